From an optimization exercise on the open Yosys and OpenROAD flow, aimed at small area; shortcuts taken in it are not production practice. Only simulation tests tie the RTL to the original design; equivalence was not proved. Runs are listed by start time; runs that overlapped did not see each other's results, and the first one shown may already differ from the original design. Not every run is shown, and edits may drop behaviour that the tests do not exercise. The flow treats the clock pin as an ideal source, which a real chip does not have. Power and IR drop assume default switching activity.

==> flow/design.v <==
module register (
    input wire sys_clk,
    input wire sys_rst_n,
    input wire wr_en,
    input wire rd_en,
    input wire [11:0] tim_paddr,
    input wire [31:0] tim_pwdata,
    input wire [3:0] tim_pstrb,
    output wire [31:0] tim_prdata,
    input wire [63:0] cnt_val,
    input wire halt_ack_status,
    input wire interrupt_status,
    output wire timer_en,
    output wire div_en,
    output wire [3:0] div_val,
    output wire halt_req,
    output wire [63:0] compare_val,
    output wire interrupt_en,
    output wire counter_clear,
    output wire [1:0] counter_write_sel,
    output wire [31:0] counter_write_data,
    output wire interrupt_clear,
    output wire reg_error_flag
);
    localparam TCR_ADDR = 12'h000;
    localparam TDR0_ADDR = 12'h004;
    localparam TDR1_ADDR = 12'h008;
    localparam TCMP0_ADDR = 12'h00C;
    localparam TCMP1_ADDR = 12'h010;
    localparam TIER_ADDR = 12'h014;
    localparam TISR_ADDR = 12'h018;
    localparam THCSR_ADDR = 12'h01C;
    wire tcr_sel = (tim_paddr == TCR_ADDR);
    wire tdr0_sel = (tim_paddr == TDR0_ADDR);
    wire tdr1_sel = (tim_paddr == TDR1_ADDR);
    wire tcmp0_sel = (tim_paddr == TCMP0_ADDR);
    wire tcmp1_sel = (tim_paddr == TCMP1_ADDR);
    wire tier_sel = (tim_paddr == TIER_ADDR);
    wire tisr_sel = (tim_paddr == TISR_ADDR);
    wire thcsr_sel = (tim_paddr == THCSR_ADDR);
    wire is_timer_running;
    wire attempt_to_change_div_settings;
    wire attempt_to_change_div_en;
    wire attempt_to_change_div_val;
    wire prohibited_div_val;
    reg [31:0] read_mux_out;
    reg [31:0] tcr_reg;
    reg [31:0] tcmp0_reg;
    reg [31:0] tcmp1_reg;
    reg [31:0] tier_reg;
    reg [31:0] thcsr_reg;
    reg timer_en_dly;
    reg [31:0] tdr_write_data_muxed;
    always @(posedge sys_clk or negedge sys_rst_n) begin
        if (!sys_rst_n) begin
            tcr_reg   <= {20'h0, 4'b0001, 6'b0, 1'b0, 1'b0};
            tcmp0_reg <= 32'hFFFF_FFFF;
            tcmp1_reg <= 32'hFFFF_FFFF;
            tier_reg  <= 32'h0;
            thcsr_reg <= 32'h0;
        end else if (wr_en) begin 
            if (tcr_sel) begin
                if (!reg_error_flag) begin
                    if (tim_pstrb[0]) tcr_reg[0] <= tim_pwdata[0];
                    if (tim_pstrb[0]) tcr_reg[1] <= tim_pwdata[1];
                    if (tim_pstrb[1]) tcr_reg[11:8] <= tim_pwdata[11:8];
                end
            end
            if (!reg_error_flag) begin
                if (tcmp0_sel) begin
                    if (tim_pstrb[0]) tcmp0_reg[7:0]   <= tim_pwdata[7:0];
                    if (tim_pstrb[1]) tcmp0_reg[15:8]  <= tim_pwdata[15:8];
                    if (tim_pstrb[2]) tcmp0_reg[23:16] <= tim_pwdata[23:16];
                    if (tim_pstrb[3]) tcmp0_reg[31:24] <= tim_pwdata[31:24];
                end
                if (tcmp1_sel) begin
                    if (tim_pstrb[0]) tcmp1_reg[7:0]   <= tim_pwdata[7:0];
                    if (tim_pstrb[1]) tcmp1_reg[15:8]  <= tim_pwdata[15:8];
                    if (tim_pstrb[2]) tcmp1_reg[23:16] <= tim_pwdata[23:16];
                    if (tim_pstrb[3]) tcmp1_reg[31:24] <= tim_pwdata[31:24];
                end
                if (tier_sel) begin
                    if (tim_pstrb[0]) tier_reg[0] <= tim_pwdata[0];
                end
                if (thcsr_sel) begin
                    if (tim_pstrb[0]) thcsr_reg[0] <= tim_pwdata[0];
                end
            end
        end
    end
    always @(posedge sys_clk or negedge sys_rst_n) begin
        if (!sys_rst_n) begin
            timer_en_dly <= 1'b0;
        end else begin
            timer_en_dly <= tcr_reg[0];
        end
    end
    always @(*) begin
        if (tdr0_sel) begin
            tdr_write_data_muxed[7:0]   = tim_pstrb[0] ? tim_pwdata[7:0]   : cnt_val[7:0];
            tdr_write_data_muxed[15:8]  = tim_pstrb[1] ? tim_pwdata[15:8]  : cnt_val[15:8];
            tdr_write_data_muxed[23:16] = tim_pstrb[2] ? tim_pwdata[23:16] : cnt_val[23:16];
            tdr_write_data_muxed[31:24] = tim_pstrb[3] ? tim_pwdata[31:24] : cnt_val[31:24];
        end else if (tdr1_sel) begin
            tdr_write_data_muxed[7:0]   = tim_pstrb[0] ? tim_pwdata[7:0]   : cnt_val[39:32];
            tdr_write_data_muxed[15:8]  = tim_pstrb[1] ? tim_pwdata[15:8]  : cnt_val[47:40];
            tdr_write_data_muxed[23:16] = tim_pstrb[2] ? tim_pwdata[23:16] : cnt_val[55:48];
            tdr_write_data_muxed[31:24] = tim_pstrb[3] ? tim_pwdata[31:24] : cnt_val[63:56];
        end else begin
            tdr_write_data_muxed = tim_pwdata;
        end
    end
    always @(*) begin
        read_mux_out = 32'h0;
        case (tim_paddr)
            TCR_ADDR:   read_mux_out = tcr_reg;
            TDR0_ADDR:  read_mux_out = cnt_val[31:0];
            TDR1_ADDR:  read_mux_out = cnt_val[63:32];
            TCMP0_ADDR: read_mux_out = tcmp0_reg;
            TCMP1_ADDR: read_mux_out = tcmp1_reg;
            TIER_ADDR:  read_mux_out = tier_reg;
            TISR_ADDR:  read_mux_out = {31'b0, interrupt_status};
            THCSR_ADDR: read_mux_out = {30'b0, halt_ack_status, thcsr_reg[0]};
        endcase
    end
    assign tim_prdata = rd_en ? read_mux_out : 32'h0;
    assign timer_en = tcr_reg[0];
    assign div_en = tcr_reg[1];
    assign div_val = tcr_reg[11:8];
    assign halt_req = thcsr_reg[0];
    assign compare_val = {tcmp1_reg, tcmp0_reg};
    assign interrupt_en = tier_reg[0];
    assign counter_clear = timer_en_dly && !tcr_reg[0];
    assign counter_write_sel[0] = wr_en && tdr0_sel;
    assign counter_write_sel[1] = wr_en && tdr1_sel;
    assign counter_write_data = tdr_write_data_muxed;
    assign interrupt_clear = wr_en && tisr_sel && tim_pwdata[0];
    assign is_timer_running = tcr_reg[0];
    assign attempt_to_change_div_en  = tim_pstrb[0] && (tim_pwdata[1]    !== tcr_reg[1]);
    assign attempt_to_change_div_val = tim_pstrb[1] && (tim_pwdata[11:8] !== tcr_reg[11:8]);
    assign attempt_to_change_div_settings =
        wr_en && tcr_sel && (attempt_to_change_div_en || attempt_to_change_div_val);
    assign prohibited_div_val = wr_en && tcr_sel && tim_pstrb[1] && (tim_pwdata[11:8] > 4'b1000);
    assign reg_error_flag = (is_timer_running && attempt_to_change_div_settings) || prohibited_div_val;
endmodule
module counter (
    input wire sys_clk,
    input wire sys_rst_n,
    input wire cnt_en,
    input wire counter_clear,
    input wire [31:0] counter_write_data,
    input wire [1:0] counter_write_sel,
    output wire [63:0] cnt_val
);
    reg [63:0] counter_reg;
    assign cnt_val = counter_reg;
    always @(posedge sys_clk or negedge sys_rst_n) begin
        if (!sys_rst_n) begin
            counter_reg <= 64'd0;
        end else if (counter_clear) begin
            counter_reg <= 64'd0;
        end else if (counter_write_sel == 2'b01) begin
            counter_reg[31:0] <= counter_write_data;
        end else if (counter_write_sel == 2'b10) begin
            counter_reg[63:32] <= counter_write_data;
        end else if (cnt_en) begin
            counter_reg <= counter_reg + 1;
        end
    end
endmodule
module apb_slave (
    input wire sys_clk,
    input wire sys_rst_n,
    input wire tim_psel,
    input wire tim_pwrite,
    input wire tim_penable,
    output wire tim_pready,
    output wire tim_pslverr,
    input wire reg_error_flag,
    output wire wr_en,
    output wire rd_en
);
    localparam [1:0] IDLE   = 2'b00;
    localparam [1:0] SETUP  = 2'b01;
    localparam [1:0] ACCESS = 2'b10;
    reg [1:0] current_state_reg;
    reg [1:0] next_state;
    always @(posedge sys_clk or negedge sys_rst_n) begin
        if (!sys_rst_n) begin
            current_state_reg <= IDLE;
        end else begin
            current_state_reg <= next_state;
        end
    end
    always @(*) begin
        next_state = current_state_reg;
        case (current_state_reg)
            IDLE:   if (tim_psel) next_state = SETUP;
            SETUP:  if (tim_penable) next_state = ACCESS;
                    else if (!tim_psel) next_state = IDLE;  
            ACCESS: if (tim_pready) next_state = IDLE;  
        endcase
    end
    assign tim_pready  = (current_state_reg == ACCESS) && tim_penable && tim_psel;
    assign wr_en = tim_pready && tim_pwrite;
    assign rd_en = tim_pready && !tim_pwrite;
    assign tim_pslverr = tim_pready && reg_error_flag;
endmodule
module counter_control (
    input wire sys_clk,
    input wire sys_rst_n,
    input wire timer_en,
    input wire div_en,
    input wire [3:0] div_val,
    input wire halt_req,
    input wire dbg_mode,
    output wire cnt_en,
    output wire halt_ack_status
);
    assign halt_ack_status = halt_req && dbg_mode;
    reg  [7:0] divisor_counter;
    wire [7:0] limit;
    wire       is_limit;
    assign limit = (1 << div_val) - 1;
    always @(posedge sys_clk or negedge sys_rst_n) begin
        if (!sys_rst_n) begin
            divisor_counter <= 8'd0;
        end else if (!timer_en || !div_en || (is_limit && !halt_ack_status)) begin
            divisor_counter <= 8'd0;
        end else if (timer_en && div_en && !halt_ack_status) begin
            divisor_counter <= divisor_counter + 1;
        end
    end
    assign is_limit = (divisor_counter == limit);
    wire cnt_en_pre_halt;
    assign cnt_en_pre_halt = div_en ? (timer_en && is_limit) : timer_en;
    assign cnt_en = cnt_en_pre_halt && !halt_ack_status;
endmodule
module interrupt (
    input wire sys_clk,
    input wire sys_rst_n,
    input wire [63:0] cnt_val,
    input wire [63:0] compare_val,
    input wire interrupt_en,
    input wire interrupt_clear,
    output reg interrupt_status,
    output wire tim_int
);
    wire match = (cnt_val == compare_val);
    always @(posedge sys_clk or negedge sys_rst_n) begin
        if (!sys_rst_n) begin
            interrupt_status <= 1'b0;
        end else if (interrupt_clear) begin
            interrupt_status <= 1'b0;
        end else if (match) begin
            interrupt_status <= 1'b1;
        end
    end
    assign tim_int = interrupt_status && interrupt_en;
endmodule
module timer_top (
    input wire          sys_clk,
    input wire          sys_rst_n,
    input wire          tim_psel,
    input wire          tim_pwrite,
    input wire          tim_penable,
    input wire [11:0]   tim_paddr,
    input wire [31:0]   tim_pwdata,
    input wire [3:0]    tim_pstrb,
    output wire         tim_pready,
    output wire [31:0]  tim_prdata,
    output wire         tim_pslverr,
    output wire         tim_int,   
    input wire          dbg_mode
);
    wire wr_en;
    wire rd_en;
    wire reg_error_flag;
    wire        timer_en;
    wire        div_en;
    wire [3:0]  div_val;
    wire        halt_req;
    wire [1:0]  counter_write_sel;
    wire [31:0] counter_write_data;
    wire        counter_clear;
    wire [63:0] compare_val;
    wire        interrupt_en;
    wire        interrupt_clear;
    wire cnt_en;
    wire halt_ack_status;
    wire [63:0] cnt_val;
    wire interrupt_status;
    apb_slave u_apb_slave (
        .sys_clk(sys_clk),
        .sys_rst_n(sys_rst_n),
        .tim_psel(tim_psel),
        .tim_pwrite(tim_pwrite),
        .tim_penable(tim_penable),
        .reg_error_flag(reg_error_flag),
        .wr_en(wr_en),
        .rd_en(rd_en),
        .tim_pslverr(tim_pslverr),
        .tim_pready(tim_pready)
    );
    register u_register (
        .sys_clk(sys_clk),
        .sys_rst_n(sys_rst_n),
        .wr_en(wr_en),
        .rd_en(rd_en),
        .tim_paddr(tim_paddr),
        .tim_pwdata(tim_pwdata),
        .tim_pstrb(tim_pstrb),
        .halt_ack_status(halt_ack_status),
        .cnt_val(cnt_val),
        .interrupt_status(interrupt_status),
        .reg_error_flag(reg_error_flag),
        .timer_en(timer_en),
        .div_en(div_en),
        .div_val(div_val),
        .halt_req(halt_req),
        .counter_write_sel(counter_write_sel),
        .counter_write_data(counter_write_data),
        .counter_clear(counter_clear),
        .compare_val(compare_val),
        .interrupt_en(interrupt_en),
        .interrupt_clear(interrupt_clear),
        .tim_prdata(tim_prdata)
    );
    counter_control u_counter_control (
        .sys_clk(sys_clk),
        .sys_rst_n(sys_rst_n),
        .timer_en(timer_en),
        .div_en(div_en),
        .div_val(div_val),
        .halt_req(halt_req),
        .dbg_mode(dbg_mode),
        .cnt_en(cnt_en),
        .halt_ack_status(halt_ack_status)
    );
    counter u_counter (
        .sys_clk(sys_clk),
        .sys_rst_n(sys_rst_n),
        .counter_write_sel(counter_write_sel),
        .counter_write_data(counter_write_data),
        .counter_clear(counter_clear),
        .cnt_en(cnt_en),
        .cnt_val(cnt_val)
    );
    interrupt u_interrupt_logic (
        .sys_clk(sys_clk),
        .sys_rst_n(sys_rst_n),
        .compare_val(compare_val),
        .interrupt_en(interrupt_en),
        .interrupt_clear(interrupt_clear),
        .cnt_val(cnt_val),
        .interrupt_status(interrupt_status),
        .tim_int(tim_int)
    );
endmodule
==> flow/run.sh <==
#!/bin/bash
# synth_recipe.tcl (not shown) runs the flow's synth.tcl, then flattens the netlist and writes it again
# the make line also repeats each setting of config.mk as NAME=value (left out here)
make -C /OpenROAD-flow-scripts/flow DESIGN_CONFIG=/design/flow/config.mk WORK_HOME=/design/flow/orfs CLKGATE_MAP_FILE= SYNTH_SCRIPT=/design/flow/synth_recipe.tcl finish
==> flow/config.mk <==
export PLATFORM = sky130hd
export DESIGN_NAME = timer_top
export DESIGN_NICKNAME = timer_top
export VERILOG_FILES = /design/flow/design.v
export SDC_FILE = /design/flow/constraint.sdc
export NUM_CORES = 4
export LEC_CHECK = 0
export CAP_MARGIN = 20
export CORE_MARGIN = 2
export CORE_UTILIZATION = 40
export SLEW_MARGIN = 20
==> flow/constraint.sdc <==
create_clock -name core_clock -period 5.0 [get_ports {sys_clk}]
set_input_delay 1.0000 -clock core_clock [delete_from_list [all_inputs] [get_ports {sys_clk}]]
set_output_delay 1.0000 -clock core_clock [all_outputs]
set_load 0.01 [all_outputs]
==> impl_metrics.env, run 1 <==
export IMPL_status="no timing/DRC/antenna violations"
export IMPL_synth_seq_cells=148
export IMPL_vias=10338
export IMPL_first_iter_violations=1145
export IMPL_crit_family="buffers and inverters"
export IMPL_hold_path_cell_count=2
export IMPL_drive_gt1_frac=0.191
export IMPL_die_w_microns=167
export IMPL_fin_tns_setup_ps=0
export IMPL_ys_warn_count=5
export IMPL_die_area_sq_um=27800
export IMPL_die_y_microns=167
export IMPL_ctsResizeCount=0
export IMPL_coreArea_sq_um=26100
export IMPL_worst_slew_pin_slew_ps=1090
export IMPL_clock_sinks=148
export IMPL_rows=59
export IMPL_placed_cells=1572
export IMPL_grt_max_degree=92
export IMPL_crit_fanout=19
export IMPL_layout_commonest_cell="a21oi_1"
export IMPL_num_io_pins=89
export IMPL_diodes=0
export IMPL_syn2layout_area_growth_pct=17.2
export IMPL_ys_flop_type="dfrtp_1"
export IMPL_setup_viol=0
export IMPL_post_cts_buffers=0
export IMPL_cts_root_buf="clkbuf_16"
export IMPL_hold_viol_final=0
export IMPL_utilization=0.477
export IMPL_place_congestion=0.940
export IMPL_wl_mm=38.8
export IMPL_skew_ps=13.3
export IMPL_min_period_over_period=0.909
export IMPL_largest_reg_flops=64
export IMPL_syn_area_sq_um=10600
export IMPL_drt_pass1_iter_count=5
export IMPL_final_net_count=1317
export IMPL_cp_cell_sequence="clkdlybuf4s50_1 -> nor4_4 -> nand2_1 -> nor4_4 -> buf_4 -> a22oi_1 -> a21oi_1 -> clkdlybuf4s50_1"
export IMPL_gr_total_overflow=0
export IMPL_multi_input_area_sq_um=6330
export IMPL_grt_antenna_before_repair=2
export IMPL_cts_tree="built"
export IMPL_seq_area_frac_synth=0.357
export IMPL_powerDensity_nw_per_um2=230
export IMPL_wl_per_cell_microns=24.2
export IMPL_clockBufferDepth=2
export IMPL_max_slew_margin=0.269
export IMPL_ff2ff_path_depth=10
export IMPL_synth_cells=1215
export IMPL_grt_total_usage=0.279
export IMPL_leakagePower_uw=0.00498
export IMPL_critical_path_arrival_ps=3540
export IMPL_grt_pass1_vias=9849
export IMPL_r2r_start="u_register.tcr_reg[11]$_DFFE_PN0P_"
export IMPL_hold_start="u_register.tcmp0_reg[13]$_DFFE_PN1P_"
export IMPL_grt_pass1_wl_mm=60.1
export IMPL_post_route_drc_count=0
export IMPL_clkSlewWorstSetupHoldPaths_ps=60
export IMPL_avgSynthCellArea_sq_um=8.73
export IMPL_async_reset_ff_frac=1.00
export IMPL_mostFrequentLayoutCells="a21oi_1, nand2_1, o21ai_0"
export IMPL_min_to="u_register.tcmp0_reg[13]$_DFFE_PN1P_"
export IMPL_endpoint_kind="output pin"
export IMPL_worstSetupPathType="in -> out"
export IMPL_synth_edf_count=0
export IMPL_maxCapViolCount=0
export IMPL_rsz0062_at_grt="false"
export IMPL_whs_ps=503
export IMPL_fin_cells=1605
export IMPL_synth_top_area_cell="dfrtp_1"
export IMPL_hold_buffers=0
export IMPL_slowest_stage="clkdlybuf4s50_1"
export IMPL_syn_num_nets=1275
export IMPL_dp_hpwl_mm=27.6
export IMPL_cts_made_buffers=17
export IMPL_h_tree_depth=4
export IMPL_start_util=0.407
export IMPL_fin_crit_ps=4540
export IMPL_fillers=2539
export IMPL_synth_area_leaders="dfrtp_1, dfstp_2, mux2_2, xor2_1, a21oi_1"
export IMPL_io_buffers=88
export IMPL_register_area_sq_um=3780
export IMPL_critPathLaunchType="input port"
export IMPL_reg2reg_slack_ps=870
export IMPL_ys_types=82
export IMPL_clock_latency_ps=440
export IMPL_synth_top_cell_area_share=0.196
export IMPL_irDropWorstVdd_mv=0.208
export IMPL_worst_path_buf_inv=3
export IMPL_required_ps=4000
export IMPL_drtAntennaViolNets=0
export IMPL_slowest_delay_ps=580
export IMPL_r2r_end="u_counter.counter_reg[11]$_DFFE_PN0P_"
export IMPL_fmax_mhz=220
export IMPL_vias_per_cell=6.44
export IMPL_slew_viol_final=0
export IMPL_hold_path_class="reg -> reg"
[kinds of logic after synthesis]
group,Yosys count,synth area share
compound gates,404,0.250
xor+xnor,74,0.0618
fa+ha+maj,6,0.00707
buf+inv,113,0.0478
flops,148,0.357
mux,74,0.0779
simple gates,396,0.199
[synth_stat cells, drive strengths merged (5+ instances only)]
cell type and number:
and3 23, or4 5, a311oi 10, ha 6, a211oi 25, o211ai 12, a21o 7, nor3 38
dfstp 65, or3 8, a31oi 9, and2 10, nand4 26, o31ai 13, mux2i 5, a21oi 123
buf 34, dfrtp 83, o21ai 91, nand2b 6, nand3 49, nand2 98, a22oi 59, mux2 69
o22ai 12, and4 7, nor2 74, inv 14, nor4 30, xor2 71, clkbuf 64
[worst min-delay path, stage by stage (launching register included)]
cell     delay (ps)
dfstp_2         380
nand2_1          50
o21ai_0          60
[routing by layer]
metal | wire length (microns) | up-vias | track usage
met2 | 16900 | 517 | 0.419
met5 | 27 | - | 0
met3 | 4100 | 102 | 0.0996
met1 | 16400 | 5049 | 0.374
met4 | 1350 | 4 | 0.0918
li1 | - | 4666 | -
[metrics by stage]
| step | total power [uW] | setup slack (ps) | cell area (sq um) |
|---|---|---|---|
| after floorplan | 1300 | 1050 | 10600 |
| after global placement | 1410 | 519 | 11800 |
| after detailed placement | 1420 | 481 | 11800 |
| after CTS | 2880 | 466 | 12400 |
| after global routing | 2960 | 283 | 12400 |
| final | 2860 | 456 | 12400 |
[area by class of cell]
cell class / count / area share
sequential: 148 / 0.304
tap: 335 / 0.0337
inverter: 15 / 0.00453
clock buffer: 20 / 0.0359
multi-input combinational: 954 / 0.509
timing repair buffer: 121 / 0.0959
clock inverter: 12 / 0.0164
[power breakdown]
group          total (uW)  switching, uW  leakage (uW)  internal [uW]
sequential           1210           3.46       0.00181           1210
clock                1460            559      0.000307            902
combinational         187            110       0.00286           76.9
[worst max path at each step]
stage / to / depth (start not counted) / from
2_1_floorplan: tim_prdata[12] / 8 / tim_paddr[1]
3_3_place_gp: tim_prdata[0] / 9 / tim_paddr[7]
3_5_place_dp: tim_prdata[17] / 8 / tim_paddr[7]
6_report: tim_prdata[17] / 8 / tim_paddr[7]
5_1_grt: tim_prdata[17] / 9 / tim_paddr[7]
4_1_cts: tim_prdata[17] / 8 / tim_paddr[7]
==> inputs of run 2 (changes only) <==
==> flow/design.v (replaced) <==
module timer_top (
    input  wire        sys_clk,
    input  wire        sys_rst_n,
    input  wire        tim_psel,
    input  wire        tim_pwrite,
    input  wire        tim_penable,
    input  wire [11:0] tim_paddr,
    input  wire [31:0] tim_pwdata,
    input  wire [3:0]  tim_pstrb,
    output wire        tim_pready,
    output wire [31:0] tim_prdata,
    output wire        tim_pslverr,
    output wire        tim_int,
    input  wire        dbg_mode
);
    reg  acc;
    wire sel_en = tim_psel & tim_penable;
    assign tim_pready = acc & sel_en;
    always @(posedge sys_clk) acc <= sel_en & ~acc;
    wire wr = tim_pready & tim_pwrite;
    wire       a_ok = (tim_paddr[11:5] == 7'd0) & (tim_paddr[1:0] == 2'd0);
    wire [2:0] ix   = tim_paddr[4:2];
    wire s_tcr   = a_ok & (ix == 3'd0);
    wire s_tdr0  = a_ok & (ix == 3'd1);
    wire s_tdr1  = a_ok & (ix == 3'd2);
    wire s_tcmp0 = a_ok & (ix == 3'd3);
    wire s_tcmp1 = a_ok & (ix == 3'd4);
    wire s_tier  = a_ok & (ix == 3'd5);
    wire s_tisr  = a_ok & (ix == 3'd6);
    wire s_thcsr = a_ok & (ix == 3'd7);
    reg        en, den;
    reg  [3:0] dv;
    reg [31:0] cmp0, cmp1;
    reg        ie, hreq, st;
    reg [63:0] cnt;
    wire dv_bad = tim_pwdata[11] & (|tim_pwdata[10:8]);
    wire chg    = (tim_pstrb[0] & (tim_pwdata[1] ^ den)) |
                  (tim_pstrb[1] & (tim_pwdata[11:8] != dv));
    wire bad    = (en & chg) | (tim_pstrb[1] & dv_bad);
    wire w_tcr  = wr & s_tcr;
    assign tim_pslverr = w_tcr & bad;
    always @(posedge sys_clk or negedge sys_rst_n) begin
        if (!sys_rst_n) begin
            en  <= 1'b0;
            den <= 1'b0;
            dv  <= 4'd1;
        end else if (w_tcr & ~bad) begin
            if (tim_pstrb[0]) begin
                en  <= tim_pwdata[0];
                den <= tim_pwdata[1];
            end
            if (tim_pstrb[1]) dv <= tim_pwdata[11:8];
        end
    end
    integer b;
    always @(posedge sys_clk or negedge sys_rst_n) begin
        if (!sys_rst_n) begin
            cmp0 <= 32'hFFFF_FFFF;
            cmp1 <= 32'hFFFF_FFFF;
        end else begin
            for (b = 0; b < 4; b = b + 1) begin
                if (wr & s_tcmp0 & tim_pstrb[b]) cmp0[8*b +: 8] <= tim_pwdata[8*b +: 8];
                if (wr & s_tcmp1 & tim_pstrb[b]) cmp1[8*b +: 8] <= tim_pwdata[8*b +: 8];
            end
        end
    end
    always @(posedge sys_clk or negedge sys_rst_n) begin
        if (!sys_rst_n) begin
            ie   <= 1'b0;
            hreq <= 1'b0;
        end else begin
            if (wr & s_tier  & tim_pstrb[0]) ie   <= tim_pwdata[0];
            if (wr & s_thcsr & tim_pstrb[0]) hreq <= tim_pwdata[0];
        end
    end
    wire halt = hreq & dbg_mode;
    reg en_d;
    always @(posedge sys_clk) en_d <= en;
    wire clear = en_d & ~en;
    reg [7:0] pre;
    wire act = en & den;
    always @(posedge sys_clk) begin
        if (!act) pre <= 8'd0;
        else if (!halt) pre <= pre + 8'd1;
    end
    wire [7:0] mask;
    genvar k;
    generate
        for (k = 0; k < 8; k = k + 1) begin : g_mask
            assign mask[k] = (dv > k);
        end
    endgenerate
    wire lim = &(pre | ~mask);
    wire cnt_en = en & ~halt & (~den | lim);
    wire w0  = wr & s_tdr0;
    wire w1  = wr & s_tdr1;
    wire inc = cnt_en & ~w0 & ~w1;
    wire [63:0] cnt_inc = cnt + 64'd1;
    always @(posedge sys_clk or negedge sys_rst_n) begin
        if (!sys_rst_n) begin
            cnt <= 64'd0;
        end else begin
            for (b = 0; b < 4; b = b + 1) begin
                if (clear) cnt[8*b +: 8] <= 8'd0;
                else if (w0 & tim_pstrb[b]) cnt[8*b +: 8] <= tim_pwdata[8*b +: 8];
                else if (inc) cnt[8*b +: 8] <= cnt_inc[8*b +: 8];
                if (clear) cnt[32+8*b +: 8] <= 8'd0;
                else if (w1 & tim_pstrb[b]) cnt[32+8*b +: 8] <= tim_pwdata[8*b +: 8];
                else if (inc) cnt[32+8*b +: 8] <= cnt_inc[32+8*b +: 8];
            end
        end
    end
    wire match = (cnt == {cmp1, cmp0});
    always @(posedge sys_clk or negedge sys_rst_n) begin
        if (!sys_rst_n) st <= 1'b0;
        else if (wr & s_tisr & tim_pwdata[0]) st <= 1'b0;
        else if (match) st <= 1'b1;
    end
    assign tim_int = st & ie;
    assign tim_prdata =
          ({32{s_tcr}}   & {20'd0, dv, 6'd0, den, en})
        | ({32{s_tdr0}}  & cnt[31:0])
        | ({32{s_tdr1}}  & cnt[63:32])
        | ({32{s_tcmp0}} & cmp0)
        | ({32{s_tcmp1}} & cmp1)
        | ({32{s_tier}}  & {31'd0, ie})
        | ({32{s_tisr}}  & {31'd0, st})
        | ({32{s_thcsr}} & {30'd0, halt, hreq});
endmodule
==> run 2 against run 1 <==
Synthesized cell count fell by 19%. Count of clock-buffer cells in the layout increased by 4. Synthesized area shrank 14%. Largest power group unchanged. Total power is 8.6% lower. Combinational power fell by 44%. Sequential power about the same. Final area shrank 12%. Hold slack got worse by 76 ps. Global-route usage decreased by 1.7 points. Highest routed layer unchanged. Wire length is 20% lower. Fmax rose by 0.40%.
==> impl_metrics.env, run 2 <==
export IMPL_fillers=2124
export IMPL_drtAntennaViolNets=0
export IMPL_synth_top_area_cell="dfrtp_1"
export IMPL_r2r_end="cnt[55]$_DFFE_PN0P_"
export IMPL_mostFrequentLayoutCells="nand2_1, clkdlybuf4s50_1, xor2_1"
export IMPL_worst_path_buf_inv=3
export IMPL_async_reset_ff_frac=0.932
export IMPL_start_util=0.407
export IMPL_critPathLaunchType="input port"
export IMPL_slowest_delay_ps=540
export IMPL_fmax_mhz=221
export IMPL_hold_viol_final=0
export IMPL_min_to="acc$_DFF_P_"
export IMPL_synth_area_leaders="dfrtp_1, dfstp_2, mux2_2, xor2_1, nand2_1"
export IMPL_num_io_pins=89
export IMPL_skew_ps=11.8
export IMPL_first_iter_violations=956
export IMPL_die_w_microns=155
export IMPL_worstSetupPathType="in -> out"
export IMPL_seq_power_share=0.457
export IMPL_hold_path_cell_count=1
export IMPL_seq_area_frac_synth=0.404
export IMPL_min_period_over_period=0.905
export IMPL_post_route_drc_count=0
export IMPL_ctsResizeCount=0
export IMPL_hold_start="acc$_DFF_P_"
export IMPL_status="no timing/DRC/antenna violations"
export IMPL_syn_num_nets=1039
export IMPL_slew_viol_final=0
export IMPL_gr_total_overflow=0
export IMPL_whs_ps=427
export IMPL_rsz0062_at_grt="false"
export IMPL_grt_pass1_vias=7887
export IMPL_wl_per_cell_microns=23.3
export IMPL_synth_seq_cells=147
export IMPL_h_tree_depth=4
export IMPL_combPwrFrac=0.040
export IMPL_vias_per_cell=6.30
export IMPL_crit_family="buffers and inverters"
export IMPL_slowest_stage="clkdlybuf4s50_1"
export IMPL_clock_latency_ps=440
export IMPL_powerDensity_nw_per_um2=239
export IMPL_final_net_count=1091
export IMPL_ff2ff_path_depth=6
export IMPL_swShare=0.219
export IMPL_clockBufferDepth=2
export IMPL_fin_crit_ps=4530
export IMPL_syn2layout_area_growth_pct=19.0
export IMPL_p_int_uw=2040
export IMPL_drive_gt1_frac=0.193
export IMPL_endpoint_kind="output pin"
export IMPL_place_congestion=0.953
export IMPL_r2r_start="cnt[6]$_DFFE_PN0P_"
export IMPL_syn_area_sq_um=9180
export IMPL_clkSlewWorstSetupHoldPaths_ps=60
export IMPL_drt_pass1_iter_count=8
export IMPL_synth_top_cell_area_share=0.196
export IMPL_synth_edf_count=0
export IMPL_p_switching_uw=571
export IMPL_avgSynthCellArea_sq_um=9.34
export IMPL_hold_path_class="reg -> reg"
export IMPL_cts_root_buf="clkbuf_16"
export IMPL_irDropWorstVdd_mv=0.199
export IMPL_ys_flop_type="dfrtp_1"
export IMPL_io_buffers=88
export IMPL_clock_sinks=147
export IMPL_max_slew_margin=0.347
export IMPL_vias=8398
export IMPL_critical_path_arrival_ps=3530
export IMPL_cp_cell_sequence="clkdlybuf4s50_1 -> nor4_1 -> and3_1 -> nand2_1 -> nor3_2 -> buf_12 -> a222oi_1 -> nand2_1 -> clkdlybuf4s50_1"
export IMPL_coreArea_sq_um=22600
export IMPL_cts_made_buffers=17
export IMPL_synth_most_common_cell="nand2_1"
export IMPL_grt_max_degree=101
export IMPL_die_y_microns=155
export IMPL_rows=55
export IMPL_wl_mm=31.0
export IMPL_grt_antenna_before_repair=2
export IMPL_maxCapViolCount=0
export IMPL_cts_tree="built"
export IMPL_grt_pass1_wl_mm=47.8
export IMPL_fin_tns_setup_ps=0
export IMPL_setup_viol=0
export IMPL_ys_types=57
export IMPL_dp_hpwl_mm=22.1
export IMPL_leakagePower_uw=0.00445
export IMPL_required_ps=4000
export IMPL_post_cts_buffers=0
export IMPL_p_clk_frac=0.503
export IMPL_worst_slew_pin_slew_ps=980
export IMPL_grt_total_usage=0.261
export IMPL_largest_reg_flops=64
export IMPL_die_area_sq_um=24200
export IMPL_layout_commonest_cell="nand2_1"
export IMPL_ys_warn_count=1
export IMPL_synth_common_cells="nand2_1, xor2_1, mux2_2"
export IMPL_reg2reg_slack_ps=1620
export IMPL_synth_cells=983
export IMPL_crit_fanout=32
export IMPL_hold_buffers=0
[run 2: area by class of cell]
type / count / area [sq um] / area share
inverter: 10 / 37.5 / 0.00344
clock inverter: 8 / 100 / 0.00916
timing repair buffer: 103 / 1040 / 0.0956
sequential: 147 / 3710 / 0.340
multi-input combinational: 756 / 5170 / 0.473
clock buffer: 24 / 503 / 0.0460
tap: 285 / 357 / 0.0326
antenna: 1 / 2.50 / 0.000229
[run 2: stage by stage]
stage / cells / total power (uW) / utilization / setup WS [ps] / instance area (sq um)
final: 1334 / 2610 / 0.484 / 474 / 10900
after global routing: 1333 / 2680 / 0.484 / 212 / 10900
after CTS: 1333 / 2630 / 0.484 / 462 / 10900
after detailed placement: 1301 / 1320 / 0.457 / 468 / 10300
after global placement: 1301 / 1320 / 0.457 / 516 / 10300
after floorplan: 983 / 1230 / - / 1300 / 9180
[run 2: power by group through the flow]
stage	sequential [uW]	combinational (uW)	clock, uW
after global placement	1210	105	0
after detailed placement	1210	104	0
final	1190	105	1310
after CTS	1190	105	1330
after floorplan	1210	13.6	0
after global routing	1190	114	1380
[run 2: layer usage]
layer | part of all wire | up-vias | GRT usage
met5 | 0.00045 | - | 0
met4 | 0.034 | 2 | 0.106
met3 | 0.10 | 66 | 0.0702
met2 | 0.43 | 402 | 0.374
met1 | 0.43 | 4153 | 0.374
li1 | - | 3775 | -
[run 2: cells by family after synthesis]
logic type,count (synthesis),share of synthesized area
AND/OR/NAND/NOR,371,0.211
AO/OA/AOI/OAI,192,0.137
flip-flops,147,0.404
XOR/XNOR,106,0.101
multiplexers,85,0.109
buffers and inverters,80,0.0342
adder cells (fa/ha/maj),2,0.00273
[run 2: worst max-delay path by stage]
stage                 start        endpoint  slack (ps)  cells past startpoint
6_report       tim_paddr[7]   tim_prdata[7]         470                      9
5_1_grt        tim_paddr[7]  tim_prdata[17]         210                      9
4_1_cts        tim_paddr[7]   tim_prdata[5]         460                      9
3_5_place_dp   tim_paddr[7]   tim_prdata[5]         470                      9
3_3_place_gp   tim_paddr[7]   tim_prdata[5]         520                      9
2_1_floorplan  tim_paddr[7]  tim_prdata[12]        1300                      7
==> inputs of run 3 (changes only) <==
--- a/flow/design.v
+++ b/flow/design.v
@@ -32,3 +32,3 @@
     reg  [3:0] dv;
-    reg [31:0] cmp0, cmp1;
+    reg [31:0] ncmp0, ncmp1;    
     reg        ie, hreq, st;
@@ -57,8 +57,8 @@
         if (!sys_rst_n) begin
-            cmp0 <= 32'hFFFF_FFFF;
-            cmp1 <= 32'hFFFF_FFFF;
+            ncmp0 <= 32'd0;
+            ncmp1 <= 32'd0;
         end else begin
             for (b = 0; b < 4; b = b + 1) begin
-                if (wr & s_tcmp0 & tim_pstrb[b]) cmp0[8*b +: 8] <= tim_pwdata[8*b +: 8];
-                if (wr & s_tcmp1 & tim_pstrb[b]) cmp1[8*b +: 8] <= tim_pwdata[8*b +: 8];
+                if (wr & s_tcmp0 & tim_pstrb[b]) ncmp0[8*b +: 8] <= ~tim_pwdata[8*b +: 8];
+                if (wr & s_tcmp1 & tim_pstrb[b]) ncmp1[8*b +: 8] <= ~tim_pwdata[8*b +: 8];
             end
@@ -97,3 +97,25 @@
     wire inc = cnt_en & ~w0 & ~w1;
-    wire [63:0] cnt_inc = cnt + 64'd1;
+    wire [7:0]  blk1, pblk, tblk;
+    wire [63:0] tgl;
+    genvar j;
+    generate
+        for (k = 0; k < 8; k = k + 1) begin : g_blk
+            assign blk1[k] = &cnt[8*k +: 8];
+            if (k == 0) begin : g_first
+                assign pblk[k] = 1'b1;
+            end else begin : g_next
+                assign pblk[k] = pblk[k-1] & blk1[k-1];
+            end
+            assign tblk[k] = inc & pblk[k];
+            for (j = 0; j < 8; j = j + 1) begin : g_bit
+                if (j == 0) begin : g_lsb
+                    assign tgl[8*k] = tblk[k];
+                end else begin : g_up
+                    assign tgl[8*k+j] = tgl[8*k+j-1] & cnt[8*k+j-1];
+                end
+            end
+        end
+    endgenerate
+    wire [7:0]  bsel = {{4{w1}} & tim_pstrb, {4{w0}} & tim_pstrb} | {8{clear}};
+    wire [31:0] wdat = tim_pwdata & {32{~clear}};
     always @(posedge sys_clk or negedge sys_rst_n) begin
@@ -102,13 +124,7 @@
         end else begin
-            for (b = 0; b < 4; b = b + 1) begin
-                if (clear) cnt[8*b +: 8] <= 8'd0;
-                else if (w0 & tim_pstrb[b]) cnt[8*b +: 8] <= tim_pwdata[8*b +: 8];
-                else if (inc) cnt[8*b +: 8] <= cnt_inc[8*b +: 8];
-                if (clear) cnt[32+8*b +: 8] <= 8'd0;
-                else if (w1 & tim_pstrb[b]) cnt[32+8*b +: 8] <= tim_pwdata[8*b +: 8];
-                else if (inc) cnt[32+8*b +: 8] <= cnt_inc[32+8*b +: 8];
-            end
+            for (b = 0; b < 8; b = b + 1)
+                cnt[8*b +: 8] <= bsel[b] ? wdat[8*(b%4) +: 8] : (cnt[8*b +: 8] ^ tgl[8*b +: 8]);
         end
     end
-    wire match = (cnt == {cmp1, cmp0});
+    wire match = &(cnt ^ {ncmp1, ncmp0});
     always @(posedge sys_clk or negedge sys_rst_n) begin
@@ -123,4 +139,4 @@
         | ({32{s_tdr1}}  & cnt[63:32])
-        | ({32{s_tcmp0}} & cmp0)
-        | ({32{s_tcmp1}} & cmp1)
+        | ({32{s_tcmp0}} & ~ncmp0)
+        | ({32{s_tcmp1}} & ~ncmp1)
         | ({32{s_tier}}  & {31'd0, ie})
==> flow/flow/run.sh (new file) <==
#!/bin/bash
# Standard ORFS layout with smaller port buffers and no CTS dummy loads.
set -e
cp standard.sh standard_sh_copy.txt
cp config.mk config_mk_copy.txt
export BUFFER_PORTS_ARGS="-buffer_cell sky130_fd_sc_hd__buf_1"
export CTS_ARGS="-sink_clustering_enable -repair_clock_nets -dont_use_dummy_load"
bash standard.sh > standard.log 2>&1
==> flow/standard.sh (new file) <==
#!/bin/bash
# synth_recipe.tcl (not shown) runs the flow's synth.tcl, then flattens the netlist and writes it again
# the make line also repeats each setting of config.mk as NAME=value (left out here)
make -C /OpenROAD-flow-scripts/flow DESIGN_CONFIG=/design/flow/config.mk WORK_HOME=/design/flow/orfs CLKGATE_MAP_FILE= SYNTH_SCRIPT=/design/flow/synth_recipe.tcl "${@:-finish}"
removed: flow/run.sh
==> run 3 against run 2 <==
Synthesized cell count is 3.6% lower. Non-clock buffer count is 4 lower. Count of clock-buffer cells in the layout is 7 lower. Sequential power hardly changed. Critical endpoint is now tim_prdata[24]. Largest power group is now registers.
==> impl_metrics.env, run 3 <==
export IMPL_clkSlewWorstSetupHoldPaths_ps=50
export IMPL_placed_cells=1273
export IMPL_clock_sinks=147
export IMPL_synth_edf_count=0
export IMPL_critPathLaunchType="input port"
export IMPL_die_w_microns=150
export IMPL_cts_made_buffers=17
export IMPL_grt_max_degree=70
export IMPL_ys_flop_type="dfrtp_1"
export IMPL_first_iter_violations=485
export IMPL_leakagePower_uw=0.00394
export IMPL_synth_most_common_cell="nand2_1"
export IMPL_cp_cell_sequence="buf_1 -> and3b_1 -> buf_4 -> nand2_1 -> buf_4 -> o211ai_1 -> buf_1"
export IMPL_r2r_end="cnt[63]$_DFF_PN0_"
export IMPL_critical_path_arrival_ps=3160
export IMPL_clock_latency_ps=420
export IMPL_rows=53
export IMPL_hold_start="acc$_DFF_P_"
export IMPL_largest_reg_flops=64
export IMPL_endpoint_kind="output pin"
export IMPL_synth_common_cells="nand2_1, dfrtp_1, a21oi_1"
export IMPL_crit_family="buffers and inverters"
export IMPL_whs_ps=430
export IMPL_rsz0062_at_grt="false"
export IMPL_die_y_microns=150
export IMPL_max_slew_margin=0.356
export IMPL_syn_area_sq_um=8550
export IMPL_drt_pass1_iter_count=7
export IMPL_mostFrequentLayoutCells="nand2_1, dfrtp_1, buf_1"
export IMPL_min_period_over_period=0.832
export IMPL_seq_area_frac_synth=0.424
export IMPL_setup_viol=0
export IMPL_wl_per_cell_microns=19.6
export IMPL_grt_total_usage=0.234
export IMPL_hold_viol_final=0
export IMPL_ys_warn_count=1
export IMPL_skew_ps=12.7
export IMPL_maxCapViolCount=0
export IMPL_grt_pass1_wl_mm=39.7
export IMPL_vias=7137
export IMPL_worst_path_buf_inv=4
export IMPL_fin_tns_setup_ps=0
export IMPL_dp_hpwl_mm=18.3
export IMPL_synth_top_cell_area_share=0.398
export IMPL_synth_cells=948
export IMPL_wl_mm=25.2
export IMPL_syn_num_nets=1059
export IMPL_vias_per_cell=5.53
export IMPL_cts_root_buf="clkbuf_16"
export IMPL_hold_path_cell_count=1
export IMPL_avgSynthCellArea_sq_um=9.02
export IMPL_synth_area_leaders="dfrtp_1, nand2_1, ha_1, xnor2_1, a21oi_1"
export IMPL_final_net_count=1128
export IMPL_io_buffers=88
export IMPL_die_area_sq_um=22600
export IMPL_clockBufferDepth=2
export IMPL_fin_crit_ps=4160
export IMPL_post_cts_buffers=0
export IMPL_ctsResizeCount=0
export IMPL_synth_top_area_cell="dfrtp_1"
export IMPL_worst_slew_pin_slew_ps=966
export IMPL_required_ps=4000
export IMPL_coreArea_sq_um=21000
export IMPL_r2r_start="cnt[2]$_DFF_PN0_"
export IMPL_grt_pass1_vias=6997
export IMPL_num_io_pins=89
export IMPL_ff2ff_path_depth=14
export IMPL_gr_total_overflow=0
export IMPL_slew_viol_final=0
export IMPL_ys_types=54
export IMPL_powerDensity_nw_per_um2=242
export IMPL_fmax_mhz=240
export IMPL_start_util=0.407
export IMPL_async_reset_ff_frac=0.932
export IMPL_fin_cells=1290
export IMPL_status="no timing/DRC/antenna violations"
export IMPL_h_tree_depth=4
export IMPL_grt_antenna_before_repair=0
export IMPL_place_congestion=0.827
export IMPL_irDropWorstVdd_mv=0.199
export IMPL_cts_tree="built"
export IMPL_diodes=0
export IMPL_synth_seq_cells=147
export IMPL_slowest_delay_ps=420
export IMPL_syn2layout_area_growth_pct=11.1
export IMPL_drive_gt1_frac=0.0571
export IMPL_utilization=0.452
export IMPL_reg2reg_slack_ps=1550
export IMPL_hold_path_class="reg -> reg"
export IMPL_layout_commonest_cell="nand2_1"
export IMPL_slowest_stage="nand2_1"
export IMPL_post_route_drc_count=0
export IMPL_hold_buffers=0
export IMPL_drtAntennaViolNets=0
export IMPL_crit_fanout=18
export IMPL_worstSetupPathType="in -> out"
export IMPL_min_to="acc$_DFF_P_"
run 3: cells by family (layout without fill, tap and decap cells):
kind of cell	Yosys count	count (layout)	synth area share
muxes	7	7	0.00922
adders and majority gates	57	57	0.0834
and+or+nand+nor	389	389	0.221
AOI/OAI and AO/OA	210	210	0.145
DFF	147	147	0.424
xor gates and xnor gates	85	85	0.0871
buffers and inverters	53	120	0.0307
run 3: where the power goes:
| group | internal, uW | leakage (uW) | switching [uW] |
|---|---|---|---|
| clock | 588 | 0.000209 | 439 |
| sequential | 1190 | 0.00198 | 0.507 |
| combinational | 18.2 | 0.00175 | 61.7 |
| total | 1800 | 0.00394 | 501 |
run 3: layer usage:
layer	global-route usage	wire (microns)
met4	0.0656	478
met5	0	0
met1	0.322	11400
met3	0.0479	1570
met2	0.375	11800
run 3: worst max-delay path by stage:
stage | slack, ps | endpoint | cells past startpoint | start
floorplan | 1300 | cnt[39]$_DFF_PN0_ | 15 | tim_paddr[0]
CTS | 890 | tim_prdata[24] | 7 | tim_paddr[3]
global placement | 750 | cnt[7]$_DFF_PN0_ | 15 | tim_paddr[0]
finish | 840 | tim_prdata[24] | 7 | tim_paddr[3]
global route | 700 | tim_prdata[24] | 7 | tim_paddr[2]
detailed placement | 680 | cnt[55]$_DFF_PN0_ | 15 | tim_paddr[0]
run 3: final cells by class:
class                      count  area, sq um
timing repair buffer          99          417
fill                        2078        11500
multi-input combinational    748         4670
tap                          275          344
inverter                       4         15.0
sequential                   147         3630
clock buffer                  17          425
run 3: per-stage QoR:
step	area, sq um	setup slack, ps	total power (uW)
2_1_floorplan	8550	1300	1230
3_3_place_gp	9070	749	1290
3_5_place_dp	9070	676	1290
4_1_cts	9500	888	2320
5_1_grt	9500	699	2380
6_report	9500	839	2300
==> inputs of run 4 (changes only) <==
==> flow/flow/run.sh (replaced) <==
#!/bin/bash
# Standard ORFS layout with small port buffers and a small-buffer clock tree.
set -e
export BUFFER_PORTS_ARGS="-buffer_cell sky130_fd_sc_hd__buf_1"
export CTS_ARGS="-sink_clustering_enable -repair_clock_nets -dont_use_dummy_load -buf_list sky130_fd_sc_hd__clkbuf_4"
bash standard.sh > standard.log 2>&1
--- a/flow/config.mk
+++ b/flow/config.mk
@@ -9,3 +9,3 @@
 export CORE_MARGIN = 2
-export CORE_UTILIZATION = 40
+export CORE_UTILIZATION = 65
 export SLEW_MARGIN = 20
==> run 4 against run 3 <==
Cell count shrank 8.1%. Register-to-register slack got worse by 80 ps. Synthesized area did not move. Highest routed layer unchanged. Critical path type unchanged. Largest power group unchanged. Via count rose by 4.5%. Setup slack got worse by 26 ps. Flip-flop and latch count is the same. First-iteration DRC count up 31%. Largest cell class unchanged. Die area shrank 38%. Critical path depth unchanged. Total power decreased by 22%.
==> impl_metrics.env, run 4 <==
export IMPL_max_slew_margin=0.427
export IMPL_vias_per_cell=6.29
export IMPL_swShare=0.237
export IMPL_endpoint_kind="output pin"
export IMPL_setup_viol=0
export IMPL_combPwrFrac=0.043
export IMPL_drive_gt1_frac=0.0562
export IMPL_grt_max_degree=138
export IMPL_synth_seq_cells=147
export IMPL_ctsResizeCount=0
export IMPL_hold_viol_final=0
export IMPL_fmax_mhz=239
export IMPL_clock_latency_ps=570
export IMPL_whs_ps=435
export IMPL_fin_tns_setup_ps=0
export IMPL_die_y_microns=119
export IMPL_async_reset_ff_frac=0.932
export IMPL_critPathLaunchType="input port"
export IMPL_layout_commonest_cell="nand2_1"
export IMPL_gr_total_overflow=0
export IMPL_die_w_microns=119
export IMPL_drtAntennaViolNets=0
export IMPL_clock_sinks=147
export IMPL_slew_viol_final=0
export IMPL_p_switching_uw=422
export IMPL_mostFrequentLayoutCells="nand2_1, dfrtp_1, buf_1"
export IMPL_min_period_over_period=0.837
export IMPL_wl_mm=23.4
export IMPL_seq_area_frac_synth=0.424
export IMPL_hold_path_class="reg -> reg"
export IMPL_synth_top_area_cell="dfrtp_1"
export IMPL_critical_path_arrival_ps=3190
export IMPL_r2r_end="cnt[47]$_DFF_PN0_"
export IMPL_final_net_count=1127
export IMPL_syn_num_nets=1059
export IMPL_skew_ps=24.1
export IMPL_worst_slew_pin_slew_ps=857
export IMPL_rows=41
export IMPL_crit_fanout=18
export IMPL_seq_power_share=0.666
export IMPL_h_tree_depth=4
export IMPL_grt_antenna_before_repair=0
export IMPL_hold_path_cell_count=1
export IMPL_dp_hpwl_mm=17.0
export IMPL_grt_pass1_vias=7354
export IMPL_min_to="acc$_DFF_P_"
export IMPL_multi_input_area_sq_um=4670
export IMPL_maxCapViolCount=0
export IMPL_num_io_pins=89
export IMPL_synth_common_cells="nand2_1, dfrtp_1, a21oi_1"
export IMPL_powerDensity_nw_per_um2=196
export IMPL_ys_types=54
export IMPL_irDropWorstVdd_mv=0.151
export IMPL_diodes=0
export IMPL_syn2layout_area_growth_pct=6.20
export IMPL_coreArea_sq_um=12700
export IMPL_avgSynthCellArea_sq_um=9.02
export IMPL_first_iter_violations=634
export IMPL_hold_buffers=0
export IMPL_rsz0062_at_grt="false"
export IMPL_post_cts_buffers=0
export IMPL_status="no timing/DRC/antenna violations"
export IMPL_vias=7461
export IMPL_synth_area_leaders="dfrtp_1, nand2_1, ha_1, xnor2_1, a21oi_1"
export IMPL_cts_made_buffers=17
export IMPL_synth_most_common_cell="nand2_1"
export IMPL_start_util=0.672
export IMPL_place_congestion=0.896
export IMPL_post_route_drc_count=0
export IMPL_ys_warn_count=1
export IMPL_leakagePower_uw=0.00381
export IMPL_cts_root_buf="clkbuf_4"
export IMPL_fin_crit_ps=4190
export IMPL_p_int_uw=1360
export IMPL_grt_pass1_wl_mm=37.7
export IMPL_largest_reg_flops=64
export IMPL_ff2ff_path_depth=14
export IMPL_worstSetupPathType="in -> out"
export IMPL_register_area_sq_um=3630
export IMPL_r2r_start="dv[1]$_DFFE_PN0P_"
export IMPL_ys_flop_type="dfrtp_1"
export IMPL_drt_pass1_iter_count=5
export IMPL_grt_total_usage=0.344
export IMPL_hold_start="acc$_DFF_P_"
export IMPL_clockBufferDepth=2
export IMPL_die_area_sq_um=14100
export IMPL_syn_area_sq_um=8550
export IMPL_cts_tree="built"
export IMPL_p_clk_frac=0.290
export IMPL_io_buffers=88
export IMPL_synth_edf_count=0
export IMPL_wl_per_cell_microns=19.7
export IMPL_synth_top_cell_area_share=0.398
export IMPL_fillers=1085
export IMPL_clkSlewWorstSetupHoldPaths_ps=100
export IMPL_reg2reg_slack_ps=1470
export IMPL_required_ps=4000
export IMPL_synth_cells=948
## run 4: cells by family (layout without fill, tap and decap cells)
| group | count (synthesis) | count (layout) | share of synthesized area |
|---|---|---|---|
| mux | 7 | 7 | 0.00922 |
| compound gates | 210 | 210 | 0.145 |
| flops | 147 | 147 | 0.424 |
| xor+xnor | 85 | 85 | 0.0871 |
| fa+ha+maj | 57 | 57 | 0.0834 |
| buf+inv | 53 | 119 | 0.0307 |
| simple gates | 389 | 389 | 0.221 |
## run 4: per-stage QoR
stage / utilization / std cells / total power [uW] / worst slack, ps / area [sq um]
floorplan: - / 948 / 1230 / 1300 / 8550
finish: 0.714 / 1186 / 1780 / 813 / 9080
global placement: 0.703 / 1169 / 1290 / 832 / 8950
detailed placement: 0.703 / 1169 / 1290 / 532 / 8950
CTS: 0.713 / 1186 / 1790 / 880 / 9080
global route: 0.714 / 1186 / 1850 / 691 / 9080
## run 4: worst max-delay path by stage
stage,slack (ps),end,from,cells after the start
2_1_floorplan,1300,cnt[39]$_DFF_PN0_,tim_paddr[0],15
3_3_place_gp,830,cnt[63]$_DFF_PN0_,tim_paddr[0],15
3_5_place_dp,530,cnt[47]$_DFF_PN0_,tim_paddr[0],15
4_1_cts,880,tim_prdata[14],tim_paddr[3],7
5_1_grt,690,tim_prdata[24],tim_paddr[3],7
6_report,810,tim_prdata[14],tim_paddr[3],7
## run 4: layout make-up
class	instances	area share
multi-input cells	748	0.515
flip-flops and latches	147	0.400
repair buffers	98	0.0464
well taps	172	0.0237
clock buffers	17	0.0141
inverters	4	0.00165
## run 4: worst max-delay path, cell delays in order
cell	delay, ps
buf_1	390
and3b_1	220
buf_4	180
nand2_1	520
buf_4	430
o211ai_1	230
buf_1	180
## run 4: power groups by stage
stage,clock network (uW),logic (uW),registers [uW]
after floorplan,0,18.1,1210
after global placement,0,75.5,1210
after detailed placement,0,77.4,1210
after CTS,526,77.5,1190
after global routing,572,85.5,1190
final,517,77.2,1190
## run 4: routing by layer
| layer | global-route usage | share of wire |
|---|---|---|
| met1 | 0.449 | 0.42 |
| met4 | 0.179 | 0.045 |
| met2 | 0.548 | 0.48 |
| met3 | 0.0603 | 0.063 |
| met5 | 0 | 0 |
==> inputs of run 5 (changes only) <==
==> flow/flow/run.sh (replaced) <==
#!/bin/bash
# Layout flow: the standard synthesis, then an area-oriented re-mapping
# of the combinational logic only (flip-flops, their names and cell types are
# kept), then the standard ORFS flow with small port buffers and a clock tree
# of small buffers.
set -euo pipefail
HERE=$(pwd)
RES=$HERE/orfs/results/sky130hd/timer_top/base
LIB=$FLOW_HOME/platforms/sky130hd/lib/sky130_fd_sc_hd__tt_025C_1v80.lib
export BUFFER_PORTS_ARGS="-buffer_cell sky130_fd_sc_hd__buf_1"
export CTS_ARGS="-sink_clustering_enable -repair_clock_nets -dont_use_dummy_load -buf_list sky130_fd_sc_hd__clkbuf_4"
export POST_CTS_TCL=$HERE/flow/post_cts.tcl

# 1. standard synthesis, up to the netlist
bash standard.sh $RES/1_2_yosys.v > synth.log 2>&1
cp $RES/1_2_yosys.v $HERE/netlist_standard.v

# 2. re-map the combinational logic
sed -e "s#@LIB@#$LIB#g" -e "s#@IN@#$HERE/netlist_standard.v#g" \
    -e "s#@OUT@#$HERE/netlist_remap.v#g" $HERE/flow/remap.ys > $HERE/remap_run.ys
yosys -s $HERE/remap_run.ys > remap.log 2>&1
cp $HERE/netlist_remap.v $RES/1_2_yosys.v
touch $RES/1_2_yosys.v

# 3. the rest of the standard flow
bash standard.sh > standard.log 2>&1
==> flow/flow/post_cts.tcl (new file) <==
estimate_parasitics -placement
set limit 0.09
set changed 0
foreach inst [get_cells -filter "ref_name == sky130_fd_sc_hd__clkbuf_4"] {
  set name [get_full_name $inst]
  set net [get_nets -of_objects [get_pins $name/X]]
  set worst 0
  foreach pin [get_pins -of_objects $net -filter "direction == input"] {
    if { [get_property $pin name] != "CLK" } { continue }
    set s [get_property $pin slew_max]
    if { $s > $worst } { set worst $s }
  }
  if { $worst > $limit } {
    replace_cell $inst sky130_fd_sc_hd__clkbuf_8
    incr changed
    puts "post_cts: upsized $name (slew [format %.3f $worst] ns)"
  }
}
puts "post_cts: upsized $changed clock buffers"
if { $changed > 0 } {
  detailed_placement
  check_placement -verbose
  estimate_parasitics -placement
}
==> flow/flow/remap.ys (new file) <==
# Re-map the combinational cells of the standard synthesis netlist for area.
# Flip-flop instances are kept as black boxes, so their names, cell types and
# connections do not change.
read_liberty -ignore_miss_func @LIB@
read_verilog @IN@
hierarchy -top timer_top
setattr -mod -set keep_hierarchy 1 sky130_fd_sc_hd__df*
flatten
hierarchy -top timer_top
blackbox sky130_fd_sc_hd__df*
opt -purge
abc -liberty @LIB@ -dont_use sky130_fd_sc_hd__probe_p_8 -dont_use sky130_fd_sc_hd__probec_p_8 -dont_use sky130_fd_sc_hd__lpflow_bleeder_1 -dont_use sky130_fd_sc_hd__lpflow_clkbufkapwr_1 -dont_use sky130_fd_sc_hd__lpflow_clkbufkapwr_16 -dont_use sky130_fd_sc_hd__lpflow_clkbufkapwr_2 -dont_use sky130_fd_sc_hd__lpflow_clkbufkapwr_4 -dont_use sky130_fd_sc_hd__lpflow_clkbufkapwr_8 -dont_use sky130_fd_sc_hd__lpflow_clkinvkapwr_1 -dont_use sky130_fd_sc_hd__lpflow_clkinvkapwr_16 -dont_use sky130_fd_sc_hd__lpflow_clkinvkapwr_2 -dont_use sky130_fd_sc_hd__lpflow_clkinvkapwr_4 -dont_use sky130_fd_sc_hd__lpflow_clkinvkapwr_8 -dont_use sky130_fd_sc_hd__lpflow_decapkapwr_12 -dont_use sky130_fd_sc_hd__lpflow_decapkapwr_3 -dont_use sky130_fd_sc_hd__lpflow_decapkapwr_4 -dont_use sky130_fd_sc_hd__lpflow_decapkapwr_6 -dont_use sky130_fd_sc_hd__lpflow_decapkapwr_8 -dont_use sky130_fd_sc_hd__lpflow_inputiso0n_1 -dont_use sky130_fd_sc_hd__lpflow_inputiso0p_1 -dont_use sky130_fd_sc_hd__lpflow_inputiso1n_1 -dont_use sky130_fd_sc_hd__lpflow_inputiso1p_1 -dont_use sky130_fd_sc_hd__lpflow_inputisolatch_1 -dont_use sky130_fd_sc_hd__lpflow_isobufsrc_1 -dont_use sky130_fd_sc_hd__lpflow_isobufsrc_16 -dont_use sky130_fd_sc_hd__lpflow_isobufsrc_2 -dont_use sky130_fd_sc_hd__lpflow_isobufsrc_4 -dont_use sky130_fd_sc_hd__lpflow_isobufsrc_8 -dont_use sky130_fd_sc_hd__lpflow_isobufsrckapwr_16 -dont_use sky130_fd_sc_hd__lpflow_lsbuf_lh_hl_isowell_tap_1 -dont_use sky130_fd_sc_hd__lpflow_lsbuf_lh_hl_isowell_tap_2 -dont_use sky130_fd_sc_hd__lpflow_lsbuf_lh_hl_isowell_tap_4 -dont_use sky130_fd_sc_hd__lpflow_lsbuf_lh_isowell_4 -dont_use sky130_fd_sc_hd__lpflow_lsbuf_lh_isowell_tap_1 -dont_use sky130_fd_sc_hd__lpflow_lsbuf_lh_isowell_tap_2 -dont_use sky130_fd_sc_hd__lpflow_lsbuf_lh_isowell_tap_4  -script "+strash;&get,-n;&st;&syn2;&dch,-f;&nf,-R,1000;&put"
opt_clean -purge
read_liberty -lib -ignore_redef @LIB@
hilomap -singleton -hicell sky130_fd_sc_hd__conb_1 HI -locell sky130_fd_sc_hd__conb_1 LO
insbuf -buf sky130_fd_sc_hd__buf_4 A X
splitnets
opt_clean -purge
hierarchy -top timer_top
tee -o remap_stat.txt stat -liberty @LIB@
check -assert -mapped
write_verilog -noattr -nohex -nodec @OUT@
==> run 5 against run 4 <==
Still clean on timing, DRC and antenna. Sequential power about the same. Combinational power down 8.4%. Clock skew up 13 ps. Die area down 8.8%. Setup slack worse by 68 ps. Critical path depth up 8. Clock power up 24%. Final area down 5.3%. Synthesized area down 9.1%. Synthesized cell count down 6.3%. Via count up 4.0%.
==> impl_metrics.env, run 5 <==
export IMPL_status="no timing/DRC/antenna violations"
export IMPL_slew_viol_final=0
export IMPL_crit_fanout=7
export IMPL_skew_ps=36.7
export IMPL_maxCapViolCount=0
export IMPL_leakagePower_uw=0.00346
export IMPL_drtAntennaViolNets=0
export IMPL_ff2ff_path_depth=15
export IMPL_cp_cell_sequence="and3_1 -> and3_1 -> nand4_1 -> nor4_1 -> nand2_1 -> nor3_1 -> nand3_1 -> nor2_1 -> and4_1 -> and3_1 -> and4_1 -> and3_1 -> a21oi_1 -> nor2_1 -> a22o_1"
export IMPL_hold_path_cell_count=1
export IMPL_final_net_count=1059
export IMPL_syn_area_sq_um=7770
export IMPL_hold_viol_final=0
export IMPL_grt_antenna_before_repair=0
export IMPL_diodes=0
export IMPL_clock_sinks=147
export IMPL_placed_area_sq_um=8390
export IMPL_fin_crit_ps=4250
export IMPL_required_ps=5530
export IMPL_rsz0062_at_grt="false"
export IMPL_ys_warn_count=1
export IMPL_grt_total_usage=0.393
export IMPL_grt_pass1_vias=7343
export IMPL_cp_common_cell="and3_1"
export IMPL_syn2layout_area_growth_pct=10.7
export IMPL_fmax_mhz=235
export IMPL_start_util=0.672
export IMPL_coreArea_sq_um=11600
export IMPL_max_slew_margin=0.260
export IMPL_drt_pass1_iter_count=6
export IMPL_io_buffers=88
export IMPL_die_area_sq_um=12800
export IMPL_irDropWorstVdd_mv=0.225
export IMPL_endpoint_kind="flip-flop"
export IMPL_fillers=885
export IMPL_slowest_delay_ps=590
export IMPL_mostFrequentLayoutCells="nand2_1, dfrtp_1, o21ai_0"
export IMPL_wl_per_cell_microns=21.3
export IMPL_setup_viol=0
export IMPL_worst_slew_pin_slew_ps=1100
export IMPL_clkSlewWorstSetupHoldPaths_ps=80
export IMPL_synth_cells=888
export IMPL_first_iter_violations=923
export IMPL_num_io_pins=89
export IMPL_vias=7761
export IMPL_die_y_microns=113
export IMPL_drive_gt1_frac=0.0329
export IMPL_clock_latency_ps=610
export IMPL_vias_per_cell=6.77
export IMPL_die_w_microns=113
export IMPL_cts_tree="built"
export IMPL_syn_num_nets=942
export IMPL_grt_max_degree=70
export IMPL_grt_pass1_wl_mm=38.6
export IMPL_fin_tns_setup_ps=0
export IMPL_slowest_stage="nor4_1"
export IMPL_critPathLaunchType="flip-flop"
export IMPL_rows=39
export IMPL_fin_area_sq_um=8600
export IMPL_layout_commonest_cell="nand2_1"
export IMPL_post_route_drc_count=0
export IMPL_wl_mm=24.4
export IMPL_dp_hpwl_mm=17.4
export IMPL_powerDensity_nw_per_um2=221
export IMPL_hold_path_class="reg -> reg"
export IMPL_gr_total_overflow=0
export IMPL_min_period_over_period=0.851
export IMPL_largest_reg_flops=64
export IMPL_critical_path_arrival_ps=4780
export IMPL_avgSynthCellArea_sq_um=8.75
export IMPL_worstSetupPathType="reg -> reg"
export IMPL_place_congestion=1.00
## run 5: routing by layer
layer  track usage  wire [microns]
met4         0.179            1130
met5             0               0
met1         0.520            9590
met3        0.0986            2420
met2         0.616           11300
## run 5: worst paths after layout
check | from | to | slack, ps
min in group asynchronous | sys_rst_n | ncmp0[5]$_DFFE_PN0P_ | 550
worst max register to register | cnt[32]$_DFF_PN0_ | cnt[62]$_DFF_PN0_ | 750
max in group asynchronous | sys_rst_n | ncmp1[15]$_DFFE_PN0P_ | 3520
worst min-delay path | acc$_DFF_P_ | acc$_DFF_P_ | 420
worst max-delay path | cnt[32]$_DFF_PN0_ | cnt[62]$_DFF_PN0_ | 750
worst min register to register | acc$_DFF_P_ | acc$_DFF_P_ | 420
## run 5: report_power, final
group          switching [uW]  total, uW  internal [uW]
Sequential              0.588       1190           1190
Clock                     383        639            255
Combinational            54.4       70.7           16.3
Total                     438       1900           1460
## run 5: cell type report
type | instances | area [sq um] | share of cell area
Inverter | 9 | 33.8 | 0.00393
Clock buffer | 17 | 203 | 0.0236
Multi-Input combinational cell | 732 | 4130 | 0.481
Sequential cell | 147 | 3630 | 0.422
Timing Repair Buffer | 98 | 422 | 0.0490
Tap cell | 143 | 179 | 0.0208
## run 5: critical path, delay by kind of cell, from the launching register on
kind	cells	cell delay, ps
AND/OR/NAND/NOR	13	3480
flip-flops	1	500
AO/OA/AOI/OAI	2	200
## run 5: per-stage QoR
step / total power, uW / utilization / worst slack [ps] / hold WS, ps / cells
2_1_floorplan: 1220 / - / 533 / 382 / 888
3_3_place_gp: 1280 / 0.725 / 525 / 390 / 1129
3_5_place_dp: 1280 / 0.725 / 279 / 416 / 1129
5_1_grt: 1950 / 0.743 / 390 / 440 / 1146
6_report: 1900 / 0.743 / 746 / 425 / 1146
==> inputs of run 6 (changes only) <==
--- a/flow/design.v
+++ b/flow/design.v
@@ -31,3 +31,5 @@
     reg        en, den;
-    reg  [3:0] dv;
+    reg  [3:1] dv_hi;
+    reg        ndv0;        
+    wire [3:0] dv = {dv_hi, ~ndv0};
     reg [31:0] ncmp0, ncmp1;    
@@ -45,3 +47,4 @@
             den <= 1'b0;
-            dv  <= 4'd1;
+            dv_hi <= 3'd0;
+            ndv0  <= 1'b0;
         end else if (w_tcr & ~bad) begin
@@ -51,3 +54,6 @@
             end
-            if (tim_pstrb[1]) dv <= tim_pwdata[11:8];
+            if (tim_pstrb[1]) begin
+                dv_hi <= tim_pwdata[11:9];
+                ndv0  <= ~tim_pwdata[8];
+            end
         end
==> flow/flow/remap.ys (replaced) <==
# Re-map the combinational cells of the standard synthesis netlist for area.
# Flip-flop instances are kept as black boxes, so their names, cell types and
# connections do not change.
read_liberty -ignore_miss_func @LIB@
read_verilog @IN@
hierarchy -top timer_top
setattr -mod -set keep_hierarchy 1 sky130_fd_sc_hd__df*
flatten
hierarchy -top timer_top
blackbox sky130_fd_sc_hd__df*
opt -purge
abc -liberty @LIB@ -dont_use sky130_fd_sc_hd__probe_p_8 -dont_use sky130_fd_sc_hd__probec_p_8 -dont_use sky130_fd_sc_hd__lpflow_bleeder_1 -dont_use sky130_fd_sc_hd__lpflow_clkbufkapwr_1 -dont_use sky130_fd_sc_hd__lpflow_clkbufkapwr_16 -dont_use sky130_fd_sc_hd__lpflow_clkbufkapwr_2 -dont_use sky130_fd_sc_hd__lpflow_clkbufkapwr_4 -dont_use sky130_fd_sc_hd__lpflow_clkbufkapwr_8 -dont_use sky130_fd_sc_hd__lpflow_clkinvkapwr_1 -dont_use sky130_fd_sc_hd__lpflow_clkinvkapwr_16 -dont_use sky130_fd_sc_hd__lpflow_clkinvkapwr_2 -dont_use sky130_fd_sc_hd__lpflow_clkinvkapwr_4 -dont_use sky130_fd_sc_hd__lpflow_clkinvkapwr_8 -dont_use sky130_fd_sc_hd__lpflow_decapkapwr_12 -dont_use sky130_fd_sc_hd__lpflow_decapkapwr_3 -dont_use sky130_fd_sc_hd__lpflow_decapkapwr_4 -dont_use sky130_fd_sc_hd__lpflow_decapkapwr_6 -dont_use sky130_fd_sc_hd__lpflow_decapkapwr_8 -dont_use sky130_fd_sc_hd__lpflow_inputiso0n_1 -dont_use sky130_fd_sc_hd__lpflow_inputiso0p_1 -dont_use sky130_fd_sc_hd__lpflow_inputiso1n_1 -dont_use sky130_fd_sc_hd__lpflow_inputiso1p_1 -dont_use sky130_fd_sc_hd__lpflow_inputisolatch_1 -dont_use sky130_fd_sc_hd__lpflow_isobufsrc_1 -dont_use sky130_fd_sc_hd__lpflow_isobufsrc_16 -dont_use sky130_fd_sc_hd__lpflow_isobufsrc_2 -dont_use sky130_fd_sc_hd__lpflow_isobufsrc_4 -dont_use sky130_fd_sc_hd__lpflow_isobufsrc_8 -dont_use sky130_fd_sc_hd__lpflow_isobufsrckapwr_16 -dont_use sky130_fd_sc_hd__lpflow_lsbuf_lh_hl_isowell_tap_1 -dont_use sky130_fd_sc_hd__lpflow_lsbuf_lh_hl_isowell_tap_2 -dont_use sky130_fd_sc_hd__lpflow_lsbuf_lh_hl_isowell_tap_4 -dont_use sky130_fd_sc_hd__lpflow_lsbuf_lh_isowell_4 -dont_use sky130_fd_sc_hd__lpflow_lsbuf_lh_isowell_tap_1 -dont_use sky130_fd_sc_hd__lpflow_lsbuf_lh_isowell_tap_2 -dont_use sky130_fd_sc_hd__lpflow_lsbuf_lh_isowell_tap_4  -script "+strash;&get,-n;&st;&deepsyn,-T,60;&dch,-f;&nf,-p,-R,1000;&put"
opt_clean -purge
read_liberty -lib -ignore_redef @LIB@
hilomap -singleton -hicell sky130_fd_sc_hd__conb_1 HI -locell sky130_fd_sc_hd__conb_1 LO
insbuf -buf sky130_fd_sc_hd__buf_4 A X
splitnets
opt_clean -purge
hierarchy -top timer_top
tee -o remap_stat.txt stat -liberty @LIB@
check -assert -mapped
write_verilog -noattr -nohex -nodec @OUT@
==> run 6 against run 5 <==
The layout now fails its checks (setup timing). Critical path type is now in -> reg. Via count is 13% higher. Non-clock buffer count is 110 higher. Final area is 12% higher. Largest cell class unchanged.
==> impl_metrics.env, run 6 <==
export IMPL_ys_warn_count=1
export IMPL_num_io_pins=89
export IMPL_status="failed layout checks"
export IMPL_max_slew_margin=0.247
export IMPL_hold_viol_final=0
export IMPL_reg2reg_slack_ps=-2830
export IMPL_drive_gt1_frac=0.193
export IMPL_failed_checks="setup timing"
export IMPL_diodes=0
export IMPL_grt_total_usage=0.455
export IMPL_gr_total_overflow=0
export IMPL_skew_ps=34.6
export IMPL_min_period_over_period=1.58
export IMPL_hold_path_class="reg -> reg"
export IMPL_worst_slack_ps=-2900
export IMPL_syn_num_nets=947
export IMPL_clock_sinks=147
export IMPL_grt_pass1_vias=8460
export IMPL_vias=8750
export IMPL_irDropWorstVdd_mv=0.254
export IMPL_drtAntennaViolNets=0
export IMPL_synth_cells=893
export IMPL_placed_cells=1220
export IMPL_grt_antenna_before_repair=0
export IMPL_grt_pass1_wl_mm=44.4
export IMPL_coreArea_sq_um=11400
export IMPL_r2r_start="dv_hi[2]$_DFFE_PN0P_"
export IMPL_syn_area_sq_um=7520
export IMPL_hold_path_cell_count=1
export IMPL_fillers=682
export IMPL_fin_cells=1261
export IMPL_slowest_stage="and3_4"
export IMPL_ff2ff_path_depth=46
export IMPL_rsz0062_at_grt="true"
export IMPL_setup_viol=33
export IMPL_whs_ps=416
export IMPL_clkSlewWorstSetupHoldPaths_ps=70
export IMPL_syn2layout_area_growth_pct=27.6
export IMPL_vias_per_cell=6.94
export IMPL_critPathLaunchType="input port"
export IMPL_first_iter_violations=1467
export IMPL_fin_tns_setup_ps=-50420
export IMPL_place_congestion=1.00
export IMPL_endpoint_kind="flip-flop"
export IMPL_wl_mm=28.5
export IMPL_die_area_sq_um=12400
export IMPL_die_w_microns=112
export IMPL_clock_latency_ps=630
export IMPL_powerDensity_nw_per_um2=200
export IMPL_dp_hpwl_mm=19.1
export IMPL_slew_viol_final=0
export IMPL_required_ps=5520
export IMPL_crit_start="tim_paddr[6]"
export IMPL_cp_common_cell="and3_4"
export IMPL_wl_per_cell_microns=22.6
export IMPL_start_util=0.661
export IMPL_crit_fanout=2
export IMPL_layout_commonest_cell="a21oi_1"
export IMPL_critical_path_arrival_ps=8430
export IMPL_grt_max_degree=138
export IMPL_final_net_count=1174
export IMPL_drt_pass1_iter_count=6
export IMPL_fmax_mhz=127
export IMPL_leakagePower_uw=0.00429
export IMPL_r2r_end="cnt[62]$_DFF_PN0_"
export IMPL_crit_path_end="cnt[62]$_DFF_PN0_"
export IMPL_fin_crit_ps=7900
export IMPL_worstSetupPathType="in -> reg"
export IMPL_slowest_delay_ps=210
export IMPL_avgSynthCellArea_sq_um=8.42
export IMPL_largest_reg_flops=64
export IMPL_io_buffers=88
export IMPL_hold_start="acc$_DFF_P_"
export IMPL_post_route_drc_count=0
export IMPL_cts_tree="built"
export IMPL_maxCapViolCount=0
export IMPL_die_y_microns=112
export IMPL_utilization=0.844
export IMPL_mostFrequentLayoutCells="a21oi_1, nand2_1, nor2_1"
export IMPL_worst_slew_pin_slew_ps=1120
export IMPL_rows=39
-- run 6: power breakdown --
part           switching (uW)  internal (uW)
logic                    60.0           23.2
registers               0.605           1190
clock network             393            255
total                     453           1470
-- run 6: worst min-delay path by stage --
stage,slack [ps],endpoint
finish,420,acc$_DFF_P_
global placement,390,acc$_DFF_P_
floorplan,380,acc$_DFF_P_
detailed placement,410,acc$_DFF_P_
global route,440,acc$_DFF_P_
-- run 6: critical path, delay by kind of cell --
family | cells | cell delay (ps)
buffers and inverters | 2 | 310
XOR/XNOR | 1 | 140
AO/OA/AOI/OAI | 2 | 270
AND/OR/NAND/NOR | 43 | 6680
-- run 6: metal layers --
metal | vias to the layer above | global-route usage | wire [microns] | part of all wire
met1 | 4071 | 0.579 | 10000 | 0.35
met2 | 761 | 0.716 | 12900 | 0.45
met5 | - | 0 | 0 | 0
met4 | 0 | 0.250 | 1860 | 0.065
li1 | 3735 | - | - | -
met3 | 183 | 0.120 | 3720 | 0.13
-- run 6: layout make-up --
cell class	count	area, sq um	share of cell area
clock buffer	17	203	0.0211
inverter	4	15.0	0.00156
multi-input combinational	742	4280	0.446
sequential	147	3630	0.378
tap	143	179	0.0186
timing repair buffer	208	1300	0.135
-- run 6: stage by stage --
stage	area, sq um	setup WS, ps	total power (uW)
global placement	8950	-3440	1280
detailed placement	8950	-3640	1290
floorplan	7710	-3910	1220
global route	9600	-3190	1960
finish	9600	-2900	1920
==> inputs of run 7 (changes only) <==
--- a/flow/flow/post_cts.tcl
+++ b/flow/flow/post_cts.tcl
@@ -1,3 +1,3 @@
 estimate_parasitics -placement
-set limit 0.09
+set limit 0.105
 set changed 0
==> flow/flow/remap.ys (replaced) <==
# Re-map the combinational cells of the standard synthesis netlist for area.
# Flip-flop instances are kept as black boxes, so their names, cell types and
# connections do not change.
read_liberty -ignore_miss_func @LIB@
read_verilog @IN@
hierarchy -top timer_top
setattr -mod -set keep_hierarchy 1 sky130_fd_sc_hd__df*
flatten
hierarchy -top timer_top
blackbox sky130_fd_sc_hd__df*
opt -purge
abc -liberty @LIB@ -dont_use sky130_fd_sc_hd__probe_p_8 -dont_use sky130_fd_sc_hd__probec_p_8 -dont_use sky130_fd_sc_hd__lpflow_bleeder_1 -dont_use sky130_fd_sc_hd__lpflow_clkbufkapwr_1 -dont_use sky130_fd_sc_hd__lpflow_clkbufkapwr_16 -dont_use sky130_fd_sc_hd__lpflow_clkbufkapwr_2 -dont_use sky130_fd_sc_hd__lpflow_clkbufkapwr_4 -dont_use sky130_fd_sc_hd__lpflow_clkbufkapwr_8 -dont_use sky130_fd_sc_hd__lpflow_clkinvkapwr_1 -dont_use sky130_fd_sc_hd__lpflow_clkinvkapwr_16 -dont_use sky130_fd_sc_hd__lpflow_clkinvkapwr_2 -dont_use sky130_fd_sc_hd__lpflow_clkinvkapwr_4 -dont_use sky130_fd_sc_hd__lpflow_clkinvkapwr_8 -dont_use sky130_fd_sc_hd__lpflow_decapkapwr_12 -dont_use sky130_fd_sc_hd__lpflow_decapkapwr_3 -dont_use sky130_fd_sc_hd__lpflow_decapkapwr_4 -dont_use sky130_fd_sc_hd__lpflow_decapkapwr_6 -dont_use sky130_fd_sc_hd__lpflow_decapkapwr_8 -dont_use sky130_fd_sc_hd__lpflow_inputiso0n_1 -dont_use sky130_fd_sc_hd__lpflow_inputiso0p_1 -dont_use sky130_fd_sc_hd__lpflow_inputiso1n_1 -dont_use sky130_fd_sc_hd__lpflow_inputiso1p_1 -dont_use sky130_fd_sc_hd__lpflow_inputisolatch_1 -dont_use sky130_fd_sc_hd__lpflow_isobufsrc_1 -dont_use sky130_fd_sc_hd__lpflow_isobufsrc_16 -dont_use sky130_fd_sc_hd__lpflow_isobufsrc_2 -dont_use sky130_fd_sc_hd__lpflow_isobufsrc_4 -dont_use sky130_fd_sc_hd__lpflow_isobufsrc_8 -dont_use sky130_fd_sc_hd__lpflow_isobufsrckapwr_16 -dont_use sky130_fd_sc_hd__lpflow_lsbuf_lh_hl_isowell_tap_1 -dont_use sky130_fd_sc_hd__lpflow_lsbuf_lh_hl_isowell_tap_2 -dont_use sky130_fd_sc_hd__lpflow_lsbuf_lh_hl_isowell_tap_4 -dont_use sky130_fd_sc_hd__lpflow_lsbuf_lh_isowell_4 -dont_use sky130_fd_sc_hd__lpflow_lsbuf_lh_isowell_tap_1 -dont_use sky130_fd_sc_hd__lpflow_lsbuf_lh_isowell_tap_2 -dont_use sky130_fd_sc_hd__lpflow_lsbuf_lh_isowell_tap_4  -script "+strash;&get,-n;&st;&deepsyn,-T,60;&sopb;&dsdb;&dch,-f;&nf,-p,-R,1000;&put"
opt_clean -purge
read_liberty -lib -ignore_redef @LIB@
hilomap -singleton -hicell sky130_fd_sc_hd__conb_1 HI -locell sky130_fd_sc_hd__conb_1 LO
insbuf -buf sky130_fd_sc_hd__buf_4 A X
splitnets
opt_clean -purge
hierarchy -top timer_top
tee -o remap_stat.txt stat -liberty @LIB@
check -assert -mapped
write_verilog -noattr -nohex -nodec @OUT@
==> run 7 against run 6 <==
The run now finishes clean. Global-route usage rose by 0.34 points. Hold slack got worse by 39 ps. Wire length rose by 0.34%. Non-clock buffer count fell by 110. Utilization fell by 10 points. Largest power group unchanged.
==> impl_metrics.env, run 7 <==
export IMPL_ff2ff_path_depth=10
export IMPL_die_w_microns=113
export IMPL_clkSlewWorstSetupHoldPaths_ps=90
export IMPL_dp_hpwl_mm=21.2
export IMPL_worst_slew_pin_slew_ps=1070
export IMPL_critPathLaunchType="input port"
export IMPL_first_iter_violations=1421
export IMPL_start_util=0.673
export IMPL_die_y_microns=113
export IMPL_crit_start="tim_paddr[11]"
export IMPL_mostFrequentLayoutCells="dfrtp_1, nor2_1, nand2_1"
export IMPL_die_area_sq_um=12800
export IMPL_max_slew_margin=0.282
export IMPL_slew_viol_final=0
export IMPL_reg2reg_slack_ps=1620
export IMPL_clock_sinks=147
export IMPL_crit_path_end="tim_prdata[0]"
export IMPL_drive_gt1_frac=0.0315
export IMPL_drtAntennaViolNets=0
export IMPL_critical_path_arrival_ps=3390
export IMPL_slowest_stage="nor3_1"
export IMPL_endpoint_kind="output pin"
export IMPL_fin_cells=1161
export IMPL_grt_total_usage=0.459
export IMPL_avgSynthCellArea_sq_um=8.60
export IMPL_io_buffers=88
export IMPL_wl_per_cell_microns=24.7
export IMPL_grt_max_degree=57
export IMPL_skew_ps=34.1
export IMPL_r2r_end="cnt[48]$_DFF_PN0_"
export IMPL_maxCapViolCount=0
export IMPL_worstSetupPathType="in -> out"
export IMPL_layout_commonest_cell="dfrtp_1"
export IMPL_rows=39
export IMPL_grt_pass1_vias=8143
export IMPL_hold_path_class="in -> async"
export IMPL_fin_tns_setup_ps=0
export IMPL_vias=8315
export IMPL_ys_warn_count=1
export IMPL_fmax_mhz=228
export IMPL_cts_tree="built"
export IMPL_placed_cells=1143
export IMPL_rsz0062_at_grt="false"
export IMPL_place_congestion=1.03
export IMPL_cp_cell_sequence="buf_1 -> nor4_1 -> nand2_1 -> nor4_1 -> nand2b_1 -> nor3_1 -> a222oi_1 -> nand2_1 -> buf_1"
export IMPL_vias_per_cell=7.16
export IMPL_slowest_delay_ps=620
export IMPL_post_route_drc_count=0
export IMPL_gr_total_overflow=0
export IMPL_min_period_over_period=0.878
export IMPL_synth_cells=902
export IMPL_crit_fanout=5
export IMPL_hold_viol_final=0
export IMPL_fin_crit_ps=4390
export IMPL_grt_antenna_before_repair=1
export IMPL_irDropWorstVdd_mv=0.253
export IMPL_utilization=0.740
export IMPL_drt_pass1_iter_count=19
export IMPL_final_net_count=1073
export IMPL_wl_mm=28.6
export IMPL_syn_area_sq_um=7750
export IMPL_powerDensity_nw_per_um2=217
export IMPL_syn_num_nets=956
export IMPL_num_io_pins=89
export IMPL_fillers=859
export IMPL_largest_reg_flops=64
export IMPL_syn2layout_area_growth_pct=9.95
export IMPL_clock_latency_ps=600
export IMPL_required_ps=4000
export IMPL_r2r_start="dv_hi[1]$_DFFE_PN0P_"
export IMPL_status="no timing/DRC/antenna violations"
export IMPL_coreArea_sq_um=11500
export IMPL_leakagePower_uw=0.00378
export IMPL_setup_viol=0
export IMPL_grt_pass1_wl_mm=44.4
-- run 7: metal layers --
metal | global-route usage | part of all wire | up-vias
met1 | 0.569 | 0.35 | 3881
met3 | 0.171 | 0.14 | 160
met2 | 0.704 | 0.45 | 671
li1 | - | - | 3603
met5 | 0 | 0 | -
met4 | 0.238 | 0.062 | 0
-- run 7: through the flow --
step	cell area [sq um]	worst slack (ps)	hold WS (ps)	power, uW
floorplan	7750	377	382	1220
global placement	8360	894	388	1280
detailed placement	8360	733	408	1290
global route	8530	427	406	1890
finish	8530	611	377	1850
-- run 7: report_power, final --
group,switching (uW),total (uW),leakage [uW],internal [uW]
registers,0.622,1190,0.00198,1190
logic,58.2,74.9,0.00171,16.7
clock network,382,588,0.0000938,205
-- run 7: critical path, delay by kind of cell --
kind	cells	cell delay (ps)
AND/OR/NAND/NOR	6	1950
buffers and inverters	2	220
AO/OA/AOI/OAI	1	220
-- run 7: how the worst min path moves through the flow --
stage	startpoint	end	slack [ps]	cells past startpoint
floorplan	acc$_DFF_P_	acc$_DFF_P_	380	1
global route	sys_rst_n	cnt[17]$_DFF_PN0_	410	1
finish	sys_rst_n	cnt[17]$_DFF_PN0_	380	1
detailed placement	acc$_DFF_P_	acc$_DFF_P_	410	1
global placement	acc$_DFF_P_	acc$_DFF_P_	390	1
-- run 7: layout make-up --
class                      instances  area (sq um)  share of cell area
multi-input combinational        753          4140               0.485
sequential                       147          3630               0.426
timing repair buffer              98           409              0.0480
tap                              143           179              0.0210
clock buffer                      17           165              0.0194
inverter                           2          7.51            0.000880
antenna                            1          2.50            0.000293
==> inputs of run 8 (changes only) <==
--- a/flow/config.mk
+++ b/flow/config.mk
@@ -9,3 +9,4 @@
 export CORE_MARGIN = 2
-export CORE_UTILIZATION = 65
+export CORE_UTILIZATION = 75
+export PLACE_DENSITY = 0.8
 export SLEW_MARGIN = 20
==> run 8 against run 7 <==
Critical path type unchanged. Count of clock-buffer cells in the layout unchanged. Clock skew fell by 0.81 ps. Largest power group unchanged. Global-route usage increased by 4.4 points. Wire length is 4.7% lower. Synthesized area stayed put. Via count increased by 4.1%. Die area is 13% lower. Sequential power barely moved. Fmax fell by 0.24%. Final area down 0.56%. Hold slack improved by 27 ps. Setup slack got worse by 10 ps.
==> impl_metrics.env, run 8 <==
export IMPL_status="no timing/DRC/antenna violations"
export IMPL_die_y_microns=106
export IMPL_vias_per_cell=7.52
export IMPL_clkSlewWorstSetupHoldPaths_ps=100
export IMPL_largest_reg_flops=64
export IMPL_maxCapViolCount=0
export IMPL_grt_pass1_wl_mm=42.7
export IMPL_combPwrFrac=0.042
export IMPL_syn_area_sq_um=7750
export IMPL_drive_gt1_frac=0.0286
export IMPL_multi_input_area_sq_um=4130
export IMPL_register_area_sq_um=3630
export IMPL_post_route_drc_count=0
export IMPL_wl_per_cell_microns=23.7
export IMPL_rsz0062_at_grt="false"
export IMPL_required_ps=4000
export IMPL_critical_path_arrival_ps=3400
export IMPL_hold_path_class="in -> async"
export IMPL_grt_max_degree=54
export IMPL_cts_tree="built"
export IMPL_syn2layout_area_growth_pct=9.34
export IMPL_irDropWorstVdd_mv=0.234
export IMPL_die_w_microns=106
export IMPL_first_iter_violations=1436
export IMPL_drtAntennaViolNets=0
export IMPL_endpoint_kind="output pin"
export IMPL_fin_area_sq_um=8480
export IMPL_grt_antenna_before_repair=0
export IMPL_clock_latency_ps=590
export IMPL_fin_tns_setup_ps=0
export IMPL_dp_hpwl_mm=19.8
export IMPL_place_congestion=1.14
export IMPL_slowest_stage="nor4_1"
export IMPL_coreArea_sq_um=10200
export IMPL_fillers=650
export IMPL_grt_total_usage=0.503
export IMPL_die_area_sq_um=11200
export IMPL_crit_family="simple AND/OR/NAND/NOR gates"
export IMPL_critPathLaunchType="input port"
export IMPL_drt_pass1_iter_count=9
export IMPL_cp_cell_sequence="buf_1 -> nor4_1 -> nand2_1 -> nor4_1 -> nand2b_1 -> nor3_1 -> a222oi_1 -> nand2_1 -> buf_1"
export IMPL_p_switching_uw=435
export IMPL_fin_crit_ps=4400
export IMPL_vias=8653
export IMPL_wl_mm=27.3
export IMPL_p_clk_frac=0.305
export IMPL_num_io_pins=89
export IMPL_swShare=0.239
export IMPL_layout_commonest_cell="dfrtp_1"
export IMPL_grt_pass1_vias=8185
export IMPL_slew_viol_final=0
export IMPL_fmax_mhz=227
export IMPL_worst_path_buf_inv=2
export IMPL_diodes=0
export IMPL_worst_slew_pin_slew_ps=1110
export IMPL_min_period_over_period=0.880
export IMPL_clock_sinks=147
export IMPL_start_util=0.761
export IMPL_whs_ps=404
export IMPL_setup_viol=0
export IMPL_powerDensity_nw_per_um2=215
export IMPL_skew_ps=33.3
export IMPL_crit_fanout=5
export IMPL_slowest_delay_ps=580
export IMPL_ys_warn_count=1
export IMPL_synth_cells=902
export IMPL_mostFrequentLayoutCells="dfrtp_1, nor2_1, nand2_1"
export IMPL_final_net_count=1071
export IMPL_rows=37
export IMPL_worstSetupPathType="in -> out"
export IMPL_max_slew_margin=0.260
export IMPL_leakagePower_uw=0.00377
export IMPL_seq_power_share=0.653
export IMPL_syn_num_nets=956
export IMPL_io_buffers=88
export IMPL_avgSynthCellArea_sq_um=8.60
export IMPL_placed_area_sq_um=8330
export IMPL_gr_total_overflow=0
export IMPL_p_int_uw=1380
export IMPL_hold_viol_final=0
run 8: stage by stage:
step / cells / setup WS [ps] / total power [uW] / util
after floorplan: 902 / 377 / 1220 / -
after global placement: 1134 / 946 / 1280 / 0.818
after detailed placement: 1134 / 709 / 1280 / 0.818
after global routing: 1151 / 535 / 1860 / 0.833
final: 1151 / 601 / 1820 / 0.833
run 8: area by class of cell:
class | count | area share
Tap cell | 136 | 0.0201
Inverter | 2 | 0.000885
Sequential cell | 147 | 0.428
Multi-Input combinational cell | 753 | 0.487
Timing Repair Buffer | 96 | 0.0465
Clock buffer | 17 | 0.0173
run 8: power groups by stage:
stage | Clock, uW | Sequential [uW] | Combinational [uW]
after floorplan | 0 | 1210 | 10.6
after global placement | 0 | 1210 | 69.9
after detailed placement | 0 | 1210 | 73.2
after global routing | 589 | 1190 | 82.2
final | 556 | 1190 | 75.9
run 8: path summary, 6_finish.rpt:
check                           slack, ps               endpoint  cells after the start              start
worst max-delay path                  600          tim_prdata[0]                      9      tim_paddr[11]
worst min register to register        410            acc$_DFF_P_                      1        acc$_DFF_P_
worst max register to register       1880      cnt[62]$_DFF_PN0_                     11  cnt[30]$_DFF_PN0_
worst min-delay path                  400  ncmp1[17]$_DFFE_PN0P_                      1          sys_rst_n
min in group core_clock               410            acc$_DFF_P_                      1        acc$_DFF_P_
max in group asynchronous            3480  ncmp1[25]$_DFFE_PN0P_                      2          sys_rst_n
run 8: metal layers:
layer  vias up  track usage  part of all wire
met5         -            0                 0
met4         0        0.284             0.070
met3       224        0.158              0.15
met2       853        0.771              0.44
met1      3981        0.634              0.34
li1       3595            -                 -
==> inputs of run 9 (changes only) <==
--- a/flow/flow/run.sh
+++ b/flow/flow/run.sh
@@ -17,7 +17,34 @@
 
-# 2. re-map the combinational logic
-sed -e "s#@LIB@#$LIB#g" -e "s#@IN@#$HERE/netlist_standard.v#g" \
-    -e "s#@OUT@#$HERE/netlist_remap.v#g" $HERE/flow/remap.ys > $HERE/remap_run.ys
-yosys -s $HERE/remap_run.ys > remap.log 2>&1
-cp $HERE/netlist_remap.v $RES/1_2_yosys.v
+# 2. re-map the combinational logic: a few ABC scripts in parallel, keeping
+#    the smallest result whose estimated delay stays well inside the period
+CANDS=(
+  "&deepsyn,-I,3,-T,30;&sopb;&dsdb;&dch,-f;&nf,-p,-R,1000"
+  "&deepsyn,-I,3,-T,30,-S,11;&sopb;&dsdb;&dch,-f;&nf,-p,-R,1000"
+  "&deepsyn,-I,3,-T,30,-S,5;&sopb;&dsdb;&dch,-f;&nf,-p,-R,1000"
+  "&syn2;&dch,-f;&nf,-R,1000"
+)
+for i in "${!CANDS[@]}"; do
+  sed -e "s#@LIB@#$LIB#g" -e "s#@IN@#$HERE/netlist_standard.v#g" \
+      -e "s#@OUT@#$HERE/netlist_remap_$i.v#g" -e "s#@STAT@#$HERE/remap_stat_$i.txt#g" \
+      -e "s#@ABCSCRIPT@#$HERE/abc_$i.script#g" $HERE/flow/remap.ys > $HERE/remap_run_$i.ys
+  printf '%s\n' strash "&get -n" "&st" ${CANDS[$i]//;/ } "&put" topo stime | tr ',' ' ' > $HERE/abc_$i.script
+  (yosys -s $HERE/remap_run_$i.ys > remap_$i.log 2>&1 || true) &
+done
+wait
+BEST=""; BEST_AREA=""
+for i in "${!CANDS[@]}"; do
+  [[ -f $HERE/netlist_remap_$i.v ]] || continue
+  AREA=$(grep "Chip area" $HERE/remap_stat_$i.txt | awk '{print $NF}' || true)
+  DELAY=$(grep -o "Delay = *[0-9.]* ps" remap_$i.log | tail -1 | awk '{print $3}' || true)
+  [[ -n "$AREA" && -n "$DELAY" ]] || continue
+  echo "remap candidate $i: area $AREA, delay $DELAY ps, script ${CANDS[$i]}" | tee -a remap_choice.log
+  if awk -v d="$DELAY" 'BEGIN { exit !(d <= 3600) }'; then
+    if [[ -z "$BEST" ]] || awk -v a="$AREA" -v b="$BEST_AREA" 'BEGIN { exit !(a < b) }'; then
+      BEST=$i; BEST_AREA=$AREA
+    fi
+  fi
+done
+[[ -n "$BEST" ]]
+echo "remap choice: candidate $BEST ($BEST_AREA um2)" | tee -a remap_choice.log
+cp $HERE/netlist_remap_$BEST.v $RES/1_2_yosys.v
 touch $RES/1_2_yosys.v
==> flow/flow/remap.ys (replaced) <==
# Re-map the combinational cells of the standard synthesis netlist for area.
# Flip-flop instances are kept as black boxes, so their names, cell types and
# connections do not change.
read_liberty -ignore_miss_func @LIB@
read_verilog @IN@
hierarchy -top timer_top
setattr -mod -set keep_hierarchy 1 sky130_fd_sc_hd__df*
flatten
hierarchy -top timer_top
blackbox sky130_fd_sc_hd__df*
opt -purge
abc -liberty @LIB@ -dont_use sky130_fd_sc_hd__probe_p_8 -dont_use sky130_fd_sc_hd__probec_p_8 -dont_use sky130_fd_sc_hd__lpflow_bleeder_1 -dont_use sky130_fd_sc_hd__lpflow_clkbufkapwr_1 -dont_use sky130_fd_sc_hd__lpflow_clkbufkapwr_16 -dont_use sky130_fd_sc_hd__lpflow_clkbufkapwr_2 -dont_use sky130_fd_sc_hd__lpflow_clkbufkapwr_4 -dont_use sky130_fd_sc_hd__lpflow_clkbufkapwr_8 -dont_use sky130_fd_sc_hd__lpflow_clkinvkapwr_1 -dont_use sky130_fd_sc_hd__lpflow_clkinvkapwr_16 -dont_use sky130_fd_sc_hd__lpflow_clkinvkapwr_2 -dont_use sky130_fd_sc_hd__lpflow_clkinvkapwr_4 -dont_use sky130_fd_sc_hd__lpflow_clkinvkapwr_8 -dont_use sky130_fd_sc_hd__lpflow_decapkapwr_12 -dont_use sky130_fd_sc_hd__lpflow_decapkapwr_3 -dont_use sky130_fd_sc_hd__lpflow_decapkapwr_4 -dont_use sky130_fd_sc_hd__lpflow_decapkapwr_6 -dont_use sky130_fd_sc_hd__lpflow_decapkapwr_8 -dont_use sky130_fd_sc_hd__lpflow_inputiso0n_1 -dont_use sky130_fd_sc_hd__lpflow_inputiso0p_1 -dont_use sky130_fd_sc_hd__lpflow_inputiso1n_1 -dont_use sky130_fd_sc_hd__lpflow_inputiso1p_1 -dont_use sky130_fd_sc_hd__lpflow_inputisolatch_1 -dont_use sky130_fd_sc_hd__lpflow_isobufsrc_1 -dont_use sky130_fd_sc_hd__lpflow_isobufsrc_16 -dont_use sky130_fd_sc_hd__lpflow_isobufsrc_2 -dont_use sky130_fd_sc_hd__lpflow_isobufsrc_4 -dont_use sky130_fd_sc_hd__lpflow_isobufsrc_8 -dont_use sky130_fd_sc_hd__lpflow_isobufsrckapwr_16 -dont_use sky130_fd_sc_hd__lpflow_lsbuf_lh_hl_isowell_tap_1 -dont_use sky130_fd_sc_hd__lpflow_lsbuf_lh_hl_isowell_tap_2 -dont_use sky130_fd_sc_hd__lpflow_lsbuf_lh_hl_isowell_tap_4 -dont_use sky130_fd_sc_hd__lpflow_lsbuf_lh_isowell_4 -dont_use sky130_fd_sc_hd__lpflow_lsbuf_lh_isowell_tap_1 -dont_use sky130_fd_sc_hd__lpflow_lsbuf_lh_isowell_tap_2 -dont_use sky130_fd_sc_hd__lpflow_lsbuf_lh_isowell_tap_4  -script @ABCSCRIPT@
opt_clean -purge
read_liberty -lib -ignore_redef @LIB@
hilomap -singleton -hicell sky130_fd_sc_hd__conb_1 HI -locell sky130_fd_sc_hd__conb_1 LO
insbuf -buf sky130_fd_sc_hd__buf_4 A X
splitnets
opt_clean -purge
hierarchy -top timer_top
tee -o @STAT@ stat -liberty @LIB@
check -assert -mapped
write_verilog -noattr -nohex -nodec @OUT@
==> run 9 against run 8 <==
Critical path depth shrank 1. Total power rose by 1.1%. Non-clock buffer count grew 7. Cell count decreased by 2.3%. Final area down 0.50%. Count of clock-buffer cells in the layout unchanged. Die area shrank 1.4%. First-iteration DRC count up 31%. Sequential share of layout area rose by 0.22 points. Global-route usage increased by 2.3 points. Clock power is 4.1% higher. Flip-flop and latch count unchanged. Critical endpoint is now tim_prdata[8].
==> impl_metrics.env, run 9 <==
export IMPL_status="no timing/DRC/antenna violations"
export IMPL_die_area_sq_um=11000
export IMPL_post_place_ws_ps=494
export IMPL_dp_hpwl_mm=19.7
export IMPL_fillers=562
export IMPL_worst_slew_pin_slew_ps=1120
export IMPL_die_y_microns=105
export IMPL_wl_per_cell_microns=24.7
export IMPL_cts_tree="built"
export IMPL_power_uw=1840
export IMPL_syn_num_nets=926
export IMPL_min_period_over_period=0.939
export IMPL_required_ps=4000
export IMPL_critical_path_arrival_ps=3690
export IMPL_ys_warn_count=1
export IMPL_drive_gt1_frac=0.0383
export IMPL_maxCapViolCount=0
export IMPL_syn2layout_area_growth_pct=10.5
export IMPL_first_iter_violations=1882
export IMPL_syn_area_sq_um=7640
export IMPL_wl_mm=27.8
export IMPL_gr_total_overflow=0
export IMPL_slowest_delay_ps=630
export IMPL_powerDensity_nw_per_um2=218
export IMPL_clkSlewWorstSetupHoldPaths_ps=110
export IMPL_drtAntennaViolNets=0
export IMPL_clock_latency_ps=620
export IMPL_die_w_microns=105
export IMPL_critPathLaunchType="input port"
export IMPL_worstSetupPathType="in -> out"
export IMPL_slew_viol_final=0
export IMPL_utilization=0.859
export IMPL_rsz0062_at_grt="false"
export IMPL_post_route_drc_count=0
export IMPL_fin_tns_setup_ps=0
export IMPL_fin_crit_ps=4690
export IMPL_fmax_mhz=213
export IMPL_io_buffers=88
export IMPL_final_net_count=1048
export IMPL_grt_max_degree=70
export IMPL_cp_common_cell="buf_1"
export IMPL_grt_pass1_wl_mm=44.6
export IMPL_mostFrequentLayoutCells="nand2_1, dfrtp_1, nor2_1"
export IMPL_grt_antenna_before_repair=0
export IMPL_rows=36
export IMPL_clock_sinks=147
export IMPL_placed_area_sq_um=8280
export IMPL_avgSynthCellArea_sq_um=8.76
export IMPL_setup_viol=0
export IMPL_crit_fanout=20
export IMPL_fin_area_sq_um=8440
export IMPL_crit_family="simple AND/OR/NAND/NOR gates"
export IMPL_worst_slack_ps=305
export IMPL_place_congestion=1.23
export IMPL_max_slew_margin=0.251
export IMPL_endpoint_kind="output pin"
export IMPL_coreArea_sq_um=9820
export IMPL_drt_pass1_iter_count=22
export IMPL_irDropWorstVdd_mv=0.214
export IMPL_hold_viol_final=0
export IMPL_vias_per_cell=7.67
export IMPL_layout_commonest_cell="nand2_1"
export IMPL_grt_pass1_vias=8501
export IMPL_vias=8634
export IMPL_cp_cell_sequence="buf_1 -> or4_1 -> nor3_1 -> nand3b_1 -> or2_1 -> buf_4 -> o211ai_1 -> buf_1"
export IMPL_synth_cells=872
export IMPL_start_util=0.778
export IMPL_largest_reg_flops=64
export IMPL_skew_ps=45.5
export IMPL_hold_path_class="reg -> reg"
export IMPL_diodes=0
export IMPL_num_io_pins=89
export IMPL_grt_total_usage=0.526
export IMPL_worst_path_buf_inv=3
export IMPL_leakagePower_uw=0.00342
export IMPL_slowest_stage="or2_1"
run 9: through the flow:
| stage | cells | hold WS, ps |
|---|---|---|
| after floorplan | 872 | 382 |
| after global placement | 1108 | 390 |
| after detailed placement | 1108 | 408 |
| after global routing | 1125 | 443 |
| final | 1125 | 423 |
run 9: power breakdown:
part	switching [uW]	internal, uW	leakage (uW)	total [uW]
Combinational	55.8	15.9	0.00134	71.8
Clock	391	188	0.0000886	579
Sequential	0.664	1190	0.00199	1190
Total	447	1390	0.00342	1840
run 9: final timing paths:
kind,start,to,slack [ps],depth (start not counted)
max in group asynchronous,sys_rst_n,cnt[11]$_DFF_PN0_,3520,2
min in group asynchronous,sys_rst_n,ncmp1[24]$_DFFE_PN0P_,550,1
worst min register to register,acc$_DFF_P_,acc$_DFF_P_,420,1
worst max-delay path,tim_paddr[5],tim_prdata[8],310,8
worst max register to register,dv_hi[2]$_DFFE_PN0P_,cnt[61]$_DFF_PN0_,1570,11
worst min-delay path,acc$_DFF_P_,acc$_DFF_P_,420,1
run 9: worst reg2reg max path, stage by stage, from the launching register on:
cell      delay (ps)
dfrtp_1          450
clkinv_1         100
o21ai_0           90
a221o_1          360
a31o_1           320
or4_1            720
nor3_1           300
buf_4            240
and3_1           270
and3_1           210
nor2_1            50
o31ai_1          240
run 9: final cells by class:
type	instances	area [sq um]	area share
clock buffer	17	153	0.0181
inverter	2	7.51	0.000890
multi-input combinational	723	4020	0.477
sequential	147	3630	0.430
tap	133	166	0.0197
timing repair buffer	103	459	0.0544
run 9: routing by layer:
metal,vias up,GRT usage,part of all wire
met2,957,0.796,0.43
met4,0,0.300,0.077
met1,3909,0.653,0.32
met3,274,0.192,0.16
li1,3494,-,-
met5,-,0,0

-- separate check: timing with driven ports --
The results above use ideal ports. As a check the final layouts listed here were re-extracted and re-timed, cells and wires unchanged. Step 1: set_driving_cell puts a clkbuf_16 on sys_clk and a buf_2 on each other input, an assumption about the parent block. Step 2 times the ports against the registers' clock, not the clock port: input delays grow and output delays shrink by t, the midpoint of the rising clock arrivals with the driver on. a / b / c = no drivers / after step 1 / after step 2; a / b = the first two.
run	shift t [ns]	setup slack, ns	worst setup path after step 2
run 1	0.486	0.456 / 0.436 / 0.436	input to output
run 2	0.477	0.474 / 0.451 / 0.451	input to output
run 3	0.464	0.839 / 0.809 / 0.672	input to register
run 4	0.595	0.813 / 0.785 / 0.519	input to register
run 5	0.632	0.746 / 0.746 / 0.155	input to register
run 6	0.651	-2.903 / -2.888 / -3.539	input to register
run 7	0.627	0.611 / 0.592 / 0.592	input to output
run 8	0.607	0.601 / 0.576 / 0.576	input to output
run 9	0.641	0.305 / 0.286 / 0.161	input to register
For run 6, which loses most, drivers alone change the setup slack by +0.015 ns; drivers and shift together by -0.636 ns.
